From an optimization exercise on the open Yosys and OpenROAD flow, aimed at small area and a short achievable clock period; shortcuts taken in it are not production practice.
RTL that was checked went through simulation tests only; none was proved equivalent to the original.
Order is by start time. A run may have started before the one above it ended, and the first run may already hold edits.
Some runs may be left out. An edit can pass the tests and still lose a function that they never use.
Only the layout flow was run in run 2; the RTL was not checked for function there.

===== flow/design.v =====
module b15(BE_n, Address, W_R_n, D_C_n, M_IO_n, ADS_n, Datai, Datao, CLOCK, NA_n, BS16_n, READY_n, HOLD, RESET);
input CLOCK;
input RESET;
input NA_n;
input BS16_n;
input READY_n;
input HOLD;
input [31:0] Datai;
output reg [3:0] BE_n;
output reg [31:0] Address;
output reg W_R_n;
output reg D_C_n;
output reg M_IO_n;
output reg ADS_n;
output reg [31:0] Datao;
wire signed [31:0] sDatai = Datai;	 
reg StateNA;
reg StateBS16;
reg RequestPending;
parameter Pending = 1'b1;
parameter NotPending = 1'b0;
reg NonAligned;
reg ReadRequest;
reg MemoryFetch;
reg CodeFetch;
reg [3:0] ByteEnable;
reg [31:0] DataWidth;
parameter WidthByte = 0;
parameter WidthWord = 1;
parameter WidthDword = 2;
reg [3:0] State;
parameter StateInit = 0;
parameter StateTi = 1;
parameter StateT1 = 2;
parameter StateT2 = 3;
parameter StateT1P = 4;
parameter StateTh = 5;
parameter StateT2P = 6;
parameter StateT2I = 7;
parameter ZERO = 0;
parameter ONE = 1;
parameter TWO = 2;
parameter THREE = 3;
reg signed[31:0] EAX;
reg signed[31:0] EBX;
reg signed[31:0] rEIP;
parameter REP = 'HF3;
parameter REPNE = 'HF2;
parameter LOCK = 'HF0;
parameter CSsop = 'H2E;
parameter SSsop = 'H36;
parameter DSsop = 'H3E;
parameter ESsop = 'H26;
parameter FSsop = 'H64;
parameter GSsop = 'H65;
parameter OPsop = 'H66;
parameter ADsop = 'H67;
parameter MOV_al_b = 'HB0;
parameter MOV_eax_dw = 'HB8;
parameter MOV_ebx_dw = 'HBB;
parameter MOV_ebx_eax = 'H89;
parameter MOV_eax_ebx = 'H8B;
parameter IN_al = 'HE4;
parameter OUT_al = 'HE6;
parameter ADD_al_b = 'H04;
parameter ADD_ax_w = 'H05;
parameter ROL_eax_b = 'HD1;
parameter ROL_al_1 = 'HD0;
parameter ROL_al_n = 'HC0;
parameter INC_eax = 'H40;
parameter INC_ebx = 'H43;
parameter JMP_rel_short = 'HEB;
parameter JMP_rel_near = 'HE9;
parameter JMP_intseg_immed = 'HEA;
parameter HLT = 'HF4;
parameter WAITx = 'H9B;
parameter NOP = 'H90;
parameter queue_size = 16;
parameter InstQueueLimit = queue_size-1;
parameter Si = 0;
parameter S1 = 1;
parameter S2 = 2;
parameter S3 = 3;
parameter S4 = 4;
parameter S5 = 5;
parameter S6 = 6;
parameter S7 = 7;
parameter S8 = 8;
parameter S9 = 9;
parameter FALSE = 1'b0;
parameter TRUE = 1'b1;
reg [31:0]InstQueue [0:queue_size-1];
reg [31:0] InstQueueRd_Addr;
reg [31:0] InstQueueWr_Addr;
reg signed [31:0] InstAddrPointer;
reg signed[31:0] PhyAddrPointer;
reg signed[31:0] TEMPORARY; 
reg signed[31:0] TEMP_ADDR; 
reg Extended;
reg More;
reg Flush;
reg [31:0] lWord;
reg [31:0] uWord;
reg signed[31:0] fWord;
reg [3:0] State2;
always @(posedge CLOCK, posedge RESET) begin 
    if(RESET == 1'b1) begin
		BE_n <= 4'b0000;
		Address <= 0;
		W_R_n <= 1'b0;
		D_C_n <= 1'b0;
		M_IO_n <= 1'b0;
		ADS_n <= 1'b0;
		State <= StateInit;
		StateNA <= 1'b0;
		StateBS16 <= 1'b0;
		DataWidth <= 0;
		end else begin
		case(State)
			StateInit : begin
				D_C_n <= 1'b1;
				ADS_n <= 1'b1;
				State <= StateTi;
				StateNA <= 1'b1;
				StateBS16 <= 1'b1;
				DataWidth <= 2;
				State <= StateTi;
			end
			StateTi : begin
				if(RequestPending == Pending) begin
					State <= StateT1;
				end
				else if(HOLD == 1'b1) begin
					State <= StateTh;
				end
				else begin
					State <= StateTi;
				end
			end
			StateT1 : begin
				TEMP_ADDR = rEIP / 4;
				Address <= TEMP_ADDR [29:0];  
				BE_n <= ByteEnable;
				M_IO_n <= MemoryFetch;
				if(ReadRequest == Pending) begin
					W_R_n <= 1'b0;
				end
				else begin
					W_R_n <= 1'b1;
				end
				if(CodeFetch == Pending) begin
					D_C_n <= 1'b0;
				end
				else begin
					D_C_n <= 1'b1;
				end
				ADS_n <= 1'b0;
				State <= StateT2;
			end
			StateT2 : begin
				if(READY_n == 1'b0 && HOLD == 1'b0 && RequestPending == Pending) begin
					State <= StateT1;
				end
				else if(READY_n == 1'b1 && NA_n == 1'b1) begin
				end
				else if((RequestPending == Pending || HOLD == 1'b1) && (READY_n == 1'b1 && NA_n == 1'b0)) begin
					State <= StateT2I;
				end
				else if(RequestPending == Pending && HOLD == 1'b0 && READY_n == 1'b1 && NA_n == 1'b0) begin
					State <= StateT2P;
				end
				else if(RequestPending == NotPending && HOLD == 1'b0 && READY_n == 1'b0) begin
					State <= StateTi;
				end
				else if(HOLD == 1'b1 && READY_n == 1'b1) begin
					State <= StateTh;
				end
				else begin
					State <= StateT2;
				end
				StateBS16 <= BS16_n;
				if(BS16_n == 1'b0) begin
					DataWidth <= WidthWord;
				end
				else begin
					DataWidth <= WidthDword;
				end
				StateNA <= NA_n;
				ADS_n <= 1'b1;
			end
			StateT1P : begin
				if(NA_n == 1'b0 && HOLD == 1'b0 && RequestPending == Pending) begin
					State <= StateT2P;
				end
				else if(NA_n == 1'b0 && (HOLD == 1'b1 || RequestPending == NotPending)) begin
					State <= StateT2I;
				end
				else if(NA_n == 1'b1) begin
					State <= StateT2;
				end
				else begin
					State <= StateT1P;
				end
				StateBS16 <= BS16_n;
				if(BS16_n == 1'b0) begin
					DataWidth <= WidthWord;
				end
				else begin
					DataWidth <= WidthDword;
				end
				StateNA <= NA_n;
				ADS_n <= 1'b1;
			end
			StateTh : begin
				if(HOLD == 1'b0 && RequestPending == Pending) begin
					State <= StateT1;
				end
				else if(HOLD == 1'b0 && RequestPending == NotPending) begin
					State <= StateTi;
				end
				else begin
					State <= StateTh;
				end
			end
			StateT2P : begin
				TEMP_ADDR = rEIP / 2;
				Address <= TEMP_ADDR [29:0];  
				BE_n <= ByteEnable;
				M_IO_n <= MemoryFetch;
				if(ReadRequest == Pending) begin
				W_R_n <= 1'b0;
				end
				else begin
					W_R_n <= 1'b1;
				end
				if(CodeFetch == Pending) begin
					D_C_n <= 1'b0;
				end
				else begin
					D_C_n <= 1'b1;
				end
				ADS_n <= 1'b0;
				if(READY_n == 1'b0) begin
					State <= StateT1P;
				end
				else begin
					State <= StateT2P;
				end
			end
			StateT2I : begin
				if(READY_n == 1'b1 && RequestPending == Pending && HOLD == 1'b0) begin
					State <= StateT2P;
				end
				else if(READY_n == 1'b0 && HOLD == 1'b1) begin
					State <= StateTh;
				end
				else if(READY_n == 1'b0 && HOLD == 1'b0 && RequestPending == Pending) begin
					State <= StateT1;
				end
				else if(READY_n == 1'b0 && HOLD == 1'b0 && RequestPending == NotPending) begin
					State <= StateTi;
				end
				else begin
					State <= StateT2I;
				end
			end
		endcase
	end
end
integer i;
always @(posedge CLOCK, posedge RESET) begin  
    if(RESET == 1'b1) begin
		State2 = Si;
		for(i = 0; i<queue_size; i =i +1) begin
			InstQueue[i] = 0;
		end
		InstQueueRd_Addr = 0;
		InstQueueWr_Addr = 0;
		InstAddrPointer = 0;
		PhyAddrPointer = 0;
		Extended = FALSE;
		More = FALSE;
		Flush = FALSE;
		lWord = 0;
		uWord = 0;
		fWord = 0;
		CodeFetch <= 1'b0;
		Datao <= 0;
		EAX <= 0;
		EBX <= 0;
		rEIP <= 0;
		ReadRequest <= 1'b0;
		MemoryFetch <= 1'b0;
		RequestPending <= 1'b0;
		end else begin
		case(State2)
			Si : begin
				PhyAddrPointer = rEIP;
				InstAddrPointer = PhyAddrPointer;
				State2 = S1;
				rEIP <= 'HFFFF0;
				ReadRequest <= 1'b1;
				MemoryFetch <= 1'b1;
				RequestPending <= 1'b1;
			end
			S1 : begin
				RequestPending <= Pending;
				ReadRequest <= Pending;
				MemoryFetch <= Pending;
				CodeFetch <= Pending;
				if(READY_n == 1'b0) begin
					State2 = S2;
				end
				else begin
					State2 = S1;
				end
			end
			S2 : begin
				RequestPending <= NotPending;
				InstQueue[InstQueueWr_Addr] = Datai % (2 ** 8);
				InstQueueWr_Addr = (InstQueueWr_Addr + 1) % queue_size;
				InstQueue[InstQueueWr_Addr] = Datai % 2 ** 8;
				InstQueueWr_Addr = (InstQueueWr_Addr + 1) % queue_size;
				if(StateBS16 == 1'b1) begin
					TEMPORARY =  (sDatai / (2 ** 16));
					InstQueue[InstQueueWr_Addr] = TEMPORARY [7:0];
					InstQueueWr_Addr = (InstQueueWr_Addr + 1) % queue_size;
					TEMPORARY =  (sDatai / (2 ** 24));
					InstQueue[InstQueueWr_Addr] = TEMPORARY [7:0];
					InstQueueWr_Addr = (InstQueueWr_Addr + 1) % queue_size;
					PhyAddrPointer = PhyAddrPointer + 4;
					State2 = S5;
				end
				else begin
					PhyAddrPointer = PhyAddrPointer + 2;
					if((PhyAddrPointer < 0)) begin
						rEIP <=  -PhyAddrPointer;
					end
					else begin
						rEIP <= PhyAddrPointer;
					end
					State2 = S3;
				end
			end
			S3 : begin
				RequestPending <= Pending;
				if(READY_n == 1'b0) begin
					State2 = S4;
				end
				else begin
					State2 = S3;
				end
			end
			S4 : begin
				RequestPending <= NotPending;
				InstQueue[InstQueueWr_Addr] = Datai % (2 ** 8);
				InstQueueWr_Addr = (InstQueueWr_Addr + 1) % queue_size;
				InstQueue[InstQueueWr_Addr] = Datai % (2 ** 8);
				InstQueueWr_Addr = (InstQueueWr_Addr + 1) % queue_size;
				PhyAddrPointer = PhyAddrPointer + 2;
				State2 = S5;
			end
			S5 : begin
				case(InstQueue[InstQueueRd_Addr])
					NOP : begin
						InstAddrPointer = InstAddrPointer + 1;
						InstQueueRd_Addr = (InstQueueRd_Addr + 1) % queue_size;
						Flush = FALSE;
						More = FALSE;
					end
					OPsop : begin
						InstAddrPointer = InstAddrPointer + 1;
						InstQueueRd_Addr = (InstQueueRd_Addr + 1) % queue_size;
						Extended = TRUE;
						Flush = FALSE;
						More = FALSE;
					end
					JMP_rel_short : begin
						TEMPORARY = InstQueueWr_Addr - InstQueueRd_Addr;
						if(TEMPORARY >= 3) begin
							if((InstQueue[(InstQueueRd_Addr + 1)% queue_size]) > 127) begin
							PhyAddrPointer = InstAddrPointer + 1 - ((16'HFF - InstQueue[(InstQueueRd_Addr + 1)%queue_size]));
								InstAddrPointer = PhyAddrPointer;
							end
							else begin
							PhyAddrPointer = InstAddrPointer + 2 + (InstQueue[(InstQueueRd_Addr + 1)%queue_size]); 
								InstAddrPointer = PhyAddrPointer;
							end
							Flush = TRUE;
							More = FALSE;
						end
						else begin
							Flush = FALSE;
							More = TRUE;
						end
					end
					JMP_rel_near : begin
						TEMPORARY = InstQueueWr_Addr - InstQueueRd_Addr;
						if(TEMPORARY >= 5) begin
						PhyAddrPointer = InstAddrPointer + 5 + (InstQueue[(InstQueueRd_Addr + 1)%queue_size]); 
							InstAddrPointer = PhyAddrPointer;
							Flush = TRUE;
							More = FALSE;
						end
						else begin
							Flush = FALSE;
							More = TRUE;
						end
					end
					JMP_intseg_immed : begin
						InstAddrPointer = InstAddrPointer + 1;
						InstQueueRd_Addr = (InstQueueRd_Addr + 1) % queue_size;
						Flush = FALSE;
						More = FALSE; 
					end
					MOV_al_b : begin
						InstAddrPointer = InstAddrPointer + 1;
						InstQueueRd_Addr = (InstQueueRd_Addr + 1) % queue_size; 
						Flush = FALSE;
						More = FALSE;
					end
					MOV_eax_dw : begin
						TEMPORARY = InstQueueWr_Addr - InstQueueRd_Addr;
						if(TEMPORARY >= 5) begin 
						EAX <= (InstQueue[(InstQueueRd_Addr + 4)%queue_size]) * (2 ** 23) + (InstQueue[(InstQueueRd_Addr + 3)%queue_size]) * (2 ** queue_size) + (InstQueue[(InstQueueRd_Addr + 2)%queue_size]) * (2 ** 8) + (InstQueue[(InstQueueRd_Addr + 1)%queue_size]); 
							More = FALSE;
							Flush = FALSE;
							InstAddrPointer = InstAddrPointer + 5;
							InstQueueRd_Addr = (InstQueueRd_Addr + 5) % queue_size;
						end
						else begin
							Flush = FALSE;
							More = TRUE;
						end
					end
					MOV_ebx_dw : begin
						TEMPORARY = InstQueueWr_Addr - InstQueueRd_Addr;
						if(TEMPORARY >= 5) begin
						EBX <= (InstQueue[(InstQueueRd_Addr + 4)% 16]) * (2 ** 23) + (InstQueue[(InstQueueRd_Addr + 3)%16]) * (2 ** queue_size) + (InstQueue[(InstQueueRd_Addr + 2)%queue_size]) * (2 ** 8) + (InstQueue[(InstQueueRd_Addr + 1)%1]); 
							More = FALSE;
							Flush = FALSE;
							InstAddrPointer = InstAddrPointer + 5;
							InstQueueRd_Addr = (InstQueueRd_Addr + 5) % queue_size;
						end
						else begin
							Flush = FALSE;
							More = TRUE;
						end
					end
					MOV_eax_ebx : begin
						TEMPORARY = InstQueueWr_Addr - InstQueueRd_Addr;
						if(TEMPORARY >= 2) begin
							if((EBX < 0)) begin
								rEIP <=  -EBX;
							end
							else begin
								rEIP <= EBX;
							end
							RequestPending <= Pending;
							ReadRequest <= Pending;
							MemoryFetch <= Pending;
							CodeFetch <= NotPending;
							if(READY_n == 1'b0) begin
								RequestPending <= NotPending;
								uWord = Datai % (2 ** 15);
								if(StateBS16 == 1'b1) begin
									lWord = Datai % (2 ** 16);
								end
								else begin
									rEIP <= rEIP + 2;
									RequestPending <= Pending;
									if(READY_n == 1'b0) begin
										RequestPending <= NotPending;
										lWord = Datai % (2 ** 16);
									end
								end
								if(READY_n == 1'b0) begin
									EAX <= uWord * (2 ** 16) + lWord;
									More = FALSE;
									Flush = FALSE;
									InstAddrPointer = InstAddrPointer + 2;
									InstQueueRd_Addr = (InstQueueRd_Addr + 2) % queue_size; 
								end
							end
						end
						else begin
							Flush = FALSE;
							More = TRUE;
						end
					end
					MOV_ebx_eax : begin
						TEMPORARY = InstQueueWr_Addr - InstQueueRd_Addr;
						if(TEMPORARY >= 2) begin
							if(EBX < 0) begin
								rEIP <= EBX;
							end
							else begin
								rEIP <= EBX;
							end
							lWord = EAX [15:0];
							TEMPORARY = EAX / (2 ** 16);
							uWord = TEMPORARY [14:0];
							RequestPending <= Pending;
							ReadRequest <= NotPending;
							MemoryFetch <= Pending;
							CodeFetch <= NotPending;
							if(State == StateT1 || State == StateT1P) begin
								Datao <= uWord * (2 ** 16) + lWord;
								if(READY_n == 1'b0) begin
									RequestPending <= NotPending;
									if(StateBS16 == 1'b0) begin
										rEIP <= rEIP + 2;
										RequestPending <= Pending;
										ReadRequest <= NotPending;
										MemoryFetch <= Pending;
										CodeFetch <= NotPending;
										State2 = S6;
									end
									More = FALSE;
									Flush = FALSE;
									InstAddrPointer = InstAddrPointer + 2; 
									InstQueueRd_Addr = (InstQueueRd_Addr + 2) % queue_size;
								end
							end
						end
						else begin
							Flush = FALSE;
							More = TRUE;
						end
					end
					IN_al : begin
						TEMPORARY = InstQueueWr_Addr - InstQueueRd_Addr;
						if(TEMPORARY >= 2) begin
							rEIP <= InstQueueRd_Addr + 1;
							RequestPending <= Pending;
							ReadRequest <= Pending;
							MemoryFetch <= NotPending;
							CodeFetch <= NotPending;
							if(READY_n == 1'b0) begin
								RequestPending <= NotPending;
								EAX <= Datai;
								InstAddrPointer = InstAddrPointer + 2;
								InstQueueRd_Addr = InstQueueRd_Addr + 2;
								Flush = FALSE;
								More = FALSE;
							end
						end
						else begin
							Flush = FALSE;
							More = TRUE;
						end
					end
					OUT_al : begin
						TEMPORARY = InstQueueWr_Addr - InstQueueRd_Addr;
						if(TEMPORARY >= 2) begin
							rEIP <= InstQueueRd_Addr + 1;
							RequestPending <= NotPending;
							ReadRequest <= NotPending;
							MemoryFetch <= NotPending;
							CodeFetch <= NotPending;
							if(State == StateT1 || State == StateT1P) begin
								fWord = EAX [15:0]; 
								Datao <= fWord;
								if(READY_n == 1'b0) begin
									RequestPending <= NotPending;
									InstAddrPointer = InstAddrPointer + 2;
									InstQueueRd_Addr = (InstQueueRd_Addr + 2) % queue_size; 
									Flush = FALSE;
									More = FALSE;
								end
							end
						end
						else begin
							Flush = FALSE;
							More = TRUE;
						end
					end
					ADD_al_b : begin
						InstAddrPointer = InstAddrPointer + 1;
						InstQueueRd_Addr = (InstQueueRd_Addr + 1) % queue_size; 
						Flush = FALSE;
						More = FALSE;
					end
					ADD_ax_w : begin
						InstAddrPointer = InstAddrPointer + 1;
						InstQueueRd_Addr = (InstQueueRd_Addr + 1) % queue_size; 
						Flush = FALSE;
						More = FALSE;
					end
					ROL_al_1 : begin
						InstAddrPointer = InstAddrPointer + 2;
						InstQueueRd_Addr = (InstQueueRd_Addr + 2) % queue_size; 
						Flush = FALSE;
						More = FALSE;
					end
					ROL_al_n : begin
						InstAddrPointer = InstAddrPointer + 2;
						InstQueueRd_Addr = (InstQueueRd_Addr + 2) % queue_size; 
						Flush = FALSE;
						More = FALSE;
					end
					INC_eax : begin
						EAX <= EAX + 1;
						InstAddrPointer = InstAddrPointer + 1;
						InstQueueRd_Addr = (InstQueueRd_Addr + 1) % queue_size; 
						Flush = FALSE;
						More = FALSE;
					end
					INC_ebx : begin
						EBX <= EBX + 1;
						InstAddrPointer = InstAddrPointer + 1;
						InstQueueRd_Addr = (InstQueueRd_Addr + 1) % queue_size; 
						Flush = FALSE;
						More = FALSE;
					end
					default : begin
						InstAddrPointer = InstAddrPointer + 1;
						InstQueueRd_Addr = (InstQueueRd_Addr + 1) % queue_size; 
						Flush = FALSE;
						More = FALSE;
					end
				endcase
				if(!(InstQueueRd_Addr < InstQueueWr_Addr) || (((InstQueueLimit - InstQueueRd_Addr) < 4) || Flush || More)) begin
					State2 = S7;
				end
			end
			S6 : begin
				Datao <= uWord * (2 ** 16) + lWord;
				if(READY_n == 1'b0) begin
					RequestPending <= NotPending;
					State2 = S5;
				end
			end
			S7 : begin
				if(Flush) begin
					InstQueueRd_Addr = 1;
					InstQueueWr_Addr = 1;
					if((InstAddrPointer < 0)) begin
						fWord =  -InstAddrPointer;
					end
					else begin
						fWord = InstAddrPointer;
					end
					if((fWord % 2) == 1) begin
						InstQueueRd_Addr = (InstQueueRd_Addr + (fWord % 4)) % queue_size; 
					end
				end
				if((InstQueueLimit - InstQueueRd_Addr) < 3) begin
					State2 = S8;
					InstQueueWr_Addr = 0;
				end
				else begin
					State2 = S9;
				end
			end
			S8 : begin
				if(InstQueueRd_Addr <  InstQueueLimit ) begin 
					InstQueue[InstQueueWr_Addr] = InstQueue[InstQueueRd_Addr];
					InstQueueRd_Addr = (InstQueueRd_Addr + 1) % queue_size;
					InstQueueWr_Addr = (InstQueueWr_Addr + 1) % queue_size;
					State2 = S8;
				end
				else begin
					InstQueueRd_Addr = 0; 
					State2 = S9;
				end
			end
			S9 : begin
				rEIP <= PhyAddrPointer;
				State2 = S1;
			end
		endcase
	end
end
always @(posedge CLOCK, posedge RESET) begin
    if(RESET == 1'b1) begin
		ByteEnable <= 4'b0000;
		NonAligned <= 1'b0;
		end else begin
		case(DataWidth)
			WidthByte : begin
				case (rEIP [1:0])
					ZERO : begin
						ByteEnable <= 4'b1110;
					end
					ONE : begin
						ByteEnable <= 4'b1101;
					end
					TWO : begin
						ByteEnable <= 4'b1011;
					end
					THREE : begin
						ByteEnable <= 4'b0111;
					end
					default : begin
					end
				endcase
			end
			WidthWord : begin
				case (rEIP [1:0])
					ZERO : begin
						ByteEnable <= 4'b1100;
						NonAligned <= NotPending;
					end
					ONE : begin
						ByteEnable <= 4'b1001;
						NonAligned <= NotPending;
					end
					TWO : begin
						ByteEnable <= 4'b0011;
						NonAligned <= NotPending;
					end
					THREE : begin
						ByteEnable <= 4'b0111;
						NonAligned <= Pending;
					end
					default : begin
					end
				endcase
			end
			WidthDword : begin
				case (rEIP [1:0])
					ZERO : begin
						ByteEnable <= 4'b0000;
						NonAligned <= NotPending;
					end
					ONE : begin
						ByteEnable <= 4'b0001;
						NonAligned <= Pending;
					end
					TWO : begin
						NonAligned <= Pending;
						ByteEnable <= 4'b0011;
					end
					THREE : begin
						NonAligned <= Pending;
						ByteEnable <= 4'b0111;
					end
					default : begin
					end
				endcase
			end
			default : begin
			end
		endcase
	end
end
endmodule

===== flow/run.sh =====
#!/bin/bash
# synth_recipe.tcl (not shown) runs the flow's synth.tcl, then flattens the netlist and writes it again
# the make line also repeats each setting of config.mk as NAME=value (left out here)
make -C /OpenROAD-flow-scripts/flow DESIGN_CONFIG=/design/flow/config.mk WORK_HOME=/design/flow/orfs CLKGATE_MAP_FILE= SYNTH_SCRIPT=/design/flow/synth_recipe.tcl finish

===== flow/config.mk =====
export PLATFORM = sky130hd
export DESIGN_NAME = b15
export DESIGN_NICKNAME = b15
export VERILOG_FILES = /design/flow/design.v
export SDC_FILE = /design/flow/constraint.sdc
export NUM_CORES = 8
export LEC_CHECK = 0
export CAP_MARGIN = 20
export CORE_MARGIN = 2
export CORE_UTILIZATION = 40
export SETUP_SLACK_MARGIN = 0.3
export SLEW_MARGIN = 20

===== flow/constraint.sdc =====
create_clock -name core_clock -period 8.0 [get_ports {CLOCK}]
set_input_delay 1.6000 -clock core_clock [delete_from_list [all_inputs] [get_ports {CLOCK}]]
set_output_delay 1.6000 -clock core_clock [all_outputs]
set_load 0.01 [all_outputs]

==> parameters.txt, run 1 <==
Parameter                              Value

Clock network
  Clock transition at the registers of the reported paths ... 0.07 ns
  Root Driver ... clkbuf_16
  CTS tree ... done
  Insertion delay to the later sink of the worst-skew pair ... 0.85 ns
  Hold buffers post-CTS ... 0
  Number of buffers added by the clock tree synthesis step ... between 100 and 150
  H-Tree Depth ... 3
  Clk sinks ... between 800 and 900
  Number of buffers between clock root and the deepest sink ... 3

Worst setup path
  Buf+Inv Stages, Crit Path ... 6
  Arrival time of the worst setup path ... 8.37 ns
  Cells along the critical path ... clkinvlp_4, ha_4, buf_12, buf_4, a222oi_1, o221ai_1, a311oi_1, buf_4, or2_2, or3_1, nor3_1, or3b_1, o21a_1, mux2i_1, a2bb2oi_1, or2_2, ha_1, a21oi_1, a21boi_0, buf_4, nor4_1, buf_4, a31oi_2, mux2_1
  Required arrival time at the worst endpoint ... just under 9 ns
  Slowest library cell on the worst path ... a21boi_0
  Worst Setup End Kind ... flop
  Kind of critical path ... flop to flop
  Worst Setup Start Kind ... flop
  Crit-path most repeated cell ... buf_4
  Delay of the slowest cell on the worst path ... 0.70 ns
  Top delay family on crit path ... compound AO/OA/AOI/OAI gates
  Largest fanout of any net on the critical path ... 82

Placement
  Port-buffer cells ... about 110
  Global placement routability congestion ... 1.125
  DPL Wire Length ... roughly 340000 µm
  Post-Place Setup Slack ... -0.3574 ns
  Placed Area ... 78690 µm²

Timing
  Final count of pins violating max slew ... 0
  Worst slew pin tran ... 1.307 ns
  Slack of the critical path ... approximately 0.33 ns
  Final setup violating endpoints ... 0
  Number of hold violations in the final report ... 0
  Final critical-path share of the clock period ... roughly 96%
  Max_slew headroom ... approximately 13%
  RSZ-0062 raised after global routing ... false
  Min Tclk post-route ... about 7.7 ns
  Fin Clk Skew ... 0.1035 ns
  Maximum clock frequency ... approximately 130 MHz
  Setup TNS Final ... 0 ns

Routing
  Via count ... around 87000
  Total length of routed wires ... roughly 470000 µm
  Pre-antenna DRT Iters ... 12
  Remaining number of nets flagged by the antenna check after routing ... 0
  First DRT Iteration DRCs ... between 15000 and 20000
  Vias per cell ... 7.319
  Average detailed-routed wire length per instance ... between 30 and 40 µm
  Detailed-route DRC error count ... 0

Synthesis
  Number of warnings printed during yosys synthesis ... 2
  Arithmetic-cell share of the synthesized area counting full adders, half adders and majority gates ... 5.724%
  Per-instance average area after synthesis ... just under 8 µm²
  Main combinational cell family by area after synthesis ... compound AO/OA/AOI/OAI gates
  Most instantiated flip-flop cell in the synthesis netlist ... dfrtp_1
  XOR/XNOR Fraction of Synth Area ... roughly 5.2%
  Number of library cell types mapped by synthesis ... between 100 and 150
  Fraction of the mapped netlist area in compound gates ... between 30% and 40%
  Post-Synthesis Cells ... roughly 9500
  Share of the yosys chip area belonging to registers ... between 20% and 30%
  Share of synthesized area spent on multiplexers ... under 10%
  Post-Syn Area ... about 73000 µm²
  Post-synth EDFFs ... 0
  Largest area contributor in the netlist ... dfrtp_1
  Share of the synthesized area in the top cell type ... between 20% and 30%
  Top area cells in the synthesized netlist ... dfrtp_1 (28%), o21ai_0 (7.6%), nand2_1 (6.0%)
  Post-synthesis register bit count ... roughly 830
  Synthesized-area fraction occupied by and/or/nand/nor cells ... between 10% and 20%
  Fraction of registers with async set/reset ... 100.0%

Die
  I/O pin total ... 110
  Placeable core area ... ~180000 µm²
  Die outline height ... ~430 µm
  Row cnt ... 156
  Starting density of the core ... between 40 and 50%
  Die width ... between 400 and 500 µm
  Die area ... 185700 µm²

Run status
  Status ... finished clean

Global routing
  Via count of the first global-routing pass ... approximately 80000
  GR Overflow Total ... 0
  Largest net degree at the start of global routing ... around 130
  Total routing resource utilization after global routing ... 48.83%
  Number of antenna violations at the first check in global routing ... 50
  First-pass GRT wire length ... 646300 µm

Cells and area
  Final Util ... a little under half
  Post-route cell area ... approximately 83000 µm²
  Proportion of layout cells with a drive suffix above 1 ... between 10 and 15%
  NumNets Final ... 9756
  Leading cell types in the layout, fill and taps excluded ... nand2_1 (1160), o21ai_0 (1100), dfrtp_1 (823)
  Area grow syn2layout ... 13.42%
  Most common cell after layout, fill and taps aside ... nand2_1
  Filler cell count in the final layout ... ~18000

Run
  Maxcap violations ... 0

Worst hold path
  Type of the worst min-delay path ... flop to flop
-- path summary, 6_finish.rpt --
path / startpoint / endpoint / slack [ns] / cells past startpoint
max: InstQueueRd_Addr[1] / State2[2] / 0.33 / 24
min: ByteEnable[1] / BE_n[1] / 0.47 / 2
max reg2reg: InstQueueRd_Addr[1] / State2[2] / 0.33 / 24
min reg2reg: ByteEnable[1] / BE_n[1] / 0.47 / 2
max in group asynchronous: RESET / M_IO_n / 4.69 / 4
min in group asynchronous: RESET / InstQueue[14][5] / 1.27 / 2
-- cell usage after synthesis (64+ instances only) --
master    instances
inv_1           279
a222oi_1        113
a22oi_1         331
a211oi_1         64
xor2_1          153
nor2_1          657
clkbuf_1        662
o21ai_0        1108
mux2i_1         243
ha_1            252
a22o_1          322
a221oi_1        209
o22ai_1         195
buf_2            88
xnor2_1         280
buf_1            68
nand2_1        1168
nor4_1           71
and2_1           69
nand3_1         253
nor3_1          140
dfrtp_1         827
a31oi_1          91
a21oi_1         723
nand4_1         114
and3_1          130
-- repair_timing --
| action | 4_1_cts | 5_1_grt |
|---|---|---|
| endpoints found under the setup margin | 16 | 23 |
| gates resized for setup | 3 | 16 |
| hold endpoints to repair | 0 | 0 |
| buffers inserted | 7 | 5 |
| pin swaps | 2 | 1 |
-- cells by family (layout without fill, tap and decap cells) --
kind of cell,Yosys count,in the layout
buffers and inverters,1151,1179
AOI/OAI and AO/OA,3665,3665
DFF,827,827
xor gates and xnor gates,434,434
other,1,34
and+or+nand+nor,2824,2824
muxes,267,267
adders and majority gates,303,303
-- worst reg2reg max path, stage by stage (launching register included) --
cell	delay (ns)
dfrtp_2	0.49
clkinvlp_4	0.17
ha_4	0.17
buf_12	0.35
buf_4	0.77
a222oi_1	0.27
o221ai_1	0.33
a311oi_1	0.13
buf_4	0.22
or2_2	0.34
or3_1	0.43
nor3_1	0.51
or3b_1	0.25
o21a_1	0.45
mux2i_1	0.16
a2bb2oi_1	0.18
or2_2	0.34
ha_1	0.31
a21oi_1	0.07
a21boi_0	0.70
buf_4	0.26
nor4_1	0.05
buf_4	0.16
a31oi_2	0.16
mux2_1	0.33
-- per-stage QoR --
| step | instances | hold WS (ns) |
|---|---|---|
| after global routing | 11880 | 0.4946 |
| final | 11900 | 0.4735 |
| after global placement | 11660 | 0.4572 |
| after CTS | 11860 | 0.4752 |
| after detailed placement | 11670 | 0.4562 |
| after floorplan | 9474 | 0.4331 |
-- state kept, by name (all words and copies together) (netlist names), 2 cells and up, named ones only --
register and flops:
Address 30, BE_n 4, ByteEnable 4, DataWidth 2, Datao 31, EAX 32
EBX 32, InstAddrPointer 32, InstQueue 512, InstQueueRd_Addr 32, InstQueueWr_Addr 3, PhyAddrPointer 32
State 3, State2 4, lWord 16, rEIP 32, uWord 15
-- cell type report --
cell class                      count  area (µm²)  share of cell area (%)
Antenna cell                       31       77.57                 0.09380
Clock buffer                      137        2826                   3.418
Clock inverter                     55       828.3                   1.002
Inverter                          285        1077                   1.303
Multi-Input combinational cell   7496       48280                   58.38
Sequential cell                   827       20700                   25.04
Tap cell                         2370        2965                   3.586
Timing Repair Buffer              702        5941                   7.183
-- layer usage --
layer  wire length (µm)  track usage, %
met5               1083           3.279
met4              49900           41.06
met1             166100           57.80
met2             188800           68.86
met3              64560           19.10
Power of run 1 is not shown: the default activity estimate is doubtful for this run.
==> run 2: changes to the inputs <==
==> flow/design.v (replaced) <==
module b15(BE_n, Address, W_R_n, D_C_n, M_IO_n, ADS_n, Datai, Datao, CLOCK, NA_n, BS16_n, READY_n, HOLD, RESET);
input CLOCK;
input RESET;
input NA_n;
input BS16_n;
input READY_n;
input HOLD;
input [31:0] Datai;
output reg [3:0] BE_n;
output [31:0] Address;
output reg W_R_n;
output reg D_C_n;
output reg M_IO_n;
output reg ADS_n;
output [31:0] Datao;
localparam [2:0] StateInit = 3'd0, StateTi = 3'd1, StateT1 = 3'd2, StateT2 = 3'd3,
                 StateT1P = 3'd4, StateTh = 3'd5, StateT2P = 3'd6, StateT2I = 3'd7;
localparam [3:0] Si = 4'd0, S1 = 4'd1, S2 = 4'd2, S3 = 4'd3, S4 = 4'd4,
                 S5 = 4'd5, S6 = 4'd6, S7 = 4'd7, S8 = 4'd8, S9 = 4'd9;
reg [29:0] Addr;
reg [30:0] Dout;
assign Address = {2'b00, Addr};
assign Datao = {1'b0, Dout};
reg [2:0] State;
reg StateBS16;           
reg [3:0] ByteEnable;
reg RequestPending, ReadRequest, MemoryFetch, CodeFetch;
reg [3:0] State2;
reg [7:0] InstQueue [0:15];
reg [3:0] Rd, Wr;
reg [31:0] EAX, EBX, rEIP, IAP, PAP;
reg Flush, More;
wire [29:0] addr4 = rEIP[31:2] + {29'd0, rEIP[31] & (rEIP[1] | rEIP[0])};
wire [29:0] addr2 = rEIP[30:1] + {29'd0, rEIP[31] & rEIP[0]};
always @(posedge CLOCK, posedge RESET) begin
	if (RESET) begin
		BE_n <= 4'b0000;
		Addr <= 30'd0;
		W_R_n <= 1'b0;
		D_C_n <= 1'b0;
		M_IO_n <= 1'b0;
		ADS_n <= 1'b0;
		State <= StateInit;
		StateBS16 <= 1'b0;
	end else begin
		case (State)
			StateInit: begin
				D_C_n <= 1'b1;
				ADS_n <= 1'b1;
				StateBS16 <= 1'b1;
				State <= StateTi;
			end
			StateTi: begin
				if (RequestPending) State <= StateT1;
				else if (HOLD) State <= StateTh;
			end
			StateT1: begin
				Addr <= addr4;
				BE_n <= ByteEnable;
				M_IO_n <= MemoryFetch;
				W_R_n <= ~ReadRequest;
				D_C_n <= ~CodeFetch;
				ADS_n <= 1'b0;
				State <= StateT2;
			end
			StateT2: begin
				if (!READY_n && !HOLD && RequestPending) State <= StateT1;
				else if (READY_n && NA_n) State <= StateT2;
				else if ((RequestPending || HOLD) && READY_n && !NA_n) State <= StateT2I;
				else if (!RequestPending && !HOLD && !READY_n) State <= StateTi;
				StateBS16 <= BS16_n;
				ADS_n <= 1'b1;
			end
			StateT1P: begin
				if (!NA_n && !HOLD && RequestPending) State <= StateT2P;
				else if (!NA_n) State <= StateT2I;
				else State <= StateT2;
				StateBS16 <= BS16_n;
				ADS_n <= 1'b1;
			end
			StateTh: begin
				if (!HOLD) State <= RequestPending ? StateT1 : StateTi;
			end
			StateT2P: begin
				Addr <= addr2;
				BE_n <= ByteEnable;
				M_IO_n <= MemoryFetch;
				W_R_n <= ~ReadRequest;
				D_C_n <= ~CodeFetch;
				ADS_n <= 1'b0;
				if (!READY_n) State <= StateT1P;
			end
			StateT2I: begin
				if (READY_n && RequestPending && !HOLD) State <= StateT2P;
				else if (!READY_n && HOLD) State <= StateTh;
				else if (!READY_n) State <= RequestPending ? StateT1 : StateTi;
			end
		endcase
	end
end
always @(posedge CLOCK) begin
	case ({StateBS16, rEIP[1:0]})
		3'b000: ByteEnable <= 4'b1100;
		3'b001: ByteEnable <= 4'b1001;
		3'b010: ByteEnable <= 4'b0011;
		3'b011: ByteEnable <= 4'b0111;
		3'b100: ByteEnable <= 4'b0000;
		3'b101: ByteEnable <= 4'b0001;
		3'b110: ByteEnable <= 4'b0011;
		default: ByteEnable <= 4'b0111;
	endcase
end
wire [7:0] d0 = Datai[7:0];
wire [7:0] b2 = Datai[23:16] + {7'd0, Datai[31] & (|Datai[15:0])};
wire [7:0] b3 = Datai[31:24] + {7'd0, Datai[31] & (|Datai[23:0])};
wire [3:0] rd1 = Rd + 4'd1, rd2 = Rd + 4'd2, rd3 = Rd + 4'd3, rd4 = Rd + 4'd4;
wire [3:0] wr1 = Wr + 4'd1, wr2 = Wr + 4'd2, wr3 = Wr + 4'd3;
wire [7:0] op = InstQueue[Rd];
wire [7:0] q1 = InstQueue[rd1];
wire [7:0] q2 = InstQueue[rd2];
wire [7:0] q3 = InstQueue[rd3];
wire [7:0] q4 = InstQueue[rd4];
wire [7:0] q0 = InstQueue[0];
wire [4:0] avail = {1'b0, Wr} - {1'b0, Rd};
wire ge2 = !avail[4] && (avail[3:0] >= 4'd2);
wire ge3 = !avail[4] && (avail[3:0] >= 4'd3);
wire ge5 = !avail[4] && (avail[3:0] >= 4'd5);
wire inT1 = (State == StateT1) || (State == StateT1P);
wire [31:0] pap2 = PAP + 32'd2;
wire [31:0] absEBX = EBX[31] ? -EBX : EBX;
wire [14:0] eaxHi = EAX[30:16] + {14'd0, EAX[31] & (|EAX[15:0])};
wire [31:0] rdp1 = {27'd0, {1'b0, Rd} + 5'd1};
reg [3:0] rd_n;
reg [31:0] iap_n;
reg flush_n, more_n;
reg [3:0] st2_n;
integer i;
always @(posedge CLOCK, posedge RESET) begin
	if (RESET) begin
		State2 <= Si;
		for (i = 0; i < 16; i = i + 1) InstQueue[i] <= 8'd0;
		Rd <= 4'd0;
		Wr <= 4'd0;
		IAP <= 32'd0;
		PAP <= 32'd0;
		Flush <= 1'b0;
		More <= 1'b0;
		CodeFetch <= 1'b0;
		Dout <= 31'd0;
		EAX <= 32'd0;
		EBX <= 32'd0;
		rEIP <= 32'd0;
		ReadRequest <= 1'b0;
		MemoryFetch <= 1'b0;
		RequestPending <= 1'b0;
	end else begin
		case (State2)
			Si: begin
				State2 <= S1;
				rEIP <= 32'hFFFF0;
				ReadRequest <= 1'b1;
				MemoryFetch <= 1'b1;
				RequestPending <= 1'b1;
			end
			S1: begin
				RequestPending <= 1'b1;
				ReadRequest <= 1'b1;
				MemoryFetch <= 1'b1;
				CodeFetch <= 1'b1;
				if (!READY_n) State2 <= S2;
			end
			S2: begin
				RequestPending <= 1'b0;
				InstQueue[Wr] <= d0;
				InstQueue[wr1] <= d0;
				if (StateBS16) begin
					InstQueue[wr2] <= b2;
					InstQueue[wr3] <= b3;
					Wr <= Wr + 4'd4;
					PAP <= PAP + 32'd4;
					State2 <= S5;
				end else begin
					Wr <= Wr + 4'd2;
					PAP <= pap2;
					rEIP <= pap2[31] ? -pap2 : pap2;
					State2 <= S3;
				end
			end
			S3: begin
				RequestPending <= 1'b1;
				if (!READY_n) State2 <= S4;
			end
			S4: begin
				RequestPending <= 1'b0;
				InstQueue[Wr] <= d0;
				InstQueue[wr1] <= d0;
				Wr <= Wr + 4'd2;
				PAP <= pap2;
				State2 <= S5;
			end
			S5: begin
				rd_n = Rd;
				iap_n = IAP;
				flush_n = Flush;
				more_n = More;
				st2_n = S5;
				case (op)
					8'hEB: begin
						if (ge3) begin
							iap_n = IAP + 32'd2 + {{24{q1[7]}}, q1};
							PAP <= iap_n;
							flush_n = 1'b1; more_n = 1'b0;
						end else begin
							flush_n = 1'b0; more_n = 1'b1;
						end
					end
					8'hE9: begin
						if (ge5) begin
							iap_n = IAP + 32'd5 + {24'd0, q1};
							PAP <= iap_n;
							flush_n = 1'b1; more_n = 1'b0;
						end else begin
							flush_n = 1'b0; more_n = 1'b1;
						end
					end
					8'hB8: begin
						if (ge5) begin
							EAX <= {{1'b0, q4} + {8'd0, q3[7]}, q3[6:0], q2, q1};
							flush_n = 1'b0; more_n = 1'b0;
							iap_n = IAP + 32'd5;
							rd_n = Rd + 4'd5;
						end else begin
							flush_n = 1'b0; more_n = 1'b1;
						end
					end
					8'hBB: begin
						if (ge5) begin
							EBX <= {{1'b0, q4} + {8'd0, q3[7]}, q3[6:0], q2, q0};
							flush_n = 1'b0; more_n = 1'b0;
							iap_n = IAP + 32'd5;
							rd_n = Rd + 4'd5;
						end else begin
							flush_n = 1'b0; more_n = 1'b1;
						end
					end
					8'h8B: begin
						if (ge2) begin
							rEIP <= absEBX;
							RequestPending <= 1'b1;
							ReadRequest <= 1'b1;
							MemoryFetch <= 1'b1;
							CodeFetch <= 1'b0;
							if (!READY_n) begin
								RequestPending <= 1'b0;
								if (!StateBS16) rEIP <= rEIP + 32'd2;
								EAX <= {1'b0, Datai[14:0], Datai[15:0]};
								flush_n = 1'b0; more_n = 1'b0;
								iap_n = IAP + 32'd2;
								rd_n = Rd + 4'd2;
							end
						end else begin
							flush_n = 1'b0; more_n = 1'b1;
						end
					end
					8'h89: begin
						if (ge2) begin
							rEIP <= EBX;
							RequestPending <= 1'b1;
							ReadRequest <= 1'b0;
							MemoryFetch <= 1'b1;
							CodeFetch <= 1'b0;
							if (inT1) begin
								Dout <= {eaxHi, EAX[15:0]};
								if (!READY_n) begin
									RequestPending <= 1'b0;
									if (!StateBS16) begin
										rEIP <= rEIP + 32'd2;
										RequestPending <= 1'b1;
										st2_n = S6;
									end
									flush_n = 1'b0; more_n = 1'b0;
									iap_n = IAP + 32'd2;
									rd_n = Rd + 4'd2;
								end
							end
						end else begin
							flush_n = 1'b0; more_n = 1'b1;
						end
					end
					8'hE4: begin
						if (ge2) begin
							rEIP <= rdp1;
							RequestPending <= 1'b1;
							ReadRequest <= 1'b1;
							MemoryFetch <= 1'b0;
							CodeFetch <= 1'b0;
							if (!READY_n) begin
								RequestPending <= 1'b0;
								EAX <= Datai;
								iap_n = IAP + 32'd2;
								rd_n = Rd + 4'd2;
								flush_n = 1'b0; more_n = 1'b0;
							end
						end else begin
							flush_n = 1'b0; more_n = 1'b1;
						end
					end
					8'hE6: begin
						if (ge2) begin
							rEIP <= rdp1;
							RequestPending <= 1'b0;
							ReadRequest <= 1'b0;
							MemoryFetch <= 1'b0;
							CodeFetch <= 1'b0;
							if (inT1) begin
								Dout <= {15'd0, EAX[15:0]};
								if (!READY_n) begin
									iap_n = IAP + 32'd2;
									rd_n = Rd + 4'd2;
									flush_n = 1'b0; more_n = 1'b0;
								end
							end
						end else begin
							flush_n = 1'b0; more_n = 1'b1;
						end
					end
					8'hD0, 8'hC0: begin
						iap_n = IAP + 32'd2;
						rd_n = Rd + 4'd2;
						flush_n = 1'b0; more_n = 1'b0;
					end
					8'h40: begin
						EAX <= EAX + 32'd1;
						iap_n = IAP + 32'd1;
						rd_n = Rd + 4'd1;
						flush_n = 1'b0; more_n = 1'b0;
					end
					8'h43: begin
						EBX <= EBX + 32'd1;
						iap_n = IAP + 32'd1;
						rd_n = Rd + 4'd1;
						flush_n = 1'b0; more_n = 1'b0;
					end
					default: begin
						iap_n = IAP + 32'd1;
						rd_n = Rd + 4'd1;
						flush_n = 1'b0; more_n = 1'b0;
					end
				endcase
				if (!(rd_n < Wr) || rd_n >= 4'd12 || flush_n || more_n) st2_n = S7;
				Rd <= rd_n;
				IAP <= iap_n;
				Flush <= flush_n;
				More <= more_n;
				State2 <= st2_n;
			end
			S6: begin
				if (!READY_n) begin
					RequestPending <= 1'b0;
					State2 <= S5;
				end
			end
			S7: begin
				if (Flush) begin
					Rd <= IAP[0] ? ((IAP[1] ^ IAP[31]) ? 4'd4 : 4'd2) : 4'd1;
					Wr <= 4'd1;
					State2 <= S9;
				end else if (Rd >= 4'd13) begin
					Wr <= 4'd0;
					State2 <= S8;
				end else begin
					State2 <= S9;
				end
			end
			S8: begin
				if (Rd != 4'd15) begin
					InstQueue[Wr] <= InstQueue[Rd];
					Rd <= Rd + 4'd1;
					Wr <= Wr + 4'd1;
				end else begin
					Rd <= 4'd0;
					State2 <= S9;
				end
			end
			S9: begin
				rEIP <= PAP;
				State2 <= S1;
			end
			default: ;
		endcase
	end
end
endmodule
==> run 2 against run 1 <==
Compared with the run above:
- still clean
- synthesized area fell by 46%
- sequential share of layout area decreased by 3.1 points
- hold slack worse by 0.062 ns
- sequential cell count is 444 lower
- core utilization shrank 0.82 points
- cell area decreased by 47%
- global-route usage fell by 9.4 points
- setup slack improved by 0.32 ns
==> parameters.txt, run 2 <==
Parameter                              Value

Die
  Die outline height ... between 300 and 400 µm
  Starting density of the core ... between 40% and 50%
  Die width ... approximately 320 µm
  Row cnt ... 114
  Die area ... 100800 µm²
  Placeable core area ... around 97000 µm²
  I/O pin total ... 110

Synthesis
  Share of the yosys chip area belonging to registers ... about a quarter
  Largest area contributor in the netlist ... dfrtp_1
  Post-Synthesis Cells ... 5427
  Number of library cell types mapped by synthesis ... slightly above 90
  Number of warnings printed during yosys synthesis ... 2
  Post-Syn Area ... 39310 µm²
  Share of the synthesized area in the top cell type ... 24.13%
  Per-instance average area after synthesis ... 7.243 µm²
  Top area cells in the synthesized netlist ... dfrtp_1 (24%), o21ai_0 (6.4%), a21oi_1 (6.3%)
  Post-synthesis register bit count ... approximately 380
  Fraction of registers with async set/reset ... 98.96%
  Most numerous cell types in the synthesized netlist ... nand2_1 (603), o21ai_0 (506), nor2_1 (498)
  Post-synth EDFFs ... 0
  Library cell with the highest instance count after synthesis ... nand2_1
  Most instantiated flip-flop cell in the synthesis netlist ... dfrtp_1

Routing
  Detailed-route DRC error count ... 0
  Vias per cell ... roughly 7
  Average detailed-routed wire length per instance ... around 31 µm
  Pre-antenna DRT Iters ... 15
  Total length of routed wires ... 208000 µm
  Via count ... between 40000 and 50000
  First DRT Iteration DRCs ... 7014
  Remaining number of nets flagged by the antenna check after routing ... 0

Cells and area
  Proportion of layout cells with a drive suffix above 1 ... under 10%
  Number of flip-flops in the largest register ... approximately 130
  Area grow syn2layout ... 10.77%
  Most common cell after layout, fill and taps aside ... nand2_1
  Area of the multi-input gates ... roughly 28000 µm²
  Sequential cell area ... around 9600 µm²
  NumNets Final ... 5418
  Leading cell types in the layout, fill and taps excluded ... nand2_1 (599), o21ai_0 (506), nor2_1 (494)
  Filler cell count in the final layout ... just under 10000
  Non-filler instance count after layout ... around 6600
  Final Util ... around 45%

Global routing
  Via count of the first global-routing pass ... roughly 42000
  Largest net degree at the start of global routing ... ~150
  Number of antenna violations at the first check in global routing ... 17
  Total routing resource utilization after global routing ... approximately two fifths
  First-pass GRT wire length ... a little under 300000 µm
  GR Overflow Total ... 0

Timing
  Fin Clk Skew ... ~0.031 ns
  Maximum clock frequency ... about 140 MHz
  Final critical-path share of the clock period ... roughly nine tenths
  RSZ-0062 raised after global routing ... false
  Final count of pins violating max slew ... 0
  Min Tclk post-route ... 7.349 ns
  Max_slew headroom ... a little over a tenth
  Final setup violating endpoints ... 0
  Worst slew pin tran ... 1.326 ns
  Setup TNS Final ... 0 ns
  Final-layout worst hold slack ... between 0.4 and 0.5 ns
  Number of hold violations in the final report ... 0

Clock network
  Number of buffers added by the clock tree synthesis step ... 51
  Root Driver ... clkbuf_16
  Insertion delay to the later sink of the worst-skew pair ... 0.68 ns
  H-Tree Depth ... 2
  Clock transition at the registers of the reported paths ... around 0.07 ns
  Clk sinks ... about 380
  Number of gates given a new drive strength after cts ... 0
  CTS tree ... done
  Setup fix buffers added after clock tree synthesis ... 0
  Hold buffers post-CTS ... 0
  Number of buffers between clock root and the deepest sink ... 3

Run status
  Status ... finished clean

Worst hold path
  Startpoint of the tightest hold check path ... ByteEnable[0]
  Worst hold stages ... 2
  Type of the worst min-delay path ... flop to flop
  Hold Path End ... BE_n[0]

Run
  Maxcap violations ... 0

Placement
  Total instance count after detailed placement ... about 6500
  DPL Wire Length ... 148200 µm
  Global placement routability congestion ... 1.161
  Port-buffer cells ... approximately 110

Worst setup path
  Worst Setup End Kind ... flop
  Arrival time of the worst setup path ... slightly below 8 ns
  Largest fanout of any net on the critical path ... 21
  Worst Setup Start Kind ... flop
  Cell count of the worst reg-to-reg path ... 22
  R2R Setup Slk ... around 0.65 ns
  Launch instance of the worst register-to-register path ... Rd[3]
  Kind of critical path ... flop to flop
  Critical R2R Capture ... PAP[31]
  Required arrival time at the worst endpoint ... about 8.6 ns
-- run 2: cell types whose count changed in the layout (fill, tap and decap cells not counted), moves of 148 or more --
cell,previous run,this run
a22o_1,322,74
a21oi_1,712,489
o21ai_0,1100,506
inv_1,275,88
buf_4,561,170
ha_1,248,95
a22oi_1,331,125
nor2_1,642,494
nand2_1,1160,599
dfrtp_1,823,378
-- run 2: cell families (layout without fill, tap and decap cells) --
logic type	Yosys count	after routing	share of synthesized area [%]
xor gates and xnor gates	321	321	7.188
AOI/OAI and AO/OA	2003	2003	33.19
adders and majority gates	100	100	3.234
DFF	383	383	24.33
other	1	16	0.009541
and+or+nand+nor	1880	1880	22.18
muxes	159	159	4.157
buffers and inverters	580	472	5.704
-- run 2: final cells by class --
class                      count  area share [%]
multi-input combinational   4466           63.72
sequential                   383           21.98
timing repair buffer         285           5.598
tap                         1276           3.667
clock buffer                  74           3.526
inverter                      94          0.8190
clock inverter                19          0.6236
antenna                       13         0.07472
-- run 2: critical path, cell delays in order, from the launching register on --
cell and delay, ns:
dfrtp_1 0.58, clkinv_1 0.49, xnor2_2 0.81, buf_4 0.34, mux2i_1 0.21, o32ai_1 0.10, a221o_1 0.28, a2111oi_0 0.92
a21oi_4 0.29, buf_4 0.32, ha_1 0.39, a21o_1 0.21, a21o_1 0.17, a21oi_1 0.15, o21ai_0 0.09, or2_2 0.34
a41oi_1 0.36, a21oi_1 0.20, o21bai_1 0.37, nor2_1 0.07, o22a_1 0.16, or3_1 0.30, o211ai_1 0.08
-- run 2: stage by stage --
stage | instance area [µm²] | worst slack, ns
floorplan | 39320 | 1.304
global placement | 41620 | 1.041
detailed placement | 41630 | 0.8924
CTS | 43440 | 0.8366
global route | 43510 | 0.4761
finish | 43540 | 0.6509
-- run 2: routing by layer --
layer	up-vias	track usage, %	share of wire, %
li1	20030	-	-
met4	20	22.15	6.6
met2	3286	54.85	40
met3	805	15.03	14
met1	22270	51.93	40
met5	-	1.182	0.13
-- run 2: how the worst max path moves through the flow --
stage | to | from | slack [ns]
5_1_grt | PAP[31] | Rd[3] | 0.48
3_3_place_gp | PAP[31] | Rd[3] | 1.04
3_5_place_dp | PAP[31] | Rd[3] | 0.89
6_report | PAP[31] | Rd[3] | 0.65
2_1_floorplan | PAP[25] | Rd[1] | 1.30
4_1_cts | PAP[31] | Rd[3] | 0.84
Power of run 2 is not shown: the default activity estimate is doubtful for this run.
==> run 3: changes to the inputs <==
==> flow/design.v (replaced) <==
module b15(BE_n, Address, W_R_n, D_C_n, M_IO_n, ADS_n, Datai, Datao, CLOCK, NA_n, BS16_n, READY_n, HOLD, RESET);
input CLOCK;
input RESET;
input NA_n;
input BS16_n;
input READY_n;
input HOLD;
input [31:0] Datai;
output reg [3:0] BE_n;
output [31:0] Address;
output reg W_R_n;
output reg D_C_n;
output reg M_IO_n;
output reg ADS_n;
output [31:0] Datao;
localparam [2:0] StateInit = 3'd0, StateTi = 3'd1, StateT1 = 3'd2, StateT2 = 3'd3,
                 StateT1P = 3'd4, StateTh = 3'd5, StateT2P = 3'd6, StateT2I = 3'd7;
localparam [3:0] Si = 4'd0, S1 = 4'd1, S2 = 4'd2, S3 = 4'd3, S4 = 4'd4,
                 S5 = 4'd5, S6 = 4'd6, S7 = 4'd7, S8 = 4'd8, S9 = 4'd9;
reg [29:0] Addr;
reg [30:0] Dout;
assign Address = {2'b00, Addr};
assign Datao = {1'b0, Dout};
reg [2:0] State;
reg StateBS16;           
reg [3:0] ByteEnable;
reg RequestPending, ReadRequest, MemoryFetch, CodeFetch;
reg [3:0] State2;
reg [7:0] Q0, Q1, Q2, Q3, Q4, Q5, Q6, Q7, Q8, Q9, Q10, Q11, Q12, Q13, Q14;
reg [3:0] Rd, Wr;
reg [31:0] EAX, EBX, rEIP, PAP;
reg [21:0] IAPhi;
reg [9:0] IAPlo;
reg IAPcyP, IAPcyM;      
reg Jumped;              
reg Flush, More;
wire inT2P = (State == StateT2P);
wire [29:0] addrBase = inT2P ? rEIP[30:1] : rEIP[31:2];
wire addrRound = rEIP[31] & (rEIP[0] | (rEIP[1] & ~inT2P));
wire [29:0] addrNext;
b15_incc #(30) u_addr (.a(addrBase), .c(addrRound), .y(addrNext));
always @(posedge CLOCK, posedge RESET) begin
	if (RESET) begin
		BE_n <= 4'b0000;
		Addr <= 30'd0;
		W_R_n <= 1'b0;
		D_C_n <= 1'b0;
		M_IO_n <= 1'b0;
		ADS_n <= 1'b0;
		State <= StateInit;
	end else begin
		case (State)
			StateInit: begin
				D_C_n <= 1'b1;
				ADS_n <= 1'b1;
				State <= StateTi;
			end
			StateTi: begin
				if (RequestPending) State <= StateT1;
				else if (HOLD) State <= StateTh;
			end
			StateT1, StateT2P: begin
				Addr <= addrNext;
				BE_n <= ByteEnable;
				M_IO_n <= MemoryFetch;
				W_R_n <= ~ReadRequest;
				D_C_n <= ~CodeFetch;
				ADS_n <= 1'b0;
				if (!inT2P) State <= StateT2;
				else if (!READY_n) State <= StateT1P;
			end
			StateT2: begin
				if (!READY_n && !HOLD && RequestPending) State <= StateT1;
				else if (READY_n && NA_n) State <= StateT2;
				else if ((RequestPending || HOLD) && READY_n && !NA_n) State <= StateT2I;
				else if (!RequestPending && !HOLD && !READY_n) State <= StateTi;
				ADS_n <= 1'b1;
			end
			StateT1P: begin
				if (!NA_n && !HOLD && RequestPending) State <= StateT2P;
				else if (!NA_n) State <= StateT2I;
				else State <= StateT2;
				ADS_n <= 1'b1;
			end
			StateTh: begin
				if (!HOLD) State <= RequestPending ? StateT1 : StateTi;
			end
			StateT2I: begin
				if (READY_n && RequestPending && !HOLD) State <= StateT2P;
				else if (!READY_n && HOLD) State <= StateTh;
				else if (!READY_n) State <= RequestPending ? StateT1 : StateTi;
			end
		endcase
	end
end
always @(posedge CLOCK) begin
	case (State)
		StateInit: StateBS16 <= 1'b1;
		StateT2, StateT1P: StateBS16 <= BS16_n;
		default: ;
	endcase
end
always @(posedge CLOCK) begin
	case ({StateBS16, rEIP[1:0]})
		3'b000: ByteEnable <= 4'b1100;
		3'b001: ByteEnable <= 4'b1001;
		3'b010: ByteEnable <= 4'b0011;
		3'b011: ByteEnable <= 4'b0111;
		3'b100: ByteEnable <= 4'b0000;
		3'b101: ByteEnable <= 4'b0001;
		3'b110: ByteEnable <= 4'b0011;
		default: ByteEnable <= 4'b0111;
	endcase
end
wire [119:0] qa = {Q14, Q13, Q12, Q11, Q10, Q9, Q8, Q7, Q6, Q5, Q4, Q3, Q2, Q1, Q0};
wire [39:0] rw;
b15_win u_win (.qa(qa), .rd(Rd), .w(rw));
wire [7:0] op = rw[7:0];
wire [7:0] w1 = rw[15:8];
wire [7:0] w2 = rw[23:16];
wire [7:0] w3 = rw[31:24];
wire [7:0] w4 = rw[39:32];
wire [7:0] d0 = Datai[7:0];
wire [7:0] b2i, b3i;
b15_incc #(8) u_b2 (.a(Datai[23:16]), .c(1'b1), .y(b2i));
b15_incc #(8) u_b3 (.a(Datai[31:24]), .c(1'b1), .y(b3i));
wire lowNZ = |Datai[15:0];
wire [7:0] b2 = (Datai[31] & lowNZ) ? b2i : Datai[23:16];
wire [7:0] b3 = (Datai[31] & (lowNZ | (|Datai[23:16]))) ? b3i : Datai[31:24];
wire inS2 = (State2 == S2);
wire inS4 = (State2 == S4);
wire inS5 = (State2 == S5);
wire inS8 = (State2 == S8);
wire fill = inS2 | inS4;
wire fill4 = inS2 & StateBS16;
wire copy = inS8 & (Rd != 4'd15);
wire [31:0] lane;
b15_lanes u_lanes (.wr(Wr[1:0]), .d0(d0), .b2(b2), .b3(b3), .lane(lane));
wire [15:0] wsel = 16'd1 << Wr;
wire [15:0] wen = ({16{fill}} & (wsel | {wsel[14:0], wsel[15]})) |
                  ({16{fill4}} & ({wsel[13:0], wsel[15:14]} | {wsel[12:0], wsel[15:13]}));
always @(posedge CLOCK) begin
	if (copy & ~Wr[0]) Q0 <= Rd[0] ? Q13 : Q14;
	else if (wen[0]) Q0 <= lane[7:0];
	if (copy & Wr[0]) Q1 <= Q14;
	else if (wen[1]) Q1 <= lane[15:8];
	if (wen[2]) Q2 <= lane[23:16];
	if (wen[3]) Q3 <= lane[31:24];
	if (wen[4]) Q4 <= lane[7:0];
	if (wen[5]) Q5 <= lane[15:8];
	if (wen[6]) Q6 <= lane[23:16];
	if (wen[7]) Q7 <= lane[31:24];
	if (wen[8]) Q8 <= lane[7:0];
	if (wen[9]) Q9 <= lane[15:8];
	if (wen[10]) Q10 <= lane[23:16];
	if (wen[11]) Q11 <= lane[31:24];
	if (wen[12]) Q12 <= lane[7:0];
end
always @(posedge CLOCK, posedge RESET) begin
	if (RESET) begin
		Q13 <= 8'd0;
		Q14 <= 8'd0;
	end else begin
		if (wen[13]) Q13 <= lane[15:8];
		if (wen[14]) Q14 <= lane[23:16];
	end
end
wire [4:0] avail = {1'b0, Wr} - {1'b0, Rd};
wire ge2 = !avail[4] && (avail[3:0] >= 4'd2);
wire ge3 = !avail[4] && (avail[3:0] >= 4'd3);
wire ge5 = !avail[4] && (avail[3:0] >= 4'd5);
wire isEB = (op == 8'hEB);
wire isE9 = (op == 8'hE9);
wire isB8 = (op == 8'hB8);
wire isBB = (op == 8'hBB);
wire is8B = (op == 8'h8B);
wire is89 = (op == 8'h89);
wire isE4 = (op == 8'hE4);
wire isE6 = (op == 8'hE6);
wire isROL = (op == 8'hD0) || (op == 8'hC0);
wire is40 = (op == 8'h40);
wire is43 = (op == 8'h43);
wire isIO = is8B | is89 | isE4 | isE6;
wire needs = isEB | isE9 | isB8 | isBB | isIO;
wire enough = isEB ? ge3 : (isE9 | isB8 | isBB) ? ge5 : ge2;
wire short = needs & ~enough;              
wire jump = (isEB | isE9) & enough;        
wire inT1 = (State == StateT1) || (State == StateT1P);
wire ioGo = (is8B | isE4) ? !READY_n : (inT1 & !READY_n);
wire ioWait = isIO & enough & ~ioGo;       
wire load5 = (isB8 | isBB) & enough;
wire adv2 = isROL | (isIO & enough & ioGo);
wire adv1 = ~needs & ~isROL;
wire [3:0] rdP1 = Rd + 4'd1, rdP2 = Rd + 4'd2, rdP5 = Rd + 4'd5;
wire [3:0] rdNext = load5 ? rdP5 : adv2 ? rdP2 : adv1 ? rdP1 : Rd;
wire flushNext = jump | (ioWait & Flush);
wire moreNext = short | (ioWait & More);
wire stop0 = !(Rd < Wr) || (Rd >= 4'd12);
wire stop1 = !(rdP1 < Wr) || (rdP1 >= 4'd12);
wire stop2 = !(rdP2 < Wr) || (rdP2 >= 4'd12);
wire stop5 = !(rdP5 < Wr) || (rdP5 >= 4'd12);
wire toS7 = (load5 ? stop5 : adv2 ? stop2 : adv1 ? stop1 : stop0) || flushNext || moreNext;
wire toS6 = is89 & enough & inT1 & !READY_n & !StateBS16;
wire [10:0] lo1, lo2, lo5;
b15_lok u_lok (.a(IAPlo), .p1(lo1), .p2(lo2), .p5(lo5));
wire [11:0] jsum2, jsum5;
b15_jadd u_jadd2 (.base(lo2), .x(w1), .sx(1'b1), .s(jsum2));
b15_jadd u_jadd5 (.base(lo5), .x(w1), .sx(1'b0), .s(jsum5));
wire [21:0] hiP, hiM;
b15_incdec #(22) u_hi (.a(IAPhi), .p(hiP), .m(hiM));
wire [21:0] hiRes = IAPcyP ? hiP : IAPcyM ? hiM : IAPhi;
wire [10:0] lok = load5 ? lo5 : adv2 ? lo2 : adv1 ? lo1 : {1'b0, IAPlo};
wire [9:0] jlo = op[1] ? jsum2[9:0] : jsum5[9:0];
wire jcyP = op[1] ? (~jsum2[11] & jsum2[10]) : jsum5[10];
wire jcyM = op[1] & jsum2[11];
wire [9:0] loNext = jump ? jlo : lok[9:0];
wire cyPNext = jump ? jcyP : lok[10];
wire cyMNext = jump & jcyM;
wire iapSign = hiRes[21];
wire [30:0] papHi;
b15_add2 #(31) u_pap (.a(PAP[31:1]), .b({fill4, ~fill4}), .y(papHi));
wire [31:0] papInc = {papHi, PAP[0]};
wire papNeg = papHi[30];
wire [31:0] papAbs = !papNeg ? papInc : PAP[0] ? {~papHi, 1'b1} : {~PAP[31:1], 1'b0};
wire [31:0] eaxInc, ebxInc, ebxDec;
b15_incc #(32) u_eaxinc (.a(EAX), .c(1'b1), .y(eaxInc));
b15_incdec #(32) u_ebx (.a(EBX), .p(ebxInc), .m(ebxDec));
wire [31:0] ebxAbs = EBX[31] ? ~ebxDec : EBX;
wire [30:0] eipHi;
b15_incc #(31) u_eip (.a(rEIP[31:1]), .c(1'b1), .y(eipHi));
wire [31:0] eipInc = {eipHi, rEIP[0]};
wire [7:0] loadHi8;
b15_incc #(8) u_lh (.a(w4), .c(w3[7]), .y(loadHi8));
wire [8:0] loadHi = {w4[7] & (&w4[6:0]) & w3[7], loadHi8};
wire [14:0] eaxHi;
b15_incc #(15) u_eaxhi (.a(EAX[30:16]), .c(EAX[31] & (|EAX[15:0])), .y(eaxHi));
wire [31:0] rdp1 = {27'd0, {1'b0, Rd} + 5'd1};
always @(posedge CLOCK, posedge RESET) begin
	if (RESET) begin
		State2 <= Si;
		Rd <= 4'd0;
		Wr <= 4'd0;
		IAPhi <= 22'd0;
		IAPlo <= 10'd0;
		IAPcyP <= 1'b0;
		IAPcyM <= 1'b0;
		Jumped <= 1'b0;
		PAP <= 32'd0;
		Flush <= 1'b0;
		More <= 1'b0;
		Dout <= 31'd0;
		EAX <= 32'd0;
		EBX <= 32'd0;
	end else begin
		IAPhi <= hiRes;
		IAPcyP <= 1'b0;
		IAPcyM <= 1'b0;
		Jumped <= 1'b0;
		if (Jumped) PAP[31:10] <= hiRes;
		case (State2)
			Si: begin
				State2 <= S1;
			end
			S1: begin
				if (!READY_n) State2 <= S2;
			end
			S2: begin
				PAP <= papInc;
				if (StateBS16) begin
					Wr <= Wr + 4'd4;
					State2 <= S5;
				end else begin
					Wr <= Wr + 4'd2;
					State2 <= S3;
				end
			end
			S3: begin
				if (!READY_n) State2 <= S4;
			end
			S4: begin
				Wr <= Wr + 4'd2;
				PAP <= papInc;
				State2 <= S5;
			end
			S5: begin
				Rd <= rdNext;
				IAPlo <= loNext;
				IAPcyP <= cyPNext;
				IAPcyM <= cyMNext;
				Flush <= flushNext;
				More <= moreNext;
				State2 <= toS7 ? S7 : toS6 ? S6 : S5;
				if (jump) begin
					PAP[9:0] <= jlo;
					Jumped <= 1'b1;
				end
				if (load5 & isB8) EAX <= {loadHi, w3[6:0], w2, w1};
				if (load5 & isBB) EBX <= {loadHi, w3[6:0], w2, Q0};
				if (is40) EAX <= eaxInc;
				if (is43) EBX <= ebxInc;
				if (isIO & enough) begin
					if (is8B) begin
						if (!READY_n) EAX <= {1'b0, Datai[14:0], Datai[15:0]};
					end
					if (is89) begin
						if (inT1) Dout <= {eaxHi, EAX[15:0]};
					end
					if (isE4) begin
						if (!READY_n) EAX <= Datai;
					end
					if (isE6) begin
						if (inT1) Dout <= {15'd0, EAX[15:0]};
					end
				end
			end
			S6: begin
				if (!READY_n) begin
					State2 <= S5;
				end
			end
			S7: begin
				if (Flush) begin
					Rd <= IAPlo[0] ? ((IAPlo[1] ^ iapSign) ? 4'd4 : 4'd2) : 4'd1;
					Wr <= 4'd1;
					State2 <= S9;
				end else if (Rd >= 4'd13) begin
					Wr <= 4'd0;
					State2 <= S8;
				end else begin
					State2 <= S9;
				end
			end
			S8: begin
				if (Rd != 4'd15) begin
					Rd <= Rd + 4'd1;
					Wr <= Wr + 4'd1;
				end else begin
					Rd <= 4'd0;
					State2 <= S9;
				end
			end
			S9: begin
				State2 <= S1;
			end
			default: ;
		endcase
	end
end
always @(posedge CLOCK) begin
	case (State2)
		Si: begin
			rEIP <= 32'hFFFF0;
			ReadRequest <= 1'b1;
			MemoryFetch <= 1'b1;
			RequestPending <= 1'b1;
		end
		S1: begin
			RequestPending <= 1'b1;
			ReadRequest <= 1'b1;
			MemoryFetch <= 1'b1;
			CodeFetch <= 1'b1;
		end
		S2: begin
			RequestPending <= 1'b0;
			if (!StateBS16) rEIP <= papAbs;
		end
		S3: RequestPending <= 1'b1;
		S4: RequestPending <= 1'b0;
		S5: begin
			if (isIO & enough) begin
				if (is8B) begin
					rEIP <= (!READY_n && !StateBS16) ? eipInc : ebxAbs;
					RequestPending <= READY_n;
					ReadRequest <= 1'b1;
					MemoryFetch <= 1'b1;
					CodeFetch <= 1'b0;
				end
				if (is89) begin
					rEIP <= (inT1 && !READY_n && !StateBS16) ? eipInc : EBX;
					RequestPending <= !(inT1 && !READY_n && StateBS16);
					ReadRequest <= 1'b0;
					MemoryFetch <= 1'b1;
					CodeFetch <= 1'b0;
				end
				if (isE4) begin
					rEIP <= rdp1;
					RequestPending <= READY_n;
					ReadRequest <= 1'b1;
					MemoryFetch <= 1'b0;
					CodeFetch <= 1'b0;
				end
				if (isE6) begin
					rEIP <= rdp1;
					RequestPending <= 1'b0;
					ReadRequest <= 1'b0;
					MemoryFetch <= 1'b0;
					CodeFetch <= 1'b0;
				end
			end
		end
		S6: if (!READY_n) RequestPending <= 1'b0;
		S9: rEIP <= PAP;
		default: ;
	endcase
end
endmodule
module b15_incc #(parameter W = 8) (input [W-1:0] a, input c, output [W-1:0] y);
	assign y = a + {{(W-1){1'b0}}, c};
endmodule
module b15_add2 #(parameter W = 8) (input [W-1:0] a, input [1:0] b, output [W-1:0] y);
	assign y = a + {{(W-2){1'b0}}, b};
endmodule
module b15_incdec #(parameter W = 8) (input [W-1:0] a, output [W-1:0] p, output [W-1:0] m);
	assign p = a + {{(W-1){1'b0}}, 1'b1};
	assign m = a - {{(W-1){1'b0}}, 1'b1};
endmodule
module b15_xinc (input [31:0] a, input s, input c, output [31:0] y);
	assign y = (a ^ {32{s}}) + {31'd0, c};
endmodule
module b15_lok (input [9:0] a, output [10:0] p1, output [10:0] p2, output [10:0] p5);
	assign p1 = {1'b0, a} + 11'd1;
	assign p2 = {1'b0, a} + 11'd2;
	assign p5 = {1'b0, a} + 11'd5;
endmodule
module b15_jadd (input [10:0] base, input [7:0] x, input sx, output [11:0] s);
	assign s = {1'b0, base} + {{4{sx & x[7]}}, x};
endmodule
module b15_lanes (input [1:0] wr, input [7:0] d0, input [7:0] b2, input [7:0] b3, output [31:0] lane);
	genvar j;
	generate
		for (j = 0; j < 4; j = j + 1) begin : l
			wire [1:0] m = j[1:0] - wr;
			assign lane[8*j +: 8] = !m[1] ? d0 : m[0] ? b3 : b2;
		end
	endgenerate
endmodule
module b15_win (input [119:0] qa, input [3:0] rd, output [39:0] w);
	wire [95:0] ra;    
	wire [63:0] rb;    
	wire [47:0] rc;    
	genvar g;
	generate
		for (g = 0; g < 12; g = g + 1) begin : rotA
			if (g < 7) begin : m
				assign ra[8*g +: 8] = rd[3] ? qa[8*(g + 8) +: 8] : qa[8*g +: 8];
			end else begin : p
				assign ra[8*g +: 8] = qa[8*g +: 8];
			end
		end
		for (g = 0; g < 8; g = g + 1) begin : rotB
			assign rb[8*g +: 8] = rd[2] ? ra[8*(g + 4) +: 8] : ra[8*g +: 8];
		end
		for (g = 0; g < 6; g = g + 1) begin : rotC
			assign rc[8*g +: 8] = rd[1] ? rb[8*(g + 2) +: 8] : rb[8*g +: 8];
		end
		for (g = 0; g < 5; g = g + 1) begin : rotD
			assign w[8*g +: 8] = rd[0] ? rc[8*(g + 1) +: 8] : rc[8*g +: 8];
		end
	endgenerate
endmodule
--- a/flow/config.mk
+++ b/flow/config.mk
@@ -5,8 +5,9 @@
 export SDC_FILE = /design/flow/constraint.sdc
 export NUM_CORES = 8
 export LEC_CHECK = 0
+export ABC_AREA = 1
 export CAP_MARGIN = 20
 export CORE_MARGIN = 2
 export CORE_UTILIZATION = 40
-export SETUP_SLACK_MARGIN = 0.3
+export SETUP_SLACK_MARGIN = 4.0
 export SLEW_MARGIN = 20
==> run 3 against run 2 <==
Compared with the run above:
- wire length shrank 46%
- via count shrank 35%
- clock-buffer cell count shrank 9
- sequential cell count shrank 5
- synthesized area shrank 26%
- non-clock buffer count shrank 80
- hold slack gained 0.017 ns
- largest cell class unchanged
- critical path depth shrank 3
- die area shrank 26%
- critical path type unchanged
- clock skew shrank 0.014 ns
- still clean on timing, DRC and antenna
- sequential share of layout area grew 8.1 points
- maximum frequency grew 89%
==> parameters.txt, run 3 <==
Parameter                              Value

Timing
  RSZ-0062 raised after global routing ... true
  Worst slew pin tran ... between 1 and 1.5 ns
  Fin Clk Skew ... between 0.015 and 0.02 ns
  Number of hold violations in the final report ... 0
  Min Tclk post-route ... ~3.9 ns
  Final setup violating endpoints ... 0
  Setup TNS Final ... 0 ns
  Maximum clock frequency ... ~260 MHz
  Final critical-path share of the clock period ... 48.55%
  Max_slew headroom ... a little over a fifth
  Final count of pins violating max slew ... 0

Routing
  Detailed-route DRC error count ... 0
  Wire length the detailed router placed on met1 ... 45630 µm
  Remaining number of nets flagged by the antenna check after routing ... 0
  Wire length on met2 ... between 50000 and 60000 µm
  Average detailed-routed wire length per instance ... ~21 µm
  Highest routed metal layer ... met5
  Total length of routed wires ... 111400 µm
  Pre-antenna DRT Iters ... 5
  First DRT Iteration DRCs ... roughly 3000
  Met3 Routed Length ... between 8000 and 9000 µm
  Via count ... around 30000
  Vias per cell ... roughly 5.7

Worst setup path
  Largest fanout of any net on the critical path ... 30
  Arrival time of the worst setup path ... ~4.2 ns
  Crit-path most repeated cell ... nand2_1
  Buf+Inv Stages, Crit Path ... 6
  Worst Setup Start Kind ... flop
  Kind of critical path ... flop to flop
  Cells along the critical path ... buf_4, bufbuf_16, nand2_1, nand3_1, nand2_1, nand2_1, nand3_1, nand2_1, nand2_1, inv_1, nand2_1, inv_1, nand2_1, buf_4, inv_1, o21ai_0, nand2_1, nand3_1, o2111ai_1
  Top delay family on crit path ... buffers and inverters
  Slowest library cell on the worst path ... dfrtp_4
  Worst Setup End Kind ... flop
  Required arrival time at the worst endpoint ... about 8.3 ns
  Delay of the slowest cell on the worst path ... 0.50 ns

Clock network
  Clock transition at the registers of the reported paths ... 0.06 ns
  H-Tree Depth ... 2
  Root Driver ... clkbuf_16
  Insertion delay to the later sink of the worst-skew pair ... around 0.60 ns
  CTS tree ... done
  Number of buffers added by the clock tree synthesis step ... 47
  Number of buffers between clock root and the deepest sink ... 3
  Clk sinks ... roughly 380
  Hold buffers post-CTS ... 0

Die
  Row cnt ... 98
  Placeable core area ... 71730 µm²
  Die outline height ... approximately 270 µm
  Starting density of the core ... between 40% and 50%
  I/O pin total ... 110
  Die area ... 74890 µm²
  Die width ... around 270 µm

Cells and area
  Most common cell after layout, fill and taps aside ... nand2_1
  NumNets Final ... about 4400
  Area grow syn2layout ... 16.14%
  Proportion of layout cells with a drive suffix above 1 ... under 10%
  Leading cell types in the layout, fill and taps excluded ... nand2_1 (1088), inv_1 (394), o21ai_0 (393)

Global routing
  Total routing resource utilization after global routing ... approximately 29%
  First-pass GRT wire length ... 166100 µm
  GR Overflow Total ... 0
  Via count of the first global-routing pass ... 27650
  Number of antenna violations at the first check in global routing ... 3
  Largest net degree at the start of global routing ... roughly 140

Placement
  Global placement routability congestion ... 0.9862
  DPL Wire Length ... 78920 µm
  Port-buffer cells ... 106

Synthesis
  Post-synth EDFFs ... between 100 and 150
  Per-instance average area after synthesis ... around 6.9 µm²
  Most instantiated flip-flop cell in the synthesis netlist ... dfrtp_1
  Fraction of registers with async set/reset ... about three fifths
  Share of the yosys chip area belonging to registers ... approximately a third
  Post-synthesis register bit count ... 378
  Most numerous cell types in the synthesized netlist ... nand2_1 (1099), o21ai_0 (435), inv_1 (410)
  Top area cells in the synthesized netlist ... dfrtp_1 (20%), edfxtp_1 (15%), nand2_1 (14%)
  Share of the synthesized area in the top cell type ... approximately 20%
  Post-Syn Area ... ~29000 µm²
  Post-Synthesis Cells ... between 4000 and 5000
  Number of library cell types mapped by synthesis ... 74
  Library cell with the highest instance count after synthesis ... nand2_1
  Number of warnings printed during yosys synthesis ... 1
  Largest area contributor in the netlist ... dfrtp_1

Worst hold path
  Type of the worst min-delay path ... flop to flop

Run
  Maxcap violations ... 0

Run status
  Status ... finished clean
run 3: changes by cell type after synthesis, sizes merged, moves of 86 or more:
cell    previous run  this run
a21oi            497       208
a221oi           114         2
a22oi            125        19
and3              87         1
clkbuf           425       140
dfrtp            379       233
edfxtp             0       141
inv               89       429
mux2i            135         0
nand2            604      1112
nand3            227       325
nor2             498       367
xnor2            193        15
run 3: worst paths after layout:
kind,startpoint,to,slack [ns],cells past startpoint
hold / removal,ByteEnable[1],BE_n[1],0.43,2
setup / recovery,Rd[3],rEIP[15],4.12,19
max in group asynchronous,RESET,Addr[26],5.22,4
hold reg to reg,ByteEnable[1],BE_n[1],0.43,2
setup reg to reg,Rd[3],rEIP[15],4.12,19
min in group asynchronous,RESET,EBX[4],1.56,3
run 3: cells by family (layout without fill, tap and decap cells):
family                   Yosys count  in the layout  share of synthesized area, %
AND/OR/NAND/NOR                 1944           1948                         28.12
other                              1              4                       0.01289
XOR/XNOR                         159            159                         4.788
buffers and inverters            650            736                         8.960
flip-flops                       378            378                         34.88
adder cells (fa/ha/maj)           76             76                         3.372
AO/OA/AOI/OAI                    987            987                         19.87
run 3: metal layers:
layer / global-route usage [%] / up-vias
met5: 0 / -
met3: 3.974 / 316
met4: 15.83 / 4
met2: 46.33 / 1302
li1: - / 14290
met1: 36.91 / 14090
run 3: stage by stage:
stage / hold WS [ns] / setup slack, ns / utilization [%] / cell area (µm²) / cells
after floorplan: 0.4096 / 3.350 / - / 29110 / 4197
after global placement: 0.4259 / 2.570 / 42.89 / 30770 / 5084
after detailed placement: 0.4279 / 2.441 / 42.91 / 30780 / 5085
after CTS: 0.4362 / 4.005 / 46.07 / 33040 / 5196
after global routing: 0.4578 / 3.903 / 47.09 / 33780 / 5237
final: 0.4292 / 4.116 / 47.10 / 33780 / 5238
run 3: worst register-to-register path, cell delays in order, from the launching register on:
cell	delay, ns
dfrtp_4	0.50
buf_4	0.17
bufbuf_16	0.31
nand2_1	0.10
nand3_1	0.12
nand2_1	0.09
nand2_1	0.09
nand3_1	0.11
nand2_1	0.06
nand2_1	0.16
inv_1	0.06
nand2_1	0.11
inv_1	0.05
nand2_1	0.05
buf_4	0.32
inv_1	0.37
o21ai_0	0.48
nand2_1	0.14
nand3_1	0.17
o2111ai_1	0.14
run 3: layout make-up:
class / instances / area (µm²)
multi-input cells: 3173 / 16860
flip-flops and latches: 378 / 10160
diodes: 1 / 2.502
clock inverters: 22 / 251.5
repair buffers: 205 / 2143
clock buffers: 65 / 1355
well taps: 950 / 1189
repair inverters: 7 / 57.56
fillers: 7377 / 37950
inverters: 437 / 1765
run 3: what timing repair did:
action,4_1_cts,5_1_grt
setup buffers,13,34
cloned,11,7
resized for setup,101,111
pin swaps,6,15
endpoints found under the setup margin,275,263
Power of run 3 is not shown: the default activity estimate is doubtful for this run.
==> run 4: changes to the inputs <==
--- a/flow/design.v
+++ b/flow/design.v
@@ -33,6 +33,10 @@
 reg [9:0] IAPlo;
 reg IAPcyP, IAPcyM;      
 reg Jumped;              
+reg [7:0] JOff;          
+reg JShort;              
+reg JFix;                
+reg RdOdd;               
 reg Flush, More;
 wire inT2P = (State == StateT2P);
 wire [29:0] addrBase = inT2P ? rEIP[30:1] : rEIP[31:2];
@@ -203,25 +207,23 @@
 wire toS6 = is89 & enough & inT1 & !READY_n & !StateBS16;
 wire [10:0] lo1, lo2, lo5;
 b15_lok u_lok (.a(IAPlo), .p1(lo1), .p2(lo2), .p5(lo5));
-wire [11:0] jsum2, jsum5;
-b15_jadd u_jadd2 (.base(lo2), .x(w1), .sx(1'b1), .s(jsum2));
-b15_jadd u_jadd5 (.base(lo5), .x(w1), .sx(1'b0), .s(jsum5));
 wire [21:0] hiP, hiM;
 b15_incdec #(22) u_hi (.a(IAPhi), .p(hiP), .m(hiM));
 wire [21:0] hiRes = IAPcyP ? hiP : IAPcyM ? hiM : IAPhi;
 wire [10:0] lok = load5 ? lo5 : adv2 ? lo2 : adv1 ? lo1 : {1'b0, IAPlo};
-wire [9:0] jlo = op[1] ? jsum2[9:0] : jsum5[9:0];
-wire jcyP = op[1] ? (~jsum2[11] & jsum2[10]) : jsum5[10];
-wire jcyM = op[1] & jsum2[11];
-wire [9:0] loNext = jump ? jlo : lok[9:0];
-wire cyPNext = jump ? jcyP : lok[10];
-wire cyMNext = jump & jcyM;
-wire iapSign = hiRes[21];
-wire [30:0] papHi;
-b15_add2 #(31) u_pap (.a(PAP[31:1]), .b({fill4, ~fill4}), .y(papHi));
-wire [31:0] papInc = {papHi, PAP[0]};
-wire papNeg = papHi[30];
-wire [31:0] papAbs = !papNeg ? papInc : PAP[0] ? {~papHi, 1'b1} : {~PAP[31:1], 1'b0};
+wire [11:0] jsum;
+b15_jadd u_jadd (.base(JShort ? lo2 : lo5), .x(JOff), .sx(JShort), .s(jsum));
+wire jcyP = ~jsum[11] & jsum[10];
+wire jcyM = jsum[11];
+wire [1:0] iapLow = Jumped ? jsum[1:0] : IAPlo[1:0];
+wire [30:0] papH1;
+wire [29:0] papH2;
+b15_incc #(31) u_pap1 (.a(PAP[31:1]), .c(1'b1), .y(papH1));
+b15_incc #(30) u_pap2 (.a(PAP[31:2]), .c(1'b1), .y(papH2));
+wire [31:0] papInc = fill4 ? {papH2, PAP[1:0]} : {papH1, PAP[0]};
+wire [30:0] papHi = papH1;
+wire papNeg = papH1[30];
+wire [31:0] papAbs = !papNeg ? {papH1, PAP[0]} : PAP[0] ? {~papHi, 1'b1} : {~PAP[31:1], 1'b0};
 wire [31:0] eaxInc, ebxInc, ebxDec;
 b15_incc #(32) u_eaxinc (.a(EAX), .c(1'b1), .y(eaxInc));
 b15_incdec #(32) u_ebx (.a(EBX), .p(ebxInc), .m(ebxDec));
@@ -245,6 +247,10 @@
 		IAPcyP <= 1'b0;
 		IAPcyM <= 1'b0;
 		Jumped <= 1'b0;
+		JOff <= 8'd0;
+		JFix <= 1'b0;
+		RdOdd <= 1'b0;
+		JShort <= 1'b0;
 		PAP <= 32'd0;
 		Flush <= 1'b0;
 		More <= 1'b0;
@@ -256,7 +262,6 @@
 		IAPcyP <= 1'b0;
 		IAPcyM <= 1'b0;
 		Jumped <= 1'b0;
-		if (Jumped) PAP[31:10] <= hiRes;
 		case (State2)
 			Si: begin
 				State2 <= S1;
@@ -284,14 +289,16 @@
 			end
 			S5: begin
 				Rd <= rdNext;
-				IAPlo <= loNext;
-				IAPcyP <= cyPNext;
-				IAPcyM <= cyMNext;
+				if (!jump) begin
+					IAPlo <= lok[9:0];
+					IAPcyP <= lok[10];
+				end
 				Flush <= flushNext;
 				More <= moreNext;
 				State2 <= toS7 ? S7 : toS6 ? S6 : S5;
 				if (jump) begin
-					PAP[9:0] <= jlo;
+					JOff <= w1;
+					JShort <= op[1];
 					Jumped <= 1'b1;
 				end
 				if (load5 & isB8) EAX <= {loadHi, w3[6:0], w2, w1};
@@ -319,8 +326,16 @@
 				end
 			end
 			S7: begin
+				JFix <= Jumped;
+				if (Jumped) begin
+					PAP[9:0] <= jsum[9:0];
+					IAPlo <= jsum[9:0];
+					IAPcyP <= jcyP;
+					IAPcyM <= jcyM;
+				end
 				if (Flush) begin
-					Rd <= IAPlo[0] ? ((IAPlo[1] ^ iapSign) ? 4'd4 : 4'd2) : 4'd1;
+					Rd <= iapLow[0] ? (iapLow[1] ? 4'd4 : 4'd2) : 4'd1;
+					RdOdd <= iapLow[0];
 					Wr <= 4'd1;
 					State2 <= S9;
 				end else if (Rd >= 4'd13) begin
@@ -341,6 +356,10 @@
 			end
 			S9: begin
 				State2 <= S1;
+				JFix <= 1'b0;
+				RdOdd <= 1'b0;
+				if (JFix) PAP[31:10] <= hiRes;
+				if (RdOdd & hiRes[21]) Rd <= Rd ^ 4'b0110;
 			end
 			default: ;
 		endcase
@@ -399,7 +418,7 @@
 			end
 		end
 		S6: if (!READY_n) RequestPending <= 1'b0;
-		S9: rEIP <= PAP;
+		S9: rEIP <= JFix ? {hiRes, PAP[9:0]} : PAP;
 		default: ;
 	endcase
 end
--- a/flow/config.mk
+++ b/flow/config.mk
@@ -9,5 +9,5 @@
 export CAP_MARGIN = 20
 export CORE_MARGIN = 2
 export CORE_UTILIZATION = 40
-export SETUP_SLACK_MARGIN = 4.0
+export SETUP_SLACK_MARGIN = 4.5
 export SLEW_MARGIN = 20
==> run 4 against run 3 <==
Compared with the run above:
- still clean
- die area up 3.7%
- maximum frequency up 13%
- clock skew up 0.0057 ns
- largest cell class unchanged
==> parameters.txt, run 4 <==
Parameter                              Value

Timing
  Number of hold violations in the final report ... 0
  Max_slew headroom ... about a tenth
  RSZ-0062 raised after global routing ... true
  Final-layout worst hold slack ... 0.4300 ns
  Final critical-path share of the clock period ... between 40 and 50%
  Setup TNS Final ... 0 ns
  Final count of pins violating max slew ... 0
  Min Tclk post-route ... between 3 and 4 ns
  Final setup violating endpoints ... 0
  Fin Clk Skew ... about 0.022 ns
  Maximum clock frequency ... between 200 and 300 MHz
  Worst slew pin tran ... 1.343 ns
  Slack of the critical path ... between 4 and 5 ns

Worst setup path
  Arrival time of the worst setup path ... around 3.8 ns
  Launch instance of the worst register-to-register path ... Rd[3]
  Worst Setup Start Kind ... flop
  Cell count of the worst reg-to-reg path ... 20
  Critical R2R Capture ... rEIP[30]
  Required arrival time at the worst endpoint ... around 8.3 ns
  Kind of critical path ... flop to flop
  Largest fanout of any net on the critical path ... 15
  Worst Setup End Kind ... flop
  R2R Setup Slk ... 4.56 ns

Synthesis
  Top area cells in the synthesized netlist ... dfrtp_1 (20%), edfxtp_1 (14%), nand2_1 (14%)
  Share of the yosys chip area belonging to registers ... roughly a third
  Post-Syn Area ... 30180 µm²
  Post-Synthesis Cells ... 4369
  Share of the synthesized area in the top cell type ... between 20% and 30%
  Post-synth EDFFs ... ~140
  Number of library cell types mapped by synthesis ... 76
  Largest area contributor in the netlist ... dfrtp_1
  Library cell with the highest instance count after synthesis ... nand2_1
  Post-synthesis register bit count ... between 300 and 400
  Number of warnings printed during yosys synthesis ... 1
  Most numerous cell types in the synthesized netlist ... nand2_1 (1102), o21ai_0 (483), inv_1 (408)
  Per-instance average area after synthesis ... a little under 7 µm²
  Fraction of registers with async set/reset ... a little over three fifths
  Most instantiated flip-flop cell in the synthesis netlist ... dfrtp_1

Die
  Die area ... between 70000 and 80000 µm²
  Die outline height ... 278.7 µm
  Placeable core area ... about 75000 µm²
  Starting density of the core ... roughly two fifths
  Die width ... 278.7 µm
  Row cnt ... 100
  I/O pin total ... 110

Run status
  Status ... finished clean

Routing
  Via count ... approximately 32000
  Vias per cell ... a little under 6
  First DRT Iteration DRCs ... around 4000
  Average detailed-routed wire length per instance ... between 20 and 25 µm
  Total length of routed wires ... 123300 µm
  Remaining number of nets flagged by the antenna check after routing ... 0
  Pre-antenna DRT Iters ... 8
  Detailed-route DRC error count ... 0

Cells and area
  Most common cell after layout, fill and taps aside ... nand2_1
  Ant. Diodes ... 0
  Proportion of layout cells with a drive suffix above 1 ... a little under an eighth
  Area grow syn2layout ... 19.46%
  Leading cell types in the layout, fill and taps excluded ... nand2_1 (1078), o21ai_0 (417), inv_1 (397)
  NumNets Final ... ~4600

Clock network
  Clk sinks ... slightly below 400
  Insertion delay to the later sink of the worst-skew pair ... ~0.62 ns
  Clock transition at the registers of the reported paths ... 0.06 ns
  CTS tree ... done
  Root Driver ... clkbuf_16
  Number of buffers between clock root and the deepest sink ... 3
  H-Tree Depth ... 2
  Number of buffers added by the clock tree synthesis step ... 48
  Hold buffers post-CTS ... 0

Worst hold path
  Hold Path End ... BE_n[1]
  Worst hold stages ... 2
  Type of the worst min-delay path ... flop to flop
  Startpoint of the tightest hold check path ... ByteEnable[1]

Run
  Maxcap violations ... 0

Placement
  Global placement routability congestion ... between 0.9 and 1
  Port-buffer cells ... ~110
  Post-Place Setup Slack ... approximately 2.9 ns
  DPL Wire Length ... between 80000 and 90000 µm

Global routing
  Number of antenna violations at the first check in global routing ... 0
  Via count of the first global-routing pass ... between 20000 and 30000
  GR Overflow Total ... 0
  Total routing resource utilization after global routing ... between 30% and 40%
  First-pass GRT wire length ... 179900 µm
  Largest net degree at the start of global routing ... around 140
==> run 4: changes by cell type after synthesis, sizes merged, moves of 11 or more <==
cell / change
a21oi: +20
buf: +21
dfrtp: +11
nand3: -18
nor2: +11
nor3: +30
o211ai: -18
o21ai: +87
o221ai: -15
xor2: +30
==> run 4: critical path, cell delays in order, from the launching register on <==
cell	delay [ns]
dfrtp_2	0.40
buf_4	0.20
clkbuf_16	0.20
nand2_1	0.08
nand3_1	0.08
nand3_1	0.11
nand3_1	0.12
nand2_1	0.12
nand2_2	0.15
nor2_2	0.06
nand2_1	0.11
nand3_2	0.12
a21oi_4	0.20
buf_12	0.14
nand2_8	0.11
nor2_8	0.17
nor2_4	0.06
buf_4	0.18
buf_4	0.15
nor2_4	0.17
clkbuf_16	0.19
==> run 4: how the worst max path moves through the flow <==
| stage | start | endpoint | slack [ns] | cells past startpoint |
|---|---|---|---|---|
| floorplan | RESET | ADS_n | 3.20 | 1 |
| global placement | Rd[2] | EAX[0] | 2.80 | 17 |
| detailed placement | Rd[2] | EAX[0] | 2.89 | 17 |
| CTS | Rd[2] | IAPlo[0] | 4.46 | 22 |
| global route | State[0] | Addr[27] | 4.39 | 20 |
| finish | Rd[3] | rEIP[30] | 4.56 | 20 |
==> run 4: cells by family after synthesis <==
logic type,share of synthesized area (%)
flip-flops,34.52
adder cells (fa/ha/maj),2.827
AO/OA/AOI/OAI,20.13
multiplexers,0.2031
other,0.01242
XOR/XNOR,5.252
buffers and inverters,9.115
AND/OR/NAND/NOR,27.94
==> run 4: area by class of cell <==
cell class                      count  area, µm²
Clock buffer                       66       1349
Clock inverter                     24      265.3
Fill cell                        7434      38510
Inverter                          444       1833
Multi-Input combinational cell   3317      18080
Sequential cell                   389      10440
Tap cell                          969       1212
Timing Repair Buffer              271       2811
Timing Repair inverter              6      61.31
==> run 4: stage by stage <==
| step | std cells | area [µm²] | util [%] |
|---|---|---|---|
| after floorplan | 4371 | 30370 | - |
| after global placement | 5263 | 31870 | 42.73 |
| after detailed placement | 5263 | 31870 | 42.74 |
| after CTS | 5410 | 34670 | 46.50 |
| after global routing | 5486 | 36060 | 48.35 |
| final | 5486 | 36060 | 48.35 |
==> run 4: per-layer routing <==
layer | wire, µm | track usage [%] | vias to the layer above | share of wire [%]
met4 | 7789 | 16.89 | 0 | 6.3
li1 | - | - | 15000 | -
met3 | 10110 | 4.150 | 373 | 8.2
met1 | 50130 | 39.60 | 14880 | 41
met2 | 55250 | 47.46 | 1621 | 45
met5 | 0 | 0 | - | 0
==> run 4: repair_timing <==
item	4_1_cts	5_1_grt
resized for setup	201	183
buffers inserted	43	61
endpoints found under the setup margin	339	291
pin swaps	29	37
gates cloned	14	15
Power of run 4 is not shown: the default activity estimate is doubtful for this run.
==> run 5: changes to the inputs <==
--- a/flow/design.v
+++ b/flow/design.v
@@ -28,6 +28,7 @@
 reg [3:0] State2;
 reg [7:0] Q0, Q1, Q2, Q3, Q4, Q5, Q6, Q7, Q8, Q9, Q10, Q11, Q12, Q13, Q14;
 reg [3:0] Rd, Wr;
+reg [3:0] RdN;           
 reg [31:0] EAX, EBX, rEIP, PAP;
 reg [21:0] IAPhi;
 reg [9:0] IAPlo;
@@ -118,7 +119,7 @@
 end
 wire [119:0] qa = {Q14, Q13, Q12, Q11, Q10, Q9, Q8, Q7, Q6, Q5, Q4, Q3, Q2, Q1, Q0};
 wire [39:0] rw;
-b15_win u_win (.qa(qa), .rd(Rd), .w(rw));
+b15_win u_win (.qa(qa), .rd(~RdN), .w(rw));
 wire [7:0] op = rw[7:0];
 wire [7:0] w1 = rw[15:8];
 wire [7:0] w2 = rw[23:16];
@@ -241,6 +242,7 @@
 	if (RESET) begin
 		State2 <= Si;
 		Rd <= 4'd0;
+		RdN <= 4'b1111;
 		Wr <= 4'd0;
 		IAPhi <= 22'd0;
 		IAPlo <= 10'd0;
@@ -289,6 +291,7 @@
 			end
 			S5: begin
 				Rd <= rdNext;
+				RdN <= ~rdNext;
 				if (!jump) begin
 					IAPlo <= lok[9:0];
 					IAPcyP <= lok[10];
@@ -335,6 +338,7 @@
 				end
 				if (Flush) begin
 					Rd <= iapLow[0] ? (iapLow[1] ? 4'd4 : 4'd2) : 4'd1;
+					RdN <= iapLow[0] ? (iapLow[1] ? 4'b1011 : 4'b1101) : 4'b1110;
 					RdOdd <= iapLow[0];
 					Wr <= 4'd1;
 					State2 <= S9;
@@ -348,9 +352,11 @@
 			S8: begin
 				if (Rd != 4'd15) begin
 					Rd <= Rd + 4'd1;
+					RdN <= RdN - 4'd1;
 					Wr <= Wr + 4'd1;
 				end else begin
 					Rd <= 4'd0;
+					RdN <= 4'b1111;
 					State2 <= S9;
 				end
 			end
@@ -359,7 +365,10 @@
 				JFix <= 1'b0;
 				RdOdd <= 1'b0;
 				if (JFix) PAP[31:10] <= hiRes;
-				if (RdOdd & hiRes[21]) Rd <= Rd ^ 4'b0110;
+				if (RdOdd & hiRes[21]) begin
+					Rd <= Rd ^ 4'b0110;
+					RdN <= RdN ^ 4'b0110;
+				end
 			end
 			default: ;
 		endcase
==> flow/flow/run.sh (new file) <==
#!/bin/bash
# Standard layout, with plain buffers (buf_2) on the ports instead of the
# default port buffer cell.
export BUFFER_PORTS_ARGS="-buffer_cell sky130_fd_sc_hd__buf_2"
bash standard.sh > standard.log 2>&1
==> flow/standard.sh (new file) <==
#!/bin/bash
# synth_recipe.tcl (not shown) runs the flow's synth.tcl, then flattens the netlist and writes it again
# the make line also repeats each setting of config.mk as NAME=value (left out here)
make -C /OpenROAD-flow-scripts/flow DESIGN_CONFIG=/design/flow/config.mk WORK_HOME=/design/flow/orfs CLKGATE_MAP_FILE= SYNTH_SCRIPT=/design/flow/synth_recipe.tcl "${@:-finish}"
removed: flow/run.sh
==> run 5 against run 4 <==
Compared with the run above:
- still clean
- critical path depth is 12 lower
- maximum frequency decreased by 3.5%
- sequential cell count grew 4
- clock skew grew 0.019 ns
- non-clock buffer count increased by 8
==> parameters.txt, run 5 <==
Parameter                              Value

Synthesis
  Top area cells in the synthesized netlist ... dfrtp_1 (20%), edfxtp_1 (14%), nand2_1 (14%)
  Per-instance average area after synthesis ... 6.917 µm²
  Fraction of registers with async set/reset ... roughly 63%
  Number of warnings printed during yosys synthesis ... 1
  Number of library cell types mapped by synthesis ... 72
  Post-Synthesis Cells ... ~4400
  Post-synth EDFFs ... roughly 140
  Post-Syn Area ... around 30000 µm²
  Most numerous cell types in the synthesized netlist ... nand2_1 (1110), o21ai_0 (459), inv_1 (449)
  Share of the yosys chip area belonging to registers ... roughly a third
  Most instantiated flip-flop cell in the synthesis netlist ... dfrtp_1
  Post-synthesis register bit count ... 393
  Share of the synthesized area in the top cell type ... 20.20%
  Largest area contributor in the netlist ... dfrtp_1
  Library cell with the highest instance count after synthesis ... nand2_1

Worst setup path
  Number of cells on the critical path ... 8
  Cell count of the worst reg-to-reg path ... 11
  Arrival time of the worst setup path ... 3.87 ns
  Required arrival time at the worst endpoint ... around 8.3 ns
  Largest fanout of any net on the critical path ... 7
  Top delay family on crit path ... compound AO/OA/AOI/OAI gates
  Delay of the slowest cell on the worst path ... about 0.75 ns
  Worst Setup End Kind ... flop
  Cells along the critical path ... buf_2, nor4_2, nand4_1, o21ai_2, mux2i_2, nand2_1, o21ai_0, o21ai_0
  Kind of critical path ... input pin to flop
  Crit-path most repeated cell ... o21ai_0
  Buf+Inv Stages, Crit Path ... 1
  Slowest library cell on the worst path ... o21ai_0
  Worst Setup Start Kind ... input pin

Timing
  Setup TNS Final ... 0 ns
  Fin Clk Skew ... around 0.041 ns
  Final-layout worst hold slack ... 0.4297 ns
  Min Tclk post-route ... 3.566 ns
  Final count of pins violating max slew ... 0
  Final critical-path share of the clock period ... roughly 45%
  Final setup violating endpoints ... 0
  Max_slew headroom ... roughly 29%
  Maximum clock frequency ... ~280 MHz
  RSZ-0062 raised after global routing ... true
  Number of hold violations in the final report ... 0
  Worst slew pin tran ... about 1.1 ns

Cells and area
  Most common cell after layout, fill and taps aside ... nand2_1
  Leading cell types in the layout, fill and taps excluded ... nand2_1 (1067), inv_1 (436), o21ai_0 (417)
  Area grow syn2layout ... 18.17%
  Ant. Diodes ... 0
  NumNets Final ... between 4000 and 5000
  Proportion of layout cells with a drive suffix above 1 ... 14.20%

Routing
  Detailed-route DRC error count ... 0
  Vias per cell ... 5.822
  Total length of routed wires ... around 130000 µm
  Via count ... 32050
  Pre-antenna DRT Iters ... 7
  Average detailed-routed wire length per instance ... roughly 23 µm
  First DRT Iteration DRCs ... around 3600
  Remaining number of nets flagged by the antenna check after routing ... 0

Global routing
  Busiest layer in global routing ... met2
  Global Route met3 Usage ... under 10%
  Met1 track demand over resource in global routing ... approximately 39%
  First-pass GRT wire length ... between 150000 and 200000 µm
  Via count of the first global-routing pass ... between 20000 and 30000
  GR Overflow Total ... 0
  Number of antenna violations at the first check in global routing ... 0
  Total routing resource utilization after global routing ... between 30% and 40%
  Largest net degree at the start of global routing ... ~140
  Routing usage on met2 ... 50.16%

Die
  Die outline height ... about 280 µm
  Die width ... ~280 µm
  Die area ... 77780 µm²
  Row cnt ... 100
  Starting density of the core ... 40.53%
  I/O pin total ... 110
  Placeable core area ... 74570 µm²

Placement
  Port-buffer cells ... between 100 and 150
  Global placement routability congestion ... about 0.98
  DPL Wire Length ... a little under 90000 µm

Clock network
  Insertion delay to the later sink of the worst-skew pair ... 0.64 ns
  Root Driver ... clkbuf_16
  Clock transition at the registers of the reported paths ... around 0.060 ns
  Number of buffers between clock root and the deepest sink ... 3
  Clk sinks ... 393
  H-Tree Depth ... 2
  CTS tree ... done
  Number of buffers added by the clock tree synthesis step ... between 40 and 50

Worst hold path
  Worst hold stages ... 2
  Type of the worst min-delay path ... flop to flop

Run
  Maxcap violations ... 0

Run status
  Status ... finished clean
## run 5: what timing repair did
| action | 4_1_cts | 5_1_grt |
|---|---|---|
| pin swaps | 19 | 71 |
| setup buffers | 31 | 73 |
| gates cloned | 9 | 14 |
| gates resized for setup | 112 | 246 |
| hold endpoints to repair | 0 | 0 |
| setup endpoints to repair | 371 | 315 |
| hold buffers | 0 | 0 |
## run 5: cell type report
cell class	instances	area (µm²)
Timing Repair inverter	5	47.55
Inverter	474	1907
Clock inverter	27	297.8
Tap cell	969	1212
Fill cell	7557	38850
Clock buffer	65	1380
Timing Repair Buffer	279	2265
Multi-Input combinational cell	3292	18060
Sequential cell	393	10550
## run 5: cell families after synthesis
| kind of cell | count (synthesis) | share of synthesized area (%) |
|---|---|---|
| adder cells (fa/ha/maj) | 68 | 2.865 |
| flip-flops | 393 | 34.82 |
| other | 1 | 0.01241 |
| AND/OR/NAND/NOR | 1987 | 27.67 |
| buffers and inverters | 693 | 9.099 |
| XOR/XNOR | 196 | 5.680 |
| AO/OA/AOI/OAI | 1024 | 19.58 |
| multiplexers | 8 | 0.2732 |
## run 5: final timing paths
kind                                from      end  slack, ns
max                             Datai[1]    Q3[1]       4.43
min in group asynchronous          RESET   M_IO_n       1.15
min reg2reg                ByteEnable[1]  BE_n[1]       0.43
max reg2reg                       RdN[2]  EBX[30]       4.48
min                        ByteEnable[1]  BE_n[1]       0.43
max in group asynchronous          RESET   EBX[2]       5.45
## run 5: layer usage
layer / routed length (µm) / up-vias / part of all wire [%]
met5: 0 / - / 0
met4: 8831 / 0 / 7.0
met3: 9688 / 354 / 7.7
met2: 57540 / 1608 / 46
met1: 49560 / 15120 / 39
li1: - / 14960 / -
## run 5: tightest hold or removal path, delay by kind of cell (launching register included)
family           cells  cell delay, ns
DFF                  1            0.30
and+or+nand+nor      2            0.10
## run 5: per-stage QoR
step                utilization [%]  setup WS (ns)  instances  instance area [µm²]
CTS                           45.58          4.409       5416                33990
detailed placement            42.24          2.459       5284                31500
finish                        47.90          4.434       5504                35720
global route                  47.90          4.382       5504                35720
floorplan                         -          3.144       4372                30300
global placement              42.24          2.582       5283                31500
Power of run 5 is not shown: the default activity estimate is doubtful for this run.
==> run 6: changes to the inputs <==
--- a/flow/design.v
+++ b/flow/design.v
@@ -38,6 +38,7 @@
 reg JShort;              
 reg JFix;                
 reg RdOdd;               
+reg First;               
 reg Flush, More;
 wire inT2P = (State == StateT2P);
 wire [29:0] addrBase = inT2P ? rEIP[30:1] : rEIP[31:2];
@@ -217,14 +218,9 @@
 wire jcyP = ~jsum[11] & jsum[10];
 wire jcyM = jsum[11];
 wire [1:0] iapLow = Jumped ? jsum[1:0] : IAPlo[1:0];
-wire [30:0] papH1;
 wire [29:0] papH2;
-b15_incc #(31) u_pap1 (.a(PAP[31:1]), .c(1'b1), .y(papH1));
 b15_incc #(30) u_pap2 (.a(PAP[31:2]), .c(1'b1), .y(papH2));
-wire [31:0] papInc = fill4 ? {papH2, PAP[1:0]} : {papH1, PAP[0]};
-wire [30:0] papHi = papH1;
-wire papNeg = papH1[30];
-wire [31:0] papAbs = !papNeg ? {papH1, PAP[0]} : PAP[0] ? {~papHi, 1'b1} : {~PAP[31:1], 1'b0};
+wire [31:0] papInc = fill4 ? {papH2, PAP[1:0]} : {PAP[1] ? papH2 : PAP[31:2], ~PAP[1], PAP[0]};
 wire [31:0] eaxInc, ebxInc, ebxDec;
 b15_incc #(32) u_eaxinc (.a(EAX), .c(1'b1), .y(eaxInc));
 b15_incdec #(32) u_ebx (.a(EBX), .p(ebxInc), .m(ebxDec));
@@ -232,6 +228,7 @@
 wire [30:0] eipHi;
 b15_incc #(31) u_eip (.a(rEIP[31:1]), .c(1'b1), .y(eipHi));
 wire [31:0] eipInc = {eipHi, rEIP[0]};
+wire [31:0] eipAbs = !eipHi[30] ? eipInc : rEIP[0] ? {~eipHi, 1'b1} : {~rEIP[31:1], 1'b0};
 wire [7:0] loadHi8;
 b15_incc #(8) u_lh (.a(w4), .c(w3[7]), .y(loadHi8));
 wire [8:0] loadHi = {w4[7] & (&w4[6:0]) & w3[7], loadHi8};
@@ -249,6 +246,7 @@
 		IAPcyP <= 1'b0;
 		IAPcyM <= 1'b0;
 		Jumped <= 1'b0;
+		First <= 1'b1;
 		JOff <= 8'd0;
 		JFix <= 1'b0;
 		RdOdd <= 1'b0;
@@ -273,6 +271,7 @@
 			end
 			S2: begin
 				PAP <= papInc;
+				First <= 1'b0;
 				if (StateBS16) begin
 					Wr <= Wr + 4'd4;
 					State2 <= S5;
@@ -390,7 +389,7 @@
 		end
 		S2: begin
 			RequestPending <= 1'b0;
-			if (!StateBS16) rEIP <= papAbs;
+			if (!StateBS16) rEIP <= First ? 32'd2 : eipAbs;
 		end
 		S3: RequestPending <= 1'b1;
 		S4: RequestPending <= 1'b0;
==> flow/run.sh (new file) <==
#!/bin/bash
# synth_recipe.tcl (not shown) runs the flow's synth.tcl, then flattens the netlist and writes it again
# the make line also repeats each setting of config.mk as NAME=value (left out here)
make -C /OpenROAD-flow-scripts/flow DESIGN_CONFIG=/design/flow/config.mk WORK_HOME=/design/flow/orfs CLKGATE_MAP_FILE= SYNTH_SCRIPT=/design/flow/synth_recipe.tcl finish
--- a/flow/config.mk
+++ b/flow/config.mk
@@ -9,5 +9,7 @@
 export CAP_MARGIN = 20
 export CORE_MARGIN = 2
 export CORE_UTILIZATION = 40
+export CTS_CLUSTER_DIAMETER = 100
+export CTS_CLUSTER_SIZE = 20
 export SETUP_SLACK_MARGIN = 4.5
 export SLEW_MARGIN = 20
removed: flow/flow/run.sh
removed: flow/standard.sh
==> run 6 against run 5 <==
Compared with the run above:
- still clean on timing, DRC and antenna
- die area decreased by 0.61%
- core utilization increased by 0.82 points
- clock skew decreased by 0.017 ns
- final cell count decreased by 2.0%
- synthesized area decreased by 0.62%
- sequential share of layout area decreased by 0.39 points
- critical path depth increased by 12
- first-iteration DRC count increased by 9.0%
- wire length decreased by 5.0%
- non-clock buffer count increased by 29
- register-to-register slack got worse by 0.11 ns
- via count decreased by 1.6%
- largest cell class unchanged
==> parameters.txt, run 6 <==
Parameter                              Value

Run status
  Status ... finished clean

Cells and area
  Final Util ... around half
  Leading cell types in the layout, fill and taps excluded ... nand2_1 (955), o21ai_0 (425), inv_1 (411)
  Most common cell after layout, fill and taps aside ... nand2_1
  Post-route cell area ... around 36000 µm²
  Area grow syn2layout ... 20.74%
  Ant. Diodes ... 0
  NumNets Final ... between 4000 and 5000
  Proportion of layout cells with a drive suffix above 1 ... 15.33%

Placement
  Global placement routability congestion ... 0.9301
  Port-buffer cells ... 106
  DPL Wire Length ... between 80000 and 90000 µm
  Placed Area ... between 30000 and 40000 µm²
  Post-Place Setup Slack ... between 2 and 2.5 ns

Worst setup path
  Slowest library cell on the worst path ... dfstp_2
  Largest fanout of any net on the critical path ... 56
  Worst Setup End Kind ... flop
  Buf+Inv Stages, Crit Path ... 6
  Kind of critical path ... flop to flop
  Required arrival time at the worst endpoint ... ~8.4 ns
  Worst Setup Start Kind ... flop
  Arrival time of the worst setup path ... a little under 4 ns
  Cells along the critical path ... buf_12, inv_16, nand2_1, nand3_1, nand3_1, nand3_2, nand2_2, nand2_2, nor2_4, nand2_4, o21a_4, nand2_4, nand2_8, nor2_8, inv_8, nand2_8, clkinvlp_4, buf_6, nor2_4, clkbuf_16
  Top delay family on crit path ... simple AND/OR/NAND/NOR gates
  Delay of the slowest cell on the worst path ... ~0.64 ns

Die
  Die width ... approximately 280 µm
  Starting density of the core ... about two fifths
  Placeable core area ... around 74000 µm²
  Row cnt ... 100
  Die area ... 77300 µm²
  Die outline height ... 278.0 µm
  I/O pin total ... 110

Global routing
  Via count of the first global-routing pass ... 28310
  First-pass GRT wire length ... around 170000 µm
  GR Overflow Total ... 0
  Number of antenna violations at the first check in global routing ... 4
  Largest net degree at the start of global routing ... about 130
  Total routing resource utilization after global routing ... approximately 29%

Synthesis
  Number of library cell types mapped by synthesis ... just under 80
  Post-Syn Area ... between 30000 and 40000 µm²
  Largest area contributor in the netlist ... dfrtp_1
  Arithmetic-cell share of the synthesized area counting full adders, half adders and majority gates ... under 10%
  Fraction of the mapped netlist area in compound gates ... 20.42%
  Most numerous cell types in the synthesized netlist ... nand2_1 (1021), o21ai_0 (501), inv_1 (434)
  Post-synth EDFFs ... ~140
  Fraction of registers with async set/reset ... 63.20%
  Library cell with the highest instance count after synthesis ... nand2_1
  Main combinational cell family by area after synthesis ... simple AND/OR/NAND/NOR gates
  Post-Synthesis Cells ... between 4000 and 5000
  Top area cells in the synthesized netlist ... dfrtp_1 (20%), edfxtp_1 (14%), nand2_1 (13%)
  Share of the yosys chip area belonging to registers ... 35.13%
  Synthesized-area fraction occupied by and/or/nand/nor cells ... a little over a quarter
  Most instantiated flip-flop cell in the synthesis netlist ... dfrtp_1
  Share of the synthesized area in the top cell type ... 20.33%
  XOR/XNOR Fraction of Synth Area ... just under 5%
  Per-instance average area after synthesis ... between 7 and 8 µm²
  Share of synthesized area spent on multiplexers ... 0.6373%
  Post-synthesis register bit count ... between 300 and 400
  Number of warnings printed during yosys synthesis ... 1

Clock network
  Hold buffers post-CTS ... 0
  H-Tree Depth ... 1
  Number of buffers added by the clock tree synthesis step ... 28
  Clock transition at the registers of the reported paths ... about 0.09 ns
  Clk sinks ... 394
  Number of buffers between clock root and the deepest sink ... 3
  Root Driver ... clkbuf_16
  CTS tree ... done
  Insertion delay to the later sink of the worst-skew pair ... 0.63 ns

Routing
  First DRT Iteration DRCs ... 3914
  Remaining number of nets flagged by the antenna check after routing ... 0
  Average detailed-routed wire length per instance ... between 20 and 25 µm
  Detailed-route DRC error count ... 0
  Pre-antenna DRT Iters ... 7
  Total length of routed wires ... about 120000 µm
  Vias per cell ... roughly 5.8
  Via count ... roughly 32000

Timing
  Worst slew pin tran ... around 1.2 ns
  Max_slew headroom ... 21.72%
  Final setup violating endpoints ... 0
  Final count of pins violating max slew ... 0
  Maximum clock frequency ... around 280 MHz
  Fin Clk Skew ... 0.02424 ns
  Final critical-path share of the clock period ... 45.33%
  Min Tclk post-route ... ~3.6 ns
  RSZ-0062 raised after global routing ... true
  Number of hold violations in the final report ... 0
  Slack of the critical path ... between 4 and 5 ns
  Setup TNS Final ... 0 ns

Worst hold path
  Type of the worst min-delay path ... flop to flop

Run
  Maxcap violations ... 0
-- run 6: cell count changes after synthesis, moves of 11 or more --
cell      before   now
a21oi_1      190   266
a221oi_1      16     4
clkbuf_1     151   131
clkbuf_8       0    13
inv_1        449   434
nand2_1     1110  1021
nand3_1      274   253
nor2_1       385   351
o211ai_1      74    63
o21ai_0      459   501
o21ai_1       54    43
o22ai_1       48    31
xor2_1       177   148
-- run 6: final cells by class --
type                            instances  area (µm²)
Timing Repair inverter                  9       76.32
Tap cell                              969        1212
Sequential cell                       394       10570
Timing Repair Buffer                  308        3371
Multi-Input combinational cell       3210       18220
Inverter                              451        1867
Fill cell                            7371       38180
Clock buffer                           39       837.1
Clock inverter                         12       120.1
-- run 6: cells by family after synthesis --
family	after synthesis
AND/OR/NAND/NOR	1861
AO/OA/AOI/OAI	1084
other	1
adder cells (fa/ha/maj)	70
multiplexers	18
XOR/XNOR	166
flip-flops	394
buffers and inverters	673
-- run 6: path summary, 6_finish.rpt --
kind	from	to	slack (ns)	cells past startpoint
setup / recovery	RdN[3]	rEIP[17]	4.37	20
hold / removal	ByteEnable[0]	BE_n[0]	0.43	2
setup reg to reg	RdN[3]	rEIP[17]	4.37	20
hold reg to reg	ByteEnable[0]	BE_n[0]	0.43	2
max in group asynchronous	RESET	IAPlo[2]	5.17	4
min in group asynchronous	RESET	Addr[7]	1.32	2
-- run 6: worst reg2reg max path: cells and delay by family (launching register included) --
kind	cells	cell delay, ns
and+or+nand+nor	13	1.67
DFF	1	0.64
AOI/OAI and AO/OA	1	0.16
buffers and inverters	6	0.88
-- run 6: metrics by stage --
step                instances  hold WS (ns)
finish                   5392        0.4330
global route             5392        0.4644
floorplan                4269        0.4096
detailed placement       5162        0.4234
CTS                      5284        0.4362
global placement         5162        0.4248
-- run 6: metal layers --
metal | track usage, % | share of wire [%] | up-vias
met5 | 0 | 0.031 | -
met1 | 37.68 | 40 | 14910
met3 | 3.635 | 7.7 | 352
met2 | 46.39 | 46 | 1581
li1 | - | - | 14680
met4 | 13.80 | 6.0 | 6
-- run 6: timing repair --
item                                    4_1_cts  5_1_grt
gates resized for setup                     221      349
setup buffers                                56       87
pin swaps                                    35      107
cloned                                       15       21
endpoints found under the setup margin      365      307
Power of run 6 is not shown: the default activity estimate is doubtful for this run.
==> run 7: changes to the inputs <==
==> flow/design.v: back to that of run 4 <==
==> run 7 against run 6 <==
Compared with the run above:
- sequential share of layout area rose by 0.70 points
- setup slack improved by 0.20 ns
- global-route usage rose by 1.3 points
- die area rose by 0.48%
- core utilization fell by 1.8 points
- wire length rose by 1.8%
- first-iteration DRC count fell by 1.2%
- still clean on timing, DRC and antenna
- final cell count rose by 0.83%
- clock-buffer cell count fell by 1
- synthesized cell count rose by 2.4%
- sequential cell count fell by 5
==> parameters.txt, run 7 <==
Parameter                              Value

Synthesis
  Post-Synthesis Cells ... approximately 4400
  Share of the yosys chip area belonging to registers ... roughly 35%
  Post-synthesis register bit count ... 389
  Number of warnings printed during yosys synthesis ... 1
  Library cell with the highest instance count after synthesis ... nand2_1
  Number of library cell types mapped by synthesis ... 76
  XOR/XNOR Fraction of Synth Area ... under 10%
  Per-instance average area after synthesis ... 6.909 µm²
  Largest area contributor in the netlist ... dfrtp_1
  Fraction of registers with async set/reset ... 62.72%
  Main combinational cell family by area after synthesis ... simple AND/OR/NAND/NOR gates
  Top area cells in the synthesized netlist ... dfrtp_1 (20%), edfxtp_1 (14%), nand2_1 (14%)
  Most instantiated flip-flop cell in the synthesis netlist ... dfrtp_1
  Share of synthesized area spent on multiplexers ... 0.2031%
  Most numerous cell types in the synthesized netlist ... nand2_1 (1102), o21ai_0 (483), inv_1 (408)
  Synthesized-area fraction occupied by and/or/nand/nor cells ... between 20 and 30%
  Fraction of the mapped netlist area in compound gates ... 20.13%
  Post-Syn Area ... a little over 30000 µm²
  Share of the synthesized area in the top cell type ... between 20% and 30%
  Post-synth EDFFs ... around 140
  Arithmetic-cell share of the synthesized area counting full adders, half adders and majority gates ... under 10%

Cells and area
  Post-route cell area ... ~35000 µm²
  Sequential cell area ... around 10000 µm²
  Leading cell types in the layout, fill and taps excluded ... nand2_1 (1071), o21ai_0 (430), inv_1 (398)
  Proportion of layout cells with a drive suffix above 1 ... 10.94%
  Area of the multi-input gates ... 17940 µm²
  Most common cell after layout, fill and taps aside ... nand2_1
  Filler cell count in the final layout ... 7564
  Area grow syn2layout ... 15.96%
  Ant. Diodes ... 0
  NumNets Final ... 4554

Timing
  Worst slew pin tran ... approximately 1.3 ns
  Fin Clk Skew ... approximately 0.025 ns
  Final critical-path share of the clock period ... ~43%
  RSZ-0062 raised after global routing ... true
  Setup TNS Final ... 0 ns
  Final setup violating endpoints ... 0
  Maximum clock frequency ... about 290 MHz
  Max_slew headroom ... 13.60%
  Number of hold violations in the final report ... 0
  Min Tclk post-route ... around 3.4 ns
  Final count of pins violating max slew ... 0

Run
  Maxcap violations ... 0

Worst setup path
  Worst Setup Start Kind ... input pin
  Arrival time of the worst setup path ... between 3 and 4 ns
  Largest fanout of any net on the critical path ... 5
  Cell count of the worst reg-to-reg path ... 20
  Required arrival time at the worst endpoint ... between 8 and 9 ns
  Worst setup endpoint ... Q11[1]
  Launch instance of the worst register-to-register path ... State[1]
  Kind of critical path ... input pin to flop
  R2R Setup Slk ... around 4.6 ns
  Crit path from ... Datai[2]
  Critical R2R Capture ... Addr[29]
  Worst Setup End Kind ... flop

Global routing
  Total routing resource utilization after global routing ... ~30%
  Largest net degree at the start of global routing ... about 140
  First-pass GRT wire length ... 179100 µm
  Number of antenna violations at the first check in global routing ... 2
  Via count of the first global-routing pass ... about 28000
  GR Overflow Total ... 0

Routing
  First DRT Iteration DRCs ... about 3900
  Total length of routed wires ... 121600 µm
  Pre-antenna DRT Iters ... 6
  Detailed-route DRC error count ... 0
  Vias per cell ... a little under 6
  Via count ... 31460
  Average detailed-routed wire length per instance ... roughly 22 µm
  Remaining number of nets flagged by the antenna check after routing ... 0

Clock network
  CTS tree ... done
  Clock transition at the registers of the reported paths ... ~0.090 ns
  Hold buffers post-CTS ... 0
  Root Driver ... clkbuf_16
  Clk sinks ... 389
  Number of buffers added by the clock tree synthesis step ... 27
  Insertion delay to the later sink of the worst-skew pair ... around 0.63 ns
  Number of buffers between clock root and the deepest sink ... 3
  H-Tree Depth ... 1

Die
  Die area ... ~80000 µm²
  I/O pin total ... 110
  Placeable core area ... approximately 75000 µm²
  Die outline height ... roughly 280 µm
  Die width ... approximately 280 µm
  Row cnt ... 100
  Starting density of the core ... 40.48%

Placement
  Global placement routability congestion ... 0.9966
  Placed Area ... ~32000 µm²
  Port-buffer cells ... 106
  DPL Wire Length ... between 80000 and 90000 µm

Run status
  Status ... finished clean

Worst hold path
  Type of the worst min-delay path ... flop to flop
-- run 7: changes by cell type after synthesis, sizes merged, moves of 12 or more --
cell	delta
nand2	+78
xor2	+26
nor2	+12
o22ai	+15
nand3	+47
inv	-18
a21oi	-40
o21ai	+12
buf	+17
-- run 7: cell type report --
cell class | count | share of cell area, %
multi-input combinational | 3314 | 51.24
clock buffer | 38 | 2.227
clock inverter | 10 | 0.2681
timing repair inverter | 7 | 0.2038
timing repair buffer | 266 | 7.550
sequential | 389 | 29.84
inverter | 444 | 5.205
tap | 969 | 3.464
-- run 7: cell families (layout without fill, tap and decap cells) --
family          count (synthesis)  count (layout)
mux                             6               6
other cells                     1               3
buf+inv                       675             765
simple gates                 1980            1987
xor+xnor                      181             181
compound gates               1070            1070
flops                         389             389
fa+ha+maj                      67              67
-- run 7: worst min-delay path by stage --
stage | depth (start not counted) | endpoint | from | slack [ns]
global route | 2 | BE_n[1] | ByteEnable[1] | 0.44
floorplan | 2 | BE_n[0] | ByteEnable[0] | 0.41
detailed placement | 2 | BE_n[1] | ByteEnable[1] | 0.42
CTS | 2 | BE_n[1] | ByteEnable[1] | 0.43
finish | 2 | BE_n[1] | ByteEnable[1] | 0.43
global placement | 2 | BE_n[1] | ByteEnable[1] | 0.42
-- run 7: worst max-delay path, cell delays in order --
cell and delay [ns]:
dlygate4sd2_1 0.33, nor4_2 0.25, nand4_1 0.24, o21ai_2 0.29, buf_4 0.16, mux2i_1 0.09
nand2_1 0.07, o21ai_0 0.14, o21ai_0 0.57
-- run 7: routing by layer --
metal | routed length [µm] | vias up | global-route usage (%)
met5 | 15 | - | 0
li1 | - | 14870 | -
met2 | 54330 | 1515 | 47.36
met1 | 49960 | 14740 | 39.84
met3 | 9585 | 329 | 3.439
met4 | 7671 | 2 | 16.06
-- run 7: repair_timing --
item	CTS	global route
pin swaps	29	32
gates resized for setup	187	156
cloned	15	12
setup buffers	43	56
setup endpoints to repair	339	303
-- run 7: metrics by stage --
stage / std cells / util, % / setup slack, ns / hold slack [ns]
after global placement: 5263 / 42.73 / 2.802 / 0.4171
after global routing: 5437 / 46.94 / 4.435 / 0.4392
after floorplan: 4371 / - / 3.196 / 0.4096
after detailed placement: 5263 / 42.74 / 2.895 / 0.4189
final: 5437 / 46.94 / 4.576 / 0.4280
after CTS: 5369 / 45.47 / 4.501 / 0.4320
Power of run 7 is not shown: the default activity estimate is doubtful for this run.
==> run 8: changes to the inputs <==
--- a/flow/config.mk
+++ b/flow/config.mk
@@ -10,6 +10,6 @@
 export CORE_MARGIN = 2
 export CORE_UTILIZATION = 40
 export CTS_CLUSTER_DIAMETER = 100
-export CTS_CLUSTER_SIZE = 20
+export CTS_CLUSTER_SIZE = 30
 export SETUP_SLACK_MARGIN = 4.5
 export SLEW_MARGIN = 20
==> run 8 against run 7 <==
Compared with the run above:
- critical endpoint is now EAX[0]
- core utilization decreased by 0.064 points
- still clean
- die area unchanged
- first-iteration DRC count decreased by 1.5%
==> parameters.txt, run 8 <==
Parameter                              Value

Clock network
  Clk sinks ... 389
  Clock transition at the registers of the reported paths ... approximately 0.12 ns
  Root Driver ... clkbuf_16
  Insertion delay to the later sink of the worst-skew pair ... around 0.63 ns
  Number of buffers between clock root and the deepest sink ... 3
  Number of buffers added by the clock tree synthesis step ... 25
  CTS tree ... done
  Hold buffers post-CTS ... 0
  H-Tree Depth ... 1

Worst hold path
  Type of the worst min-delay path ... flop to flop

Synthesis
  Share of the yosys chip area belonging to registers ... between 30% and 40%
  Largest area contributor in the netlist ... dfrtp_1
  Main combinational cell family by area after synthesis ... simple AND/OR/NAND/NOR gates
  Share of the synthesized area in the top cell type ... roughly a fifth
  Most instantiated flip-flop cell in the synthesis netlist ... dfrtp_1
  Library cell with the highest instance count after synthesis ... nand2_1
  Number of library cell types mapped by synthesis ... 76
  Most numerous cell types in the synthesized netlist ... nand2_1 (1102), o21ai_0 (483), inv_1 (408)
  Per-instance average area after synthesis ... 6.909 µm²
  Share of synthesized area spent on multiplexers ... 0.2031%
  Fraction of the mapped netlist area in compound gates ... 20.13%
  Synthesized-area fraction occupied by and/or/nand/nor cells ... approximately 28%
  Post-Synthesis Cells ... between 4000 and 5000
  Post-synth EDFFs ... roughly 140
  Number of warnings printed during yosys synthesis ... 1
  Post-Syn Area ... between 30000 and 40000 µm²
  Top area cells in the synthesized netlist ... dfrtp_1 (20%), edfxtp_1 (14%), nand2_1 (14%)
  Post-synthesis register bit count ... 389
  XOR/XNOR Fraction of Synth Area ... approximately 5.3%
  Arithmetic-cell share of the synthesized area counting full adders, half adders and majority gates ... roughly 2.8%
  Fraction of registers with async set/reset ... around 63%

Routing
  Remaining number of nets flagged by the antenna check after routing ... 0
  Pre-antenna DRT Iters ... 6
  Via count ... approximately 31000
  Total length of routed wires ... between 100000 and 150000 µm
  First DRT Iteration DRCs ... between 3000 and 4000
  Detailed-route DRC error count ... 0
  Average detailed-routed wire length per instance ... between 20 and 25 µm
  Vias per cell ... a little under 6

Cells and area
  Most common cell after layout, fill and taps aside ... nand2_1
  Area grow syn2layout ... 15.80%
  Ant. Diodes ... 0
  Non-filler instance count after layout ... about 5400
  Leading cell types in the layout, fill and taps excluded ... nand2_1 (1083), o21ai_0 (423), inv_1 (395)
  NumNets Final ... 4535
  Filler cell count in the final layout ... between 7000 and 8000
  Proportion of layout cells with a drive suffix above 1 ... roughly a tenth

Placement
  DPL Wire Length ... between 80000 and 90000 µm
  Port-buffer cells ... 106
  Global placement routability congestion ... between 0.9 and 1
  Total instance count after detailed placement ... 5263

Die
  Placeable core area ... 74570 µm²
  Die outline height ... around 280 µm
  Die width ... 278.7 µm
  Row cnt ... 100
  Starting density of the core ... approximately two fifths
  Die area ... slightly below 80000 µm²
  I/O pin total ... 110

Global routing
  GR Overflow Total ... 0
  Via count of the first global-routing pass ... ~28000
  Total routing resource utilization after global routing ... between 20 and 30%
  First-pass GRT wire length ... around 180000 µm
  Number of antenna violations at the first check in global routing ... 1
  Largest net degree at the start of global routing ... ~140

Worst setup path
  Slowest library cell on the worst path ... dfrtp_2
  Cell count of the worst reg-to-reg path ... 18
  Number of cells on the critical path ... 18
  Kind of critical path ... flop to flop
  Top delay family on crit path ... compound AO/OA/AOI/OAI gates
  Launch instance of the worst register-to-register path ... Rd[0]
  Critical R2R Capture ... EAX[0]
  Worst Setup End Kind ... flop
  Worst Setup Start Kind ... flop
  Arrival time of the worst setup path ... approximately 3.9 ns
  Cells along the critical path ... buf_12, ha_1, inv_1, fa_1, xor2_2, nor2_2, nor2_1, nor2_1, a21oi_4, nand4_1, buf_4, buf_12, a21oi_1, o21ai_1, o21ai_2, nand2_2, nand2_1, o211ai_1
  Buf+Inv Stages, Crit Path ... 4
  Required arrival time at the worst endpoint ... 8.49 ns
  Largest fanout of any net on the critical path ... 15
  Delay of the slowest cell on the worst path ... approximately 0.55 ns
  R2R Setup Slk ... 4.55 ns
  Crit path from ... Rd[0]
  Worst setup endpoint ... EAX[0]

Timing
  Final critical-path share of the clock period ... between 40% and 50%
  Setup TNS Final ... 0 ns
  RSZ-0062 raised after global routing ... true
  Min Tclk post-route ... between 3 and 4 ns
  Maximum clock frequency ... roughly 290 MHz
  Worst slew pin tran ... around 1.2 ns
  Max_slew headroom ... between 15 and 20%
  Fin Clk Skew ... around 0.030 ns
  Final setup violating endpoints ... 0
  Number of hold violations in the final report ... 0
  Final count of pins violating max slew ... 0

Run
  Maxcap violations ... 0

Run status
  Status ... finished clean
run 8: cell counts after synthesis:
No cell type changed its count.
run 8: metrics by stage:
step	utilization [%]	cell area, µm²	setup WS, ns	hold WS (ns)
6_report	46.87	34950	4.547	0.4371
2_1_floorplan	-	30370	3.196	0.4096
3_5_place_dp	42.74	31870	2.895	0.4189
4_1_cts	45.39	33850	4.454	0.4368
5_1_grt	46.87	34950	4.379	0.4522
3_3_place_gp	42.73	31870	2.802	0.4171
run 8: logic make-up (layout without fill, tap and decap cells):
family / Yosys count / count (layout)
compound gates: 1070 / 1070
other cells: 1 / 3
fa+ha+maj: 67 / 67
flops: 389 / 389
buf+inv: 675 / 743
simple gates: 1980 / 1989
xor+xnor: 181 / 181
mux: 6 / 6
run 8: cell type report:
| cell class | count | area [µm²] | share of cell area (%) |
|---|---|---|---|
| Clock inverter | 20 | 312.8 | 0.8949 |
| Timing Repair inverter | 6 | 61.31 | 0.1754 |
| Multi-Input combinational cell | 3316 | 17950 | 51.35 |
| Clock buffer | 25 | 625.6 | 1.790 |
| Inverter | 444 | 1822 | 5.212 |
| Sequential cell | 389 | 10440 | 29.88 |
| Timing Repair Buffer | 248 | 2529 | 7.234 |
| Tap cell | 969 | 1212 | 3.469 |
run 8: worst min path at each step:
stage          slack, ns          start  depth (start not counted)      end
5_1_grt             0.45  ByteEnable[1]                          2  BE_n[1]
3_3_place_gp        0.42  ByteEnable[1]                          2  BE_n[1]
3_5_place_dp        0.42  ByteEnable[1]                          2  BE_n[1]
2_1_floorplan       0.41  ByteEnable[0]                          2  BE_n[0]
4_1_cts             0.44  ByteEnable[1]                          2  BE_n[1]
6_report            0.44  ByteEnable[1]                          2  BE_n[1]
run 8: what timing repair did:
item | CTS | global route
pin swaps | 30 | 40
buffers inserted | 42 | 42
setup endpoints to repair | 339 | 294
resized for setup | 181 | 162
cloned | 12 | 13
run 8: metal layers:
layer	routed length [µm]	GRT usage, %	up-vias	share of wire [%]
li1	-	-	14840	-
met1	49870	39.68	14670	41
met2	54200	47.19	1467	45
met3	9282	3.648	319	7.7
met4	7817	15.44	2	6.5
met5	13	0	-	0.011
run 8: worst register-to-register path, cell delays in order (launching register included):
cell and delay (ns):
dfrtp_2 0.55, buf_12 0.21, ha_1 0.18, inv_1 0.05, fa_1 0.42, xor2_2 0.23, nor2_2 0.08, nor2_1 0.10
nor2_1 0.07, a21oi_4 0.22, nand4_1 0.13, buf_4 0.19, buf_12 0.15, a21oi_1 0.13, o21ai_1 0.10, o21ai_2 0.17
nand2_2 0.18, nand2_1 0.10, o211ai_1 0.08
Power of run 8 is not shown: the default activity estimate is doubtful for this run.

-- what the ideal ports hide --
Ports are ideal in the flow. The routed layouts listed here were re-timed in OpenROAD. Step 1 sets driving cells, clkbuf_16 on the clock port and buf_2 on the other inputs (assumed; they add their load-dependent delay and slew). Step 2 adds t to the input delays and takes it off the output delays; t is the mean of the earliest and latest rising clock arrival at the registers after step 1. Input paths then give back, and output paths get back, about the clock's delay inside the block. Three values: no drivers, after step 1, after step 2; two values: the first two.
run	t, ns	setup slack, ns	hold slack, ns	worst register clock-pin slew, ns	pins driven straight from the clock port
run 1	0.891	0.334 / 0.334 / 0.334	0.474 / 0.474 / 0.474	0.07 / 0.07	1
run 2	0.742	0.651 / 0.651 / 0.651	0.412 / 0.412 / 0.412	0.07 / 0.07	1
run 3	0.666	4.116 / 4.116 / 3.563	0.429 / 0.429 / 0.429	0.06 / 0.06	1
run 4	0.685	4.559 / 4.559 / 3.926	0.430 / 0.430 / 0.430	0.07 / 0.07	1
run 5	0.689	4.434 / 4.483 / 3.797	0.430 / 0.430 / 0.430	0.07 / 0.07	1
run 6	0.682	4.374 / 4.374 / 3.818	0.433 / 0.433 / 0.433	0.10 / 0.10	1
run 7	0.682	4.576 / 4.576 / 3.938	0.428 / 0.428 / 0.428	0.10 / 0.10	1
run 8	0.681	4.547 / 4.547 / 3.944	0.437 / 0.437 / 0.437	0.12 / 0.12	1
After both steps setup and hold are still met in every run listed. For run 7, which loses most, drivers alone change the setup slack by 0.000 ns; drivers and shift together by -0.638 ns.
